Context: an optimization exercise on an open-source flow, tuned for small area. The choices shown serve that exercise and are no tape-out recipe.
Where RTL was checked, it was by simulation tests only, not by an equivalence proof against the original.
The runs stand in the order in which they began. Some may have run side by side, so a run need not build on the results above it, and the first need not be the original design.
The series may have gaps, and a smaller design here may also do less where the tests do not look.
Function not checked in run 2: the RTL went through the layout flow alone.
No activity file was given, so power comes from the tool's default toggle rates.

## flow/config.mk

```make
export PLATFORM = sky130hd
export DESIGN_NAME = gpio_top
export DESIGN_NICKNAME = gpio_top
export VERILOG_FILES = /design/flow/design.v
export SDC_FILE = /design/flow/constraint.sdc
export NUM_CORES = 4
export LEC_CHECK = 0
export CAP_MARGIN = 20
export CORE_MARGIN = 2
export CORE_UTILIZATION = 40
export SLEW_MARGIN = 20
```

## flow/constraint.sdc

```tcl
create_clock -name core_clock -period 10.0 [get_ports {wb_clk_i}]
set_input_delay 2.0000 -clock core_clock [delete_from_list [all_inputs] [get_ports {wb_clk_i}]]
set_output_delay 2.0000 -clock core_clock [all_outputs]
set_load 0.01 [all_outputs]
```

## flow/design.v

```verilog
`timescale 1ns/10ps
 `timescale 1ns/10ps
module gpio_top(
	wb_clk_i, wb_rst_i, wb_cyc_i, wb_adr_i, wb_dat_i, wb_sel_i, wb_we_i, wb_stb_i,
	wb_dat_o, wb_ack_o, wb_err_o, wb_inta_o,
	ext_pad_i, ext_pad_o, ext_padoe_o
  , clk_pad_i 
);
parameter dw = 32;
parameter aw = 7+1;
parameter gw = 31;
input             wb_clk_i;	 
input             wb_rst_i;	 
input             wb_cyc_i;	 
input   [aw-1:0]	wb_adr_i;	 
input   [dw-1:0]	wb_dat_i;	 
input	  [3:0]     wb_sel_i;	 
input             wb_we_i;	 
input             wb_stb_i;	 
output  [dw-1:0]  wb_dat_o;	 
output            wb_ack_o;	 
output            wb_err_o;	 
output            wb_inta_o;	 
input   [gw-1:0]  ext_pad_i;	 
input             clk_pad_i;	 
output  [gw-1:0]  ext_pad_o;	 
output  [gw-1:0]  ext_padoe_o;	 
reg	[gw-1:0]	rgpio_in;	 
reg	[gw-1:0]	rgpio_out;	 
reg	[gw-1:0]	rgpio_oe;	 
reg	[gw-1:0]	rgpio_inte;	 
reg	[gw-1:0]	rgpio_ptrig;	 
wire	[gw-1:0]	rgpio_aux;	 
reg	[1:0]		rgpio_ctrl;	 
reg	[gw-1:0]	rgpio_ints;	 
reg	[gw-1:0]	rgpio_eclk;	 
reg	[gw-1:0]	rgpio_nec;	 
reg  [gw-1:0]  sync      ,
               ext_pad_s ;
wire            rgpio_out_sel;   
wire            rgpio_oe_sel;  
wire            rgpio_inte_sel;  
wire            rgpio_ptrig_sel; 
wire            rgpio_aux_sel;   
wire            rgpio_ctrl_sel;  
wire            rgpio_ints_sel;  
wire            rgpio_eclk_sel ;
wire            rgpio_nec_sel ;
wire            full_decoding;   
wire  [gw-1:0]  in_muxed;  
wire            wb_ack;    
wire            wb_err;    
wire            wb_inta;   
reg   [dw-1:0]  wb_dat;    
reg             wb_ack_o;  
reg             wb_err_o;  
reg             wb_inta_o;   
reg   [dw-1:0]  wb_dat_o;  
wire  [gw-1:0]  out_pad;   
reg   [gw-1:0]  ext_pad_o;   
wire  [gw-1:0]  extc_in;   
wire  [gw-1:0]  pext_clk;  
reg   [gw-1:0]  pextc_sampled;   
reg   [gw-1:0]  nextc_sampled;   
assign wb_ack = wb_cyc_i & wb_stb_i & !wb_err_o;
always @(posedge wb_clk_i or posedge wb_rst_i)
	if (wb_rst_i)
		wb_ack_o <= 1'b0;
	else
		wb_ack_o <= wb_ack & ~wb_ack_o & (!wb_err) ;
assign wb_err = wb_cyc_i & wb_stb_i & !full_decoding;
always @(posedge wb_clk_i or posedge wb_rst_i)
	if (wb_rst_i)
		wb_err_o <= 1'b0;
	else
		wb_err_o <= wb_err & ~wb_err_o;
assign full_decoding = (wb_adr_i[7:6] == {7-6+1{1'b0}}) &
			(wb_adr_i[1:0] == {1-0+1{1'b0}});
assign rgpio_out_sel = wb_cyc_i & wb_stb_i & (wb_adr_i[6-1:1+1] == 4'h1) & full_decoding;
assign rgpio_oe_sel = wb_cyc_i & wb_stb_i & (wb_adr_i[6-1:1+1] == 4'h2) & full_decoding;
assign rgpio_inte_sel = wb_cyc_i & wb_stb_i & (wb_adr_i[6-1:1+1] == 4'h3) & full_decoding;
assign rgpio_ptrig_sel = wb_cyc_i & wb_stb_i & (wb_adr_i[6-1:1+1] == 4'h4) & full_decoding;
assign rgpio_ctrl_sel = wb_cyc_i & wb_stb_i & (wb_adr_i[6-1:1+1] == 4'h6) & full_decoding;
assign rgpio_ints_sel = wb_cyc_i & wb_stb_i & (wb_adr_i[6-1:1+1] == 4'h7) & full_decoding;
assign rgpio_eclk_sel = wb_cyc_i & wb_stb_i & (wb_adr_i[6-1:1+1] == 4'h8) & full_decoding;
assign rgpio_nec_sel = wb_cyc_i & wb_stb_i & (wb_adr_i[6-1:1+1] == 4'h9) & full_decoding;
always @(posedge wb_clk_i or posedge wb_rst_i)
	if (wb_rst_i)
		rgpio_ctrl <= 2'b0;
	else if (rgpio_ctrl_sel && wb_we_i)
		rgpio_ctrl <= wb_dat_i[1:0];
	else if (rgpio_ctrl[0])
		rgpio_ctrl[1] <= rgpio_ctrl[1] | wb_inta_o;
always @(posedge wb_clk_i or posedge wb_rst_i)
	if (wb_rst_i)
		rgpio_out <= {gw{1'b0}};
	else if (rgpio_out_sel && wb_we_i)
    begin
     if ( wb_sel_i [3] == 1'b1 )
       rgpio_out [gw-1:24] <= wb_dat_i [gw-1:24] ;
     if ( wb_sel_i [2] == 1'b1 )
       rgpio_out [23:16] <= wb_dat_i [23:16] ;
     if ( wb_sel_i [1] == 1'b1 )
       rgpio_out [15:8] <= wb_dat_i [15:8] ;
     if ( wb_sel_i [0] == 1'b1 )
       rgpio_out [7:0] <= wb_dat_i [7:0] ;
   end
always @(posedge wb_clk_i or posedge wb_rst_i)
	if (wb_rst_i)
		rgpio_oe <= {gw{1'b0}};
	else if (rgpio_oe_sel && wb_we_i)
  begin
     if ( wb_sel_i [3] == 1'b1 )
       rgpio_oe [gw-1:24] <= wb_dat_i [gw-1:24] ;
     if ( wb_sel_i [2] == 1'b1 )
       rgpio_oe [23:16] <= wb_dat_i [23:16] ;
     if ( wb_sel_i [1] == 1'b1 )
       rgpio_oe [15:8] <= wb_dat_i [15:8] ;
     if ( wb_sel_i [0] == 1'b1 )
       rgpio_oe [7:0] <= wb_dat_i [7:0] ;
   end
always @(posedge wb_clk_i or posedge wb_rst_i)
	if (wb_rst_i)
		rgpio_inte <= {gw{1'b0}};
	else if (rgpio_inte_sel && wb_we_i)
  begin
     if ( wb_sel_i [3] == 1'b1 )
       rgpio_inte [gw-1:24] <= wb_dat_i [gw-1:24] ;
     if ( wb_sel_i [2] == 1'b1 )
       rgpio_inte [23:16] <= wb_dat_i [23:16] ;
     if ( wb_sel_i [1] == 1'b1 )
       rgpio_inte [15:8] <= wb_dat_i [15:8] ;
     if ( wb_sel_i [0] == 1'b1 )
       rgpio_inte [7:0] <= wb_dat_i [7:0] ;
   end
always @(posedge wb_clk_i or posedge wb_rst_i)
	if (wb_rst_i)
		rgpio_ptrig <= {gw{1'b0}};
	else if (rgpio_ptrig_sel && wb_we_i)
  begin
     if ( wb_sel_i [3] == 1'b1 )
       rgpio_ptrig [gw-1:24] <= wb_dat_i [gw-1:24] ;
     if ( wb_sel_i [2] == 1'b1 )
       rgpio_ptrig [23:16] <= wb_dat_i [23:16] ;
     if ( wb_sel_i [1] == 1'b1 )
       rgpio_ptrig [15:8] <= wb_dat_i [15:8] ;
     if ( wb_sel_i [0] == 1'b1 )
       rgpio_ptrig [7:0] <= wb_dat_i [7:0] ;
   end
assign rgpio_aux = 31'h0;	 
always @(posedge wb_clk_i or posedge wb_rst_i)
	if (wb_rst_i)
		rgpio_eclk <= {gw{1'b0}};
	else if (rgpio_eclk_sel && wb_we_i)
  begin
     if ( wb_sel_i [3] == 1'b1 )
       rgpio_eclk [gw-1:24] <= wb_dat_i [gw-1:24] ;
     if ( wb_sel_i [2] == 1'b1 )
       rgpio_eclk [23:16] <= wb_dat_i [23:16] ;
     if ( wb_sel_i [1] == 1'b1 )
       rgpio_eclk [15:8] <= wb_dat_i [15:8] ;
     if ( wb_sel_i [0] == 1'b1 )
       rgpio_eclk [7:0] <= wb_dat_i [7:0] ;
   end
always @(posedge wb_clk_i or posedge wb_rst_i)
	if (wb_rst_i)
		rgpio_nec <= {gw{1'b0}};
	else if (rgpio_nec_sel && wb_we_i)
  begin
     if ( wb_sel_i [3] == 1'b1 )
       rgpio_nec [gw-1:24] <= wb_dat_i [gw-1:24] ;
     if ( wb_sel_i [2] == 1'b1 )
       rgpio_nec [23:16] <= wb_dat_i [23:16] ;
     if ( wb_sel_i [1] == 1'b1 )
       rgpio_nec [15:8] <= wb_dat_i [15:8] ;
     if ( wb_sel_i [0] == 1'b1 )
       rgpio_nec [7:0] <= wb_dat_i [7:0] ;
   end
always @(posedge wb_clk_i or posedge wb_rst_i)
  if (wb_rst_i) begin
    sync      <= {gw{1'b0}} ; 
    ext_pad_s <= {gw{1'b0}} ; 
  end else begin
    sync      <= ext_pad_i  ; 
    ext_pad_s <= sync       ; 
  end
always @(posedge wb_clk_i or posedge wb_rst_i)
	if (wb_rst_i)
		rgpio_in <= {gw{1'b0}};
	else
		rgpio_in <= in_muxed;
reg  sync_clk,
     clk_s   ,
     clk_r   ;
wire pedge   ,
     nedge   ;
wire [gw-1:0] pedge_vec   ,
              nedge_vec   ;
wire [gw-1:0] in_lach     ;
assign pedge =  clk_s & !clk_r ; 
assign nedge = !clk_s &  clk_r ; 
assign pedge_vec = {gw{pedge}} ;   
assign nedge_vec = {gw{nedge}} ;   
assign in_lach = (~rgpio_nec & pedge_vec) | (rgpio_nec & nedge_vec) ;
assign extc_in = (in_lach & ext_pad_s) | (~in_lach & pextc_sampled) ;
always @(posedge wb_clk_i or posedge wb_rst_i)
  if (wb_rst_i) begin
    sync_clk <= 1'b0 ;
    clk_s    <= 1'b0 ;
    clk_r    <= 1'b0 ;
  end else begin
    sync_clk <= clk_pad_i ;
    clk_s    <= sync_clk  ;
    clk_r    <= clk_s     ;
  end
always @(posedge wb_clk_i or posedge wb_rst_i)
  if (wb_rst_i) begin
    pextc_sampled <= {gw{1'b0}};
  end else begin
    pextc_sampled <= extc_in ;
  end
assign in_muxed = (rgpio_eclk & pextc_sampled) | (~rgpio_eclk & ext_pad_s) ;
always @(wb_adr_i or rgpio_in or rgpio_out or rgpio_oe or rgpio_inte or
		rgpio_ptrig or rgpio_aux or rgpio_ctrl or rgpio_ints or rgpio_eclk or rgpio_nec)
	case (wb_adr_i[6-1:1+1])
  	4'h1: begin
			wb_dat[dw-1:0] = rgpio_out;
		end
		4'h2: begin
			wb_dat[dw-1:0] = rgpio_oe;
		end
		4'h3: begin
			wb_dat[dw-1:0] = rgpio_inte;
		end
		4'h4: begin
			wb_dat[dw-1:0] = rgpio_ptrig;
		end
		4'h9: begin
			wb_dat[dw-1:0] = rgpio_nec;
		end
		4'h8: begin
			wb_dat[dw-1:0] = rgpio_eclk;
		end
		4'h6: begin
			wb_dat[1:0] = rgpio_ctrl;
			wb_dat[dw-1:2] = {dw-2{1'b0}};
		end
		4'h7: begin
			wb_dat[dw-1:0] = rgpio_ints;
		end
		default: begin
			wb_dat[dw-1:0] = rgpio_in;
		end
	endcase
always @(posedge wb_clk_i or posedge wb_rst_i)
	if (wb_rst_i)
		wb_dat_o <= {dw{1'b0}};
	else
		wb_dat_o <= wb_dat;
always @(posedge wb_clk_i or posedge wb_rst_i)
	if (wb_rst_i)
		rgpio_ints <= {gw{1'b0}};
	else if (rgpio_ints_sel && wb_we_i)
		rgpio_ints <= wb_dat_i[gw-1:0];
	else if (rgpio_ctrl[0])
		rgpio_ints <= (rgpio_ints | ((in_muxed ^ rgpio_in) & ~(in_muxed ^ rgpio_ptrig)) & rgpio_inte);
assign wb_inta = |rgpio_ints ? rgpio_ctrl[0] : 1'b0;
always @(posedge wb_clk_i or posedge wb_rst_i)
	if (wb_rst_i)
		wb_inta_o <= 1'b0;
	else
		wb_inta_o <= wb_inta;
assign ext_padoe_o = rgpio_oe;
assign out_pad = rgpio_out ;
always @(posedge wb_clk_i or posedge wb_rst_i)
	if (wb_rst_i)
		ext_pad_o <= {gw{1'b0}};
	else
		ext_pad_o <= out_pad;
endmodule
```

## flow/run.sh

```bash
#!/bin/bash
# synth_recipe.tcl (not shown) runs the flow's synth.tcl, then flattens the netlist and writes it again
# the make line also repeats each setting of config.mk as NAME=value (left out here)
make -C /OpenROAD-flow-scripts/flow DESIGN_CONFIG=/design/flow/config.mk WORK_HOME=/design/flow/orfs CLKGATE_MAP_FILE= SYNTH_SCRIPT=/design/flow/synth_recipe.tcl finish
```

==> results of run 1 <==
[logic make-up after synthesis]
group	after synthesis
AO/OA/AOI/OAI	210
other	1
buffers and inverters	60
flip-flops	411
multiplexers	303
AND/OR/NAND/NOR	275
[registers in the layout, summed over array words and instances (netlist names), named ones only]
name	cells
rgpio_out	31
sync	31
rgpio_ints	31
ext_pad_o	31
wb_dat_o	31
wb_ack_o	1
sync_clk	1
clk_s	1
rgpio_nec	31
rgpio_oe	31
clk_r	1
rgpio_in	31
rgpio_ctrl	2
rgpio_ptrig	31
rgpio_inte	31
ext_pad_s	31
rgpio_eclk	31
wb_inta_o	1
wb_err_o	1
[power by group through the flow]
| stage | registers, mW | logic (mW) | clock network [mW] |
|---|---|---|---|
| 4_1_cts | 1.76 | 0.255 | 1.71 |
| 3_5_place_dp | 1.78 | 0.254 | 0 |
| 2_1_floorplan | 1.78 | 0.122 | 0 |
| 5_1_grt | 1.76 | 0.273 | 1.78 |
| 3_3_place_gp | 1.78 | 0.251 | 0 |
| 6_report | 1.76 | 0.251 | 1.67 |
[area by class of cell]
class	count	share of cell area [%]
Inverter	2	0.0542
Sequential cell	411	49.5
Multi-Input combinational cell	789	30.9
Antenna cell	1	0.0120
Tap cell	539	3.25
Clock buffer	64	6.15
Timing Repair Buffer	192	9.12
Clock inverter	16	1.04
[final timing paths]
path                                  end  slack, ns
setup / recovery           rgpio_ints[23]       5.32
hold / removal              ext_pad_s[25]       0.34
setup reg to reg                 register       7.97
hold reg to reg             ext_pad_s[25]       0.34
max in group asynchronous     wb_dat_o[2]       6.14
min in group asynchronous   rgpio_out[27]       1.86
[through the flow]
| stage | instances | hold WS [ns] | setup slack (ns) | total power [mW] |
|---|---|---|---|---|
| 2_1_floorplan | 1260 | 0.331 | 2.46 | 1.90 |
| 6_report | 2014 | 0.336 | 5.32 | 3.68 |
| 3_3_place_gp | 1933 | 0.332 | 4.80 | 2.03 |
| 4_1_cts | 2013 | 0.337 | 5.40 | 3.72 |
| 5_1_grt | 2013 | 0.345 | 5.21 | 3.82 |
| 3_5_place_dp | 1933 | 0.335 | 4.82 | 2.04 |
[per-layer routing]
layer	GRT usage, %	vias to the layer above	wire [um]
met1	30.1	5791	21000
met5	0	-	0
met2	33.6	371	21800
met3	4.97	95	3090
met4	8.71	0	1650
li1	-	4977	-
[Yosys cell counts (3+ instances only)]
master	count	share of area, %
nand2_2	20	0.74
nor2b_1	6	0.22
a22oi_1	26	1.2
a221oi_1	19	0.98
nand4_1	7	0.26
mux2_1	18	1.2
nand3b_1	8	0.35
a22o_1	18	0.93
mux2i_1	46	2.7
o211ai_1	9	0.40
nand2b_1	63	2.3
a21oi_1	44	1.3
nand2_1	68	1.5
nor2_1	43	0.95
and4b_1	3	0.18
nor4b_4	3	0.42
o2bb2ai_1	10	0.52
buf_4	4	0.18
a32oi_1	4	0.21
o21ai_0	30	0.89
a222oi_1	8	0.47
nor4_1	7	0.26
mux2_2	239	16
nand2_4	4	0.27
clkbuf_1	23	0.51
buf_2	27	0.80
dfrtp_1	411	61
and3_1	3	0.11
nand3_1	17	0.50
and2_1	9	0.33
a31oi_1	31	1.1
a2bb2oi_1	5	0.26
[worst max-delay path, cell delays in order]
cell and delay [ns]:
clkdlybuf4s50_1 0.46, buf_4 0.45, and4b_1 0.73, nand3_2 0.71, buf_4 0.52, nor2_1 0.15
a21oi_1 0.05
==> impl_metrics.csv, run 1 <==
group,metric,value,unit
finish,fillers,3700,
power,powerDensity,177,nW/um^2
finish,stdcell_area,20800,um^2
logic_synthesis,synth_compound_area_share,8.60,%
logic_synthesis,synth_mux_area_share,19.8,%
finish,drive_above_1_share,24.8,%
clocking,clk_latency,0.57,ns
worst_hold_path,worstHoldStart,"sync[25]",
run,maxCapViolCount,0,
sta,finalHoldViolCount,0,
grt,grt.overflow.total,0,
setup_path,r2r_start,"clk_s",
sta,fin_crit,4.68,ns
detailed_routing,route.detailed.drc,0,
sta,finClkSkew,0.0170,ns
clocking,cts.htree.levels,2,
finish,area_delta_synth_final,22.7,%
power,seq_power_share,47.7,%
sta,fmax,0.214,GHz
detailed_routing,vias,11234,
logic_synthesis,ys_warn_count,1,
finish,nets,1521,
setup_path,cp-end-kind,"register",
sta,setup-violations-final,0,
clocking,cts_buffer_depth,3,
setup_path,rr_worst_depth,3,
placed_design,io_buffers,175,
detailed_routing,viasPerCell,5.58,
power,switching_share,22.6,%
die,dieArea,44000,um^2
die,ios,178,
clocking,cts_hold_buf,0,
detailed_routing,post_drt_wl_per_cell,23.6,um
clocking,clk_pin_slew_worst_paths,0.06,ns
die,die_h,210,um
placed_design,dp_hpwl,29.5,mm
finish,final_util,49.6,%
clocking,cts_tree,"built",
die,rows,75,
placed_design,globalplace.congestion,0.805,
power,ir_drop,0.103,mV
finish,ff_latch_area,10300,um^2
sta,worst_slew_pin_slew,1.10,ns
clocking,clkSinkCount,411,
power,power_frac_comb,6.8,%
logic_synthesis,netlist_instances,1260,
grt,grt_max_degree,164,
setup_path,startpoint_type,"input port",
grt,track_usage,21.8,%
sta,drv_slew,0,
logic_synthesis,synth_edf_count,0,
setup_path,critPathArrivalTime,5.11,ns
logic_synthesis,seq_area_frac_synth,60.8,%
sta,rsz0062_at_grt,"false",
finish,mostFrequentLayoutCell,"dfrtp_1",
die,start_util,40.4,%
setup_path,worstPathRequired,10.43,ns
clocking,root_buffer,"clkbuf_16",
die,die_w,210,um
sta,timing.setup.tns,0,ns
detailed_routing,finalWirelength,47.5,mm
finish,final_cell_mix,"dfrtp_1, mux2_2, clkdlybuf4s50_1, nand2_1, nand2b_1",
grt,grt_first_pass_wirelength,71.5,mm
setup_path,path_max_fanout,35,
setup_path,crit_path_start,"wb_adr_i[3]",
logic_synthesis,async_reset_ff_share,100,%
sta,fin_crit_sh,46.8,%
logic_synthesis,synth-xor-area-share,0,%
logic_synthesis,synth_simple_gate_area_share,9.14,%
grt,antenna_found_initial,1,
detailed_routing,ant_nets,0,
power,pwr-share-clk,45.5,%
worst_hold_path,hp-class,"register to register",
logic_synthesis,synth_ff_type,"dfrtp_1",
logic_synthesis,synth.ff_latch_count,411,
logic_synthesis,synthAdderAreaFrac,0,%
setup_path,worst-setup-path-type,"input port to register",
power,p_switching,0.832,mW
worst_hold_path,hold_depth,0,
die,core,41900,um^2
detailed_routing,drtPass1Iterations,5,
power,p_leak,9.37,nW
clocking,cts_setup_buffers,0,
status,status,"timing/DRC/antenna clean",
finish,multi_input_area,6410,um^2
clocking,ctsResizeCount,0,
grt,grt_pass1_vias,11558,
logic_synthesis,syn_nets,1341,
logic_synthesis,synth_cell_type_count,52,
placed_design,placed_area,19300,um^2
sta,slew_headroom,26.9,%
logic_synthesis,synth_top_family_by_area,"multiplexers",
logic_synthesis,syn_avg_cell_area,13.4,um^2
logic_synthesis,synth_area,16900,um^2
clocking,cts_buffers,44,
detailed_routing,drt_iter0_markers,952,
power,p_int,2.85,mW
==> inputs of run 2 (changes only) <==
==> flow/design.v (replaced) <==
`timescale 1ns/10ps
 `timescale 1ns/10ps
module gpio_top(
	wb_clk_i, wb_rst_i, wb_cyc_i, wb_adr_i, wb_dat_i, wb_sel_i, wb_we_i, wb_stb_i,
	wb_dat_o, wb_ack_o, wb_err_o, wb_inta_o,
	ext_pad_i, ext_pad_o, ext_padoe_o, clk_pad_i
);
parameter dw = 32;
parameter aw = 8;
parameter gw = 31;
input             wb_clk_i;
input             wb_rst_i;
input             wb_cyc_i;
input   [aw-1:0]  wb_adr_i;
input   [dw-1:0]  wb_dat_i;
input   [3:0]     wb_sel_i;
input             wb_we_i;
input             wb_stb_i;
output  [dw-1:0]  wb_dat_o;
output            wb_ack_o;
output            wb_err_o;
output            wb_inta_o;
input   [gw-1:0]  ext_pad_i;
output  [gw-1:0]  ext_pad_o;
output  [gw-1:0]  ext_padoe_o;
input             clk_pad_i;
reg             wb_ack_o;
reg             wb_err_o;
reg             wb_inta_o;
reg   [gw-1:0]  wb_dat_r;
reg   [gw-1:0]  ext_pad_o;
reg   [gw-1:0]  rgpio_in;
reg   [gw-1:0]  rgpio_oe;
reg   [gw-1:0]  rgpio_inte;
reg   [gw-1:0]  rgpio_ptrig;
reg   [1:0]     rgpio_ctrl;
reg   [gw-1:0]  rgpio_ints;
reg   [gw-1:0]  rgpio_eclk;
reg   [gw-1:0]  rgpio_nec;
reg   [gw-1:0]  sync;
reg   [gw-1:0]  ext_pad_s;
reg   [gw-1:0]  pextc_sampled;
reg             sync_clk, clk_s, clk_r;
wire req  = wb_cyc_i & wb_stb_i;
wire dec  = (wb_adr_i[7:6] == 2'b00) & (wb_adr_i[1:0] == 2'b00);
wire wreq = req & dec & wb_we_i;
wire [3:0] ofs = wb_adr_i[5:2];
wire out_we   = wreq & (ofs == 4'h1) & wb_ack_o;
wire oe_we    = wreq & (ofs == 4'h2);
wire inte_we  = wreq & (ofs == 4'h3);
wire ptrig_we = wreq & (ofs == 4'h4);
wire ctrl_we  = wreq & (ofs == 4'h6);
wire ints_we  = wreq & (ofs == 4'h7);
wire eclk_we  = wreq & (ofs == 4'h8);
wire nec_we   = wreq & (ofs == 4'h9);
function [gw-1:0] bmerge;
	input [gw-1:0] old;
	input [dw-1:0] d;
	input [3:0]    s;
	begin
		bmerge[30:24] = s[3] ? d[30:24] : old[30:24];
		bmerge[23:16] = s[2] ? d[23:16] : old[23:16];
		bmerge[15:8]  = s[1] ? d[15:8]  : old[15:8];
		bmerge[7:0]   = s[0] ? d[7:0]   : old[7:0];
	end
endfunction
always @(posedge wb_clk_i or posedge wb_rst_i)
	if (wb_rst_i) begin
		wb_ack_o <= 1'b0;
		wb_err_o <= 1'b0;
	end else begin
		wb_ack_o <= req & dec & ~wb_err_o & ~wb_ack_o;
		wb_err_o <= req & ~dec & ~wb_err_o;
	end
always @(posedge wb_clk_i or posedge wb_rst_i)
	if (wb_rst_i) begin
		ext_pad_o   <= {gw{1'b0}};
		rgpio_oe    <= {gw{1'b0}};
		rgpio_inte  <= {gw{1'b0}};
		rgpio_ptrig <= {gw{1'b0}};
		rgpio_eclk  <= {gw{1'b0}};
		rgpio_nec   <= {gw{1'b0}};
	end else begin
		if (out_we)   ext_pad_o   <= bmerge(ext_pad_o,   wb_dat_i, wb_sel_i);
		if (oe_we)    rgpio_oe    <= bmerge(rgpio_oe,    wb_dat_i, wb_sel_i);
		if (inte_we)  rgpio_inte  <= bmerge(rgpio_inte,  wb_dat_i, wb_sel_i);
		if (ptrig_we) rgpio_ptrig <= bmerge(rgpio_ptrig, wb_dat_i, wb_sel_i);
		if (eclk_we)  rgpio_eclk  <= bmerge(rgpio_eclk,  wb_dat_i, wb_sel_i);
		if (nec_we)   rgpio_nec   <= bmerge(rgpio_nec,   wb_dat_i, wb_sel_i);
	end
always @(posedge wb_clk_i or posedge wb_rst_i)
	if (wb_rst_i)
		rgpio_ctrl <= 2'b0;
	else if (ctrl_we)
		rgpio_ctrl <= wb_dat_i[1:0];
	else if (rgpio_ctrl[0])
		rgpio_ctrl[1] <= rgpio_ctrl[1] | wb_inta_o;
always @(posedge wb_clk_i or posedge wb_rst_i)
	if (wb_rst_i) begin
		sync      <= {gw{1'b0}};
		ext_pad_s <= {gw{1'b0}};
		sync_clk  <= 1'b0;
		clk_s     <= 1'b0;
		clk_r     <= 1'b0;
	end else begin
		sync      <= ext_pad_i;
		ext_pad_s <= sync;
		sync_clk  <= clk_pad_i;
		clk_s     <= sync_clk;
		clk_r     <= clk_s;
	end
wire pedge =  clk_s & ~clk_r;
wire nedge = ~clk_s &  clk_r;
wire [gw-1:0] in_lach  = (~rgpio_nec & {gw{pedge}}) | (rgpio_nec & {gw{nedge}});
wire [gw-1:0] in_muxed = (rgpio_eclk & pextc_sampled) | (~rgpio_eclk & ext_pad_s);
always @(posedge wb_clk_i or posedge wb_rst_i)
	if (wb_rst_i) begin
		pextc_sampled <= {gw{1'b0}};
		rgpio_in      <= {gw{1'b0}};
	end else begin
		pextc_sampled <= (in_lach & ext_pad_s) | (~in_lach & pextc_sampled);
		rgpio_in      <= in_muxed;
	end
wire [gw-1:0] ev = (in_muxed ^ rgpio_in) & ~(in_muxed ^ rgpio_ptrig) & rgpio_inte;
always @(posedge wb_clk_i or posedge wb_rst_i)
	if (wb_rst_i)
		rgpio_ints <= {gw{1'b0}};
	else if (ints_we)
		rgpio_ints <= wb_dat_i[gw-1:0];
	else if (rgpio_ctrl[0])
		rgpio_ints <= rgpio_ints | ev;
always @(posedge wb_clk_i or posedge wb_rst_i)
	if (wb_rst_i)
		wb_inta_o <= 1'b0;
	else
		wb_inta_o <= (|rgpio_ints) & rgpio_ctrl[0];
wire s_out   = (ofs == 4'h1);
wire s_oe    = (ofs == 4'h2);
wire s_inte  = (ofs == 4'h3);
wire s_ptrig = (ofs == 4'h4);
wire s_ctrl  = (ofs == 4'h6);
wire s_ints  = (ofs == 4'h7);
wire s_eclk  = (ofs == 4'h8);
wire s_nec   = (ofs == 4'h9);
wire s_in    = ~(s_out | s_oe | s_inte | s_ptrig | s_ctrl | s_ints | s_eclk | s_nec);
wire [gw-1:0] rd;
gpio_rdsel9 u_rd0 (.s({s_out, s_oe, s_inte, s_ptrig, s_ints, s_eclk, s_nec, s_in, s_ctrl}),
	.d({ext_pad_o[0], rgpio_oe[0], rgpio_inte[0], rgpio_ptrig[0], rgpio_ints[0], rgpio_eclk[0], rgpio_nec[0], rgpio_in[0], rgpio_ctrl[0]}), .y(rd[0]));
gpio_rdsel9 u_rd1 (.s({s_out, s_oe, s_inte, s_ptrig, s_ints, s_eclk, s_nec, s_in, s_ctrl}),
	.d({ext_pad_o[1], rgpio_oe[1], rgpio_inte[1], rgpio_ptrig[1], rgpio_ints[1], rgpio_eclk[1], rgpio_nec[1], rgpio_in[1], rgpio_ctrl[1]}), .y(rd[1]));
genvar gi;
generate for (gi = 2; gi < gw; gi = gi + 1) begin : g_rd
	gpio_rdsel8 u_rd (.s({s_out, s_oe, s_inte, s_ptrig, s_ints, s_eclk, s_nec, s_in}),
		.d({ext_pad_o[gi], rgpio_oe[gi], rgpio_inte[gi], rgpio_ptrig[gi], rgpio_ints[gi], rgpio_eclk[gi], rgpio_nec[gi], rgpio_in[gi]}), .y(rd[gi]));
end endgenerate
always @(posedge wb_clk_i)
	wb_dat_r <= rd;
assign wb_dat_o    = {1'b0, wb_dat_r};
assign ext_padoe_o = rgpio_oe;
endmodule
module gpio_rdsel8 (input [7:0] s, input [7:0] d, output y);
wire [7:0] a = s & d;
assign y = (a[0] | a[1] | a[2]) | (a[3] | a[4] | a[5]) | (a[6] | a[7]);
endmodule
module gpio_rdsel9 (input [8:0] s, input [8:0] d, output y);
wire [8:0] a = s & d;
assign y = (a[0] | a[1] | a[2]) | (a[3] | a[4] | a[5]) | (a[6] | a[7] | a[8]);
endmodule
==> flow/flow/run.sh (new file) <==
#!/bin/bash
# Layout flow: the standard ORFS flow (standard.sh) with three changes.
#  1. Synthesis is the standard flow's own synthesis script (synth_recipe.tcl), unchanged
#     except for ABC's technology mapping: the read-data multiplexer slices
#     (modules gpio_rdsel8/9, kept apart by SYNTH_HIERARCHICAL) are mapped
#     with flow/abc_nf_map.script, the rest with the area-oriented
#     flow/abc_area_map.script, instead of ORFS's speed script. Flip-flops
#     are mapped before ABC runs and all live in the top module, so the
#     registers, their names and cell types are those of the standard
#     synthesis.
#  2. Every port still gets a buffer, but the smallest one (buf_1).
#  3. Clock tree synthesis uses larger sink clusters and no dummy loads.
# Each tool's output goes to its own log under orfs/logs; make's output to
# standard_flow.log.
set -euo pipefail
W=$PWD
cat > "$W/area_synth.tcl" <<EOF
proc abc {args} {
  set i [lsearch -exact \$args -script]
  set nf \$args
  set area \$args
  if {\$i >= 0} {
    lset nf [expr {\$i + 1}] $W/flow/abc_nf_map.script
    lset area [expr {\$i + 1}] $W/flow/abc_area_map.script
  }
  yosys abc {*}\$nf gpio_rdsel8 gpio_rdsel9
  yosys abc {*}\$area
}
source $W/synth_recipe.tcl
EOF
sed "s#SYNTH_SCRIPT=[^ ]*synth_recipe.tcl#SYNTH_SCRIPT=$W/area_synth.tcl#" standard.sh > area_standard.sh
grep -q "SYNTH_SCRIPT=$W/area_synth.tcl" area_standard.sh
export BUFFER_PORTS_ARGS="-buffer_cell sky130_fd_sc_hd__buf_1"
export CTS_ARGS="-sink_clustering_enable -repair_clock_nets -dont_use_dummy_load -buf_list sky130_fd_sc_hd__clkbuf_8 -sink_clustering_size 18 -sink_clustering_max_diameter 70"
bash area_standard.sh > standard_flow.log 2>&1
==> flow/flow/abc_area_map.script (new file) <==
strash
dc2
dch -f
amap
topo
==> flow/flow/abc_nf_map.script (new file) <==
&get -n
&st
&dch
&nf -R 1000
&put
==> flow/standard.sh (new file) <==
#!/bin/bash
# synth_recipe.tcl (not shown) runs the flow's synth.tcl, then flattens the netlist and writes it again
# the make line also repeats each setting of config.mk as NAME=value (left out here)
make -C /OpenROAD-flow-scripts/flow DESIGN_CONFIG=/design/flow/config.mk WORK_HOME=/design/flow/orfs CLKGATE_MAP_FILE= SYNTH_SCRIPT=/design/flow/synth_recipe.tcl "${@:-finish}"
--- a/flow/config.mk
+++ b/flow/config.mk
@@ -7,5 +7,7 @@
 export LEC_CHECK = 0
 export CAP_MARGIN = 20
 export CORE_MARGIN = 2
-export CORE_UTILIZATION = 40
+export CORE_UTILIZATION = 65
 export SLEW_MARGIN = 20
+export SYNTH_HIERARCHICAL = 1
+export SYNTH_MINIMUM_KEEP_SIZE = 0
removed: flow/run.sh
==> run 2 against run 1 <==
Against the previous run: via count is 4.7% higher; first-iteration DRC count increased by 38%; worst hold slack gained 0.0095 ns; synthesized cell count is 6.3% higher; critical path depth rose by 1; die area fell by 47%; cell count is 8.7% lower; core utilization increased by 24 points.
==> impl_metrics.csv, run 2 <==
group,metric,value,unit
placed_design,pre_cts_ws,4.85,ns
grt,grt_max_degree,163,
setup_path,worstPathRequired,10.49,ns
sta,fmax,0.211,GHz
finish,ff_latch_area,9350,um^2
sta,finClkSkew,0.0717,ns
finish,nets,1640,
finish,fillers,1618,
detailed_routing,route.detailed.drc,0,
sta,fin_crit_sh,47.5,%
grt,track_usage,33.0,%
logic_synthesis,synth.ff_latch_count,380,
worst_hold_path,hp-class,"register to register",
logic_synthesis,ys_warn_count,7,
detailed_routing,top_layer,"met4",
clocking,root_buffer,"clkbuf_8",
setup_path,worst-setup-path-type,"input port to register",
clocking,cts_tree,"built",
detailed_routing,viasPerCell,6.40,
status,status,"timing/DRC/antenna clean",
sta,worst_slack,5.25,ns
logic_synthesis,synth_ff_type,"dfrtp_1",
clocking,cts.htree.levels,1,
logic_synthesis,async_reset_ff_share,91.8,%
clocking,cts_buffer_depth,3,
clocking,clk_latency,0.59,ns
logic_synthesis,netlist_instances,1340,
finish,drive_above_1_share,3.85,%
setup_path,path_max_fanout,32,
detailed_routing,ant_nets,0,
finish,mostFrequentLayoutCell,"dfrtp_1",
die,dieArea,23400,um^2
die,core,21800,um^2
placed_design,dp_hpwl,24.0,mm
clocking,cts_buffers,25,
power,p_leak,6.31,nW
setup_path,cp-end-kind,"register",
detailed_routing,drtPass1Iterations,6,
finish,area_delta_synth_final,11.1,%
sta,fin_crit,4.75,ns
setup_path,critPathArrivalTime,5.24,ns
finish,multi_input_area,4380,um^2
detailed_routing,drt_iter0_markers,1313,
finish,final_cell_mix,"dfrtp_1, clkinv_1, buf_1, o22ai_1, a21oi_1",
logic_synthesis,seq_area_frac_synth,64.9,%
logic_synthesis,yosysMostFrequentCell,"dfrtp_1",
clocking,clk_pin_slew_worst_paths,0.12,ns
die,start_util,66.1,%
die,ios,178,
die,die_h,153,um
placed_design,globalplace.congestion,0.851,
die,die_w,153,um
clocking,cts_hold_buf,0,
sta,finalHoldViolCount,0,
sta,rsz0062_at_grt,"false",
detailed_routing,vias,11767,
logic_synthesis,synth_area,14400,um^2
setup_path,startpoint_type,"input port",
power,ir_drop,0.146,mV
logic_synthesis,synth_edf_count,0,
sta,setup-violations-final,0,
detailed_routing,finalWirelength,38.5,mm
sta,worst_slew_pin_slew,1.19,ns
logic_synthesis,ys_top_cells_by_area,"dfrtp_1, o22ai_1, clkinv_1",
setup_path,rr_worst_depth,4,
detailed_routing,post_drt_wl_per_cell,21.0,um
sta,drv_slew,0,
logic_synthesis,syn_nets,1421,
logic_synthesis,syn_avg_cell_area,10.8,um^2
detailed_routing,dr_wl_met3,3.64,mm
detailed_routing,wl_met1,15.4,mm
power,powerDensity,159,nW/um^2
run,maxCapViolCount,0,
grt,grt.overflow.total,0,
logic_synthesis,synth_common_cells,"dfrtp_1, clkinv_1, o22ai_1",
sta,timing.setup.tns,0,ns
clocking,ctsResizeCount,0,
clocking,clkSinkCount,380,
die,rows,54,
logic_synthesis,yosysTopAreaCell,"dfrtp_1",
logic_synthesis,synth_top_area_share,60.6,%
logic_synthesis,synth_cell_type_count,26,
clocking,cts_setup_buffers,0,
detailed_routing,wl_met2,18.5,mm
placed_design,io_buffers,175,
worst_hold_path,hold_depth,0,
grt,grt_first_pass_wirelength,61.2,mm
grt,antenna_found_initial,1,
grt,grt_pass1_vias,11495,
sta,hold_ws,0.345,ns
sta,slew_headroom,20.6,%
[run 2: metal layers]
metal / vias up / track usage, %
met5: - / 0
met3: 77 / 5.08
li1: 5344 / -
met1: 5714 / 47.3
met2: 632 / 52.8
met4: 0 / 11.0
[run 2: worst paths after layout]
path,start,end,slack [ns]
max in group asynchronous,wb_rst_i,rgpio_eclk[19],7.09
min in group asynchronous,wb_rst_i,sync[11],1.54
min,sync[13],ext_pad_s[13],0.35
max reg2reg,rgpio_ints[7],wb_inta_o,8.11
min reg2reg,sync[13],ext_pad_s[13],0.35
max,wb_adr_i[2],rgpio_inte[3],5.25
[run 2: kinds of logic after synthesis]
family / count (synthesis) / synth area share (%)
AO/OA/AOI/OAI: 501 / 22.2
flip-flops: 380 / 64.9
AND/OR/NAND/NOR: 256 / 7.58
buffers and inverters: 202 / 5.28
other: 1 / 0.0260
[run 2: per-module statistics from Yosys, one instance, submodules excluded]
module       area [um^2]  copies in the design  flops+latches  cells
gpio_rdsel8         32.5                    29              0      4
gpio_rdsel9         35.0                     2              0      4
gpio_top           13400                     1            380   1216
[run 2: worst max-delay path, cell delays in order]
cell and delay [ns]:
buf_1 0.35, clkinv_1 0.36, nor3_2 0.26, buf_4 0.47, nand2b_1 0.30, nor2_1 0.68
clkinv_1 0.52, o22ai_1 0.29
[run 2: power breakdown]
group / total, mW / switching [mW] / internal, mW / leakage, nW
logic: 0.231 / 0.156 / 0.0754 / 1.89
clock network: 0.675 / 0.451 / 0.225 / 0.180
registers: 1.65 / 0.0399 / 1.61 / 4.24
total: 2.55 / 0.646 / 1.91 / 6.31
[run 2: stage by stage]
stage | power, mW | util [%] | instance area (um^2) | cells
final | 2.55 | 73.4 | 16000 | 1838
after global routing | 2.64 | 73.4 | 16000 | 1837
after floorplan | 1.82 | - | 14400 | 1340
after CTS | 2.56 | 73.2 | 16000 | 1835
after detailed placement | 1.90 | 71.6 | 15600 | 1810
after global placement | 1.90 | 71.6 | 15600 | 1810
[run 2: cell type report]
cell class / instances / share of cell area, %
Multi-Input combinational cell: 758 / 27.4
Timing Repair Buffer: 193 / 5.15
Sequential cell: 380 / 58.4
Inverter: 201 / 4.76
Antenna cell: 1 / 0.0156
Tap cell: 280 / 2.19
Clock buffer: 25 / 2.15
==> inputs of run 3 (changes only) <==
--- a/flow/design.v
+++ b/flow/design.v
@@ -114,13 +114,18 @@
 wire [gw-1:0] in_lach  = (~rgpio_nec & {gw{pedge}}) | (rgpio_nec & {gw{nedge}});
 wire [gw-1:0] in_muxed = (rgpio_eclk & pextc_sampled) | (~rgpio_eclk & ext_pad_s);
 always @(posedge wb_clk_i or posedge wb_rst_i)
-	if (wb_rst_i) begin
-		pextc_sampled <= {gw{1'b0}};
-		rgpio_in      <= {gw{1'b0}};
-	end else begin
-		pextc_sampled <= (in_lach & ext_pad_s) | (~in_lach & pextc_sampled);
-		rgpio_in      <= in_muxed;
-	end
+	if (wb_rst_i)
+		rgpio_in <= {gw{1'b0}};
+	else
+		rgpio_in <= in_muxed;
+genvar gp;
+generate for (gp = 0; gp < gw; gp = gp + 1) begin : g_pextc
+	always @(posedge wb_clk_i or posedge wb_rst_i)
+		if (wb_rst_i)
+			pextc_sampled[gp] <= 1'b0;
+		else if (in_lach[gp])
+			pextc_sampled[gp] <= ext_pad_s[gp];
+end endgenerate
 wire [gw-1:0] ev = (in_muxed ^ rgpio_in) & ~(in_muxed ^ rgpio_ptrig) & rgpio_inte;
 always @(posedge wb_clk_i or posedge wb_rst_i)
 	if (wb_rst_i)
--- a/flow/flow/run.sh
+++ b/flow/flow/run.sh
@@ -31,5 +31,5 @@
 sed "s#SYNTH_SCRIPT=[^ ]*synth_recipe.tcl#SYNTH_SCRIPT=$W/area_synth.tcl#" standard.sh > area_standard.sh
 grep -q "SYNTH_SCRIPT=$W/area_synth.tcl" area_standard.sh
 export BUFFER_PORTS_ARGS="-buffer_cell sky130_fd_sc_hd__buf_1"
-export CTS_ARGS="-sink_clustering_enable -repair_clock_nets -dont_use_dummy_load -buf_list sky130_fd_sc_hd__clkbuf_8 -sink_clustering_size 18 -sink_clustering_max_diameter 70"
+export CTS_ARGS="-sink_clustering_enable -repair_clock_nets -dont_use_dummy_load -buf_list sky130_fd_sc_hd__clkbuf_4 -sink_clustering_size 8 -sink_clustering_max_diameter 60"
 bash area_standard.sh > standard_flow.log 2>&1
--- a/flow/config.mk
+++ b/flow/config.mk
@@ -5,9 +5,9 @@
 export SDC_FILE = /design/flow/constraint.sdc
 export NUM_CORES = 4
 export LEC_CHECK = 0
-export CAP_MARGIN = 20
+export CAP_MARGIN = 0
 export CORE_MARGIN = 2
 export CORE_UTILIZATION = 65
-export SLEW_MARGIN = 20
+export SLEW_MARGIN = 0
 export SYNTH_HIERARCHICAL = 1
 export SYNTH_MINIMUM_KEEP_SIZE = 0
==> run 3 against run 2 <==
Against the previous run: clock skew down 0.021 ns; still clean; worst hold slack about the same; maximum frequency up 6.8%; critical path type unchanged; first-iteration DRC count down 1.5%; cell count up 1.3%; global-route usage down 0.27 points; area after synthesis down 0.53%; die area down 0.52%; core utilization down 0.30 points.
==> impl_metrics.csv, run 3 <==
group,metric,value,unit
status,status,"timing/DRC/antenna clean",
sta,worst_slew_pin_slew,1.29,ns
finish,mostFrequentLayoutCell,"dfrtp_1",
setup_path,path_max_fanout,9,
power,switching_share,25.3,%
power,power_frac_comb,7.6,%
logic_synthesis,synth_top_area_share,60.9,%
die,die_h,153,um
detailed_routing,finalWirelength,37.9,mm
power,p_switching,0.642,mW
setup_path,startpoint_type,"input port",
setup_path,cp-end-kind,"register",
clocking,cts_tree,"built",
finish,stdcell_area,15900,um^2
setup_path,crit_slowest_cell,"nor2_1",
clocking,clk_pin_slew_worst_paths,0.09,ns
clocking,cts.htree.levels,2,
die,rows,54,
run,maxCapViolCount,0,
die,start_util,65.9,%
power,p_int,1.90,mW
power,ir_drop,0.129,mV
placed_design,globalplace.congestion,0.823,
setup_path,worstPathRequired,10.59,ns
grt,antenna_found_initial,1,
die,core,21800,um^2
clocking,clkSinkCount,380,
placed_design,placed_area,15500,um^2
grt,grt_max_degree,126,
setup_path,critPathMaxStageDelay,0.71,ns
logic_synthesis,synth_area,14300,um^2
setup_path,worst-setup-path-type,"input port to register",
logic_synthesis,synth_common_cells,"dfrtp_1, a21oi_1, nor2_1",
finish,multi_input_area,4480,um^2
sta,drv_slew,0,
power,p_leak,6.34,nW
placed_design,pre_cts_ws,4.93,ns
detailed_routing,drtPass1Iterations,9,
placed_design,dp_hpwl,23.0,mm
detailed_routing,viasPerCell,6.26,
grt,track_usage,32.7,%
sta,worst_slack,5.56,ns
clocking,cts_setup_buffers,0,
worst_hold_path,hp-class,"register to register",
logic_synthesis,ys_warn_count,7,
clocking,root_buffer,"clkbuf_4",
detailed_routing,ant_nets,0,
detailed_routing,post_drt_wl_per_cell,20.4,um
setup_path,crit_path_start,"wb_adr_i[6]",
grt,grt_first_pass_wirelength,60.1,mm
finish,fin_cells,1862,
logic_synthesis,syn_avg_cell_area,10.7,um^2
setup_path,cp_cell_sequence,"buf_1 -> nor4_1 -> nand4_1 -> or3_1 -> nor2_1 -> clkinv_1 -> o22ai_1",
logic_synthesis,synth_edf_count,0,
power,powerDensity,160,nW/um^2
sta,finalHoldViolCount,0,
power,pwr-share-clk,28.4,%
clocking,cts_buffer_depth,3,
sta,finClkSkew,0.0509,ns
placed_design,io_buffers,175,
grt,grt.overflow.total,0,
placed_design,dp.cells,1807,
sta,timing.setup.tns,0,ns
logic_synthesis,synth.ff_latch_count,380,
worst_hold_path,hold_depth,0,
logic_synthesis,synth_cell_type_count,25,
detailed_routing,drt_iter0_markers,1293,
detailed_routing,vias,11652,
die,die_w,153,um
finish,drive_above_1_share,5.00,%
logic_synthesis,synth_ff_type,"dfrtp_1",
grt,grt_pass1_vias,11310,
logic_synthesis,syn_nets,1420,
worst_hold_path,worstHoldStart,"sync[25]",
detailed_routing,route.detailed.drc,0,
finish,fillers,1632,
clocking,cts_hold_buf,0,
logic_synthesis,ys_top_cells_by_area,"dfrtp_1, a21oi_1, nor2_1",
clocking,ctsResizeCount,0,
clocking,clk_latency,0.71,ns
setup_path,reg2reg_slack,8.08,ns
sta,slew_headroom,13.9,%
finish,area_delta_synth_final,10.9,%
logic_synthesis,async_reset_ff_share,91.8,%
sta,fin_crit_sh,44.4,%
sta,fmax,0.225,GHz
finish,final_cell_mix,"dfrtp_1, a21oi_1, nor2_1, buf_1, clkinv_1",
die,dieArea,23300,um^2
setup_path,rr_worst_depth,3,
finish,ff_latch_area,9350,um^2
power,seq_power_share,64.0,%
clocking,cts_buffers,53,
sta,setup-violations-final,0,
setup_path,r2r_end,"ext_pad_o[18]",
finish,nets,1663,
sta,rsz0062_at_grt,"false",
logic_synthesis,seq_area_frac_synth,65.2,%
logic_synthesis,netlist_instances,1339,
die,ios,178,
setup_path,r2r_start,"wb_ack_o",
worst_hold_path,holdPathEnd,"ext_pad_s[25]",
logic_synthesis,yosysTopAreaCell,"dfrtp_1",
sta,fin_crit,4.44,ns
logic_synthesis,yosysMostFrequentCell,"dfrtp_1",
power,total_power,2.54,mW
setup_path,critPathArrivalTime,5.04,ns
## run 3: cell types whose count changed after synthesis, sizes merged, moves of 2 or more
cell,previous run,this run
a21oi,130,185
or4,2,0
nor2b,2,0
nor2,120,180
o22ai,148,95
nor4,8,10
o21ai,97,93
clkinv,201,146
## run 3: how the worst max path moves through the flow
stage                          to  slack [ns]  cells after the start
floorplan                   clk_r        1.52                      1
global route        rgpio_nec[10]        5.36                      7
finish              rgpio_nec[10]        5.56                      7
detailed placement  rgpio_nec[10]        4.93                      7
CTS                 rgpio_nec[10]        5.66                      7
global placement    rgpio_nec[10]        5.06                      7
## run 3: logic make-up (layout without fill, tap and decap cells)
logic type	after synthesis	after routing	share of synthesized area, %
other	1	3	0.0261
AND/OR/NAND/NOR	311	311	8.98
AO/OA/AOI/OAI	500	500	21.9
buffers and inverters	147	388	3.87
flip-flops	380	380	65.2
## run 3: cell type report
class / instances / share of cell area [%]
antenna: 2 / 0.0315
sequential: 380 / 58.8
clock buffer: 53 / 2.50
timing repair buffer: 189 / 4.79
multi-input combinational: 812 / 28.2
tap: 280 / 2.20
inverter: 146 / 3.49
## run 3: through the flow
step                util, %  hold WS [ns]
CTS                    73.1         0.349
global placement       71.3         0.331
finish                 73.1         0.345
floorplan                 -         0.331
global route           73.1         0.352
detailed placement     71.3         0.335
## run 3: power groups by stage
stage	sequential, mW	clock [mW]	combinational, mW
5_1_grt	1.63	0.796	0.217
3_5_place_dp	1.66	0	0.193
4_1_cts	1.62	0.736	0.194
6_report	1.63	0.720	0.194
3_3_place_gp	1.65	0	0.189
2_1_floorplan	1.66	0	0.113
## run 3: per-module statistics from Yosys (local to each module, per instance)
module / cells inside / area, um^2 / copies in the design / flops+latches
gpio_rdsel9: 4 / 35.0 / 2 / 0
gpio_rdsel8: 4 / 32.5 / 29 / 0
gpio_top: 1215 / 13300 / 1 / 380
## run 3: per-layer routing
metal | vias up | global-route usage, % | share of wire [%]
met5 | - | 0 | 0
met4 | 0 | 10.7 | 2.7
met3 | 76 | 6.91 | 9.8
met2 | 565 | 50.0 | 47
met1 | 5606 | 48.0 | 41
li1 | 5405 | - | -
## run 3: worst max-delay path, delay by kind of cell
kind	cells	cell delay, ns
buffers and inverters	2	0.65
AOI/OAI and AO/OA	1	0.33
and+or+nand+nor	4	2.05
==> inputs of run 4 (changes only) <==
--- a/flow/config.mk
+++ b/flow/config.mk
@@ -7,7 +7,7 @@
 export LEC_CHECK = 0
 export CAP_MARGIN = 0
 export CORE_MARGIN = 2
-export CORE_UTILIZATION = 65
+export CORE_UTILIZATION = 72
 export SLEW_MARGIN = 0
 export SYNTH_HIERARCHICAL = 1
 export SYNTH_MINIMUM_KEEP_SIZE = 0
==> run 4 against run 3 <==
Against the previous run: critical path depth stayed put; worst setup slack lost 0.13 ns; clock-buffer cell count stayed put; via count grew 4.4%; cell count down 0.86%; die area shrank 9.5%; sequential power barely moved; core utilization is 8.2 points higher; sequential cell count stayed put; power decreased by 0.20%; area after synthesis did not move; critical path type unchanged; highest routed layer unchanged.
==> impl_metrics.csv, run 4 <==
group,metric,value,unit
finish,mostFrequentLayoutCell,"dfrtp_1",
sta,worst_slew_pin_slew,1.31,ns
sta,drv_slew,0,
logic_synthesis,synth_area,14300,um^2
detailed_routing,route.detailed.drc,0,
placed_design,globalplace.congestion,0.863,
logic_synthesis,synth_common_cells,"dfrtp_1, a21oi_1, nor2_1",
finish,nets,1663,
logic_synthesis,ys_top_cells_by_area,"dfrtp_1, a21oi_1, nor2_1",
finish,ff_latch_area,9350,um^2
status,status,"timing/DRC/antenna clean",
sta,slew_headroom,12.1,%
placed_design,io_buffers,175,
logic_synthesis,yosysMostFrequentCell,"dfrtp_1",
die,dieArea,21100,um^2
run,maxCapViolCount,0,
power,ir_drop,0.140,mV
worst_hold_path,hp-class,"register to register",
worst_hold_path,holdPathEnd,"clk_s",
setup_path,worstPathRequired,10.57,ns
logic_synthesis,synth_top_area_share,60.9,%
setup_path,cp-end-kind,"register",
clocking,cts.htree.levels,2,
logic_synthesis,synth_edf_count,0,
finish,final_cell_mix,"dfrtp_1, a21oi_1, nor2_1, buf_1, clkinv_1",
logic_synthesis,syn_avg_cell_area,10.7,um^2
detailed_routing,ant_nets,0,
logic_synthesis,async_reset_ff_share,91.8,%
setup_path,reg2reg_slack,8.09,ns
sta,setup-violations-final,0,
power,p_leak,6.34,nW
detailed_routing,drtPass1Iterations,10,
placed_design,dp.cells,1792,
sta,fin_crit,4.57,ns
grt,track_usage,36.9,%
die,die_w,145,um
grt,grt_pass1_vias,12347,
finish,multi_input_area,4480,um^2
finish,fin_cells,1846,
die,core,19500,um^2
detailed_routing,post_drt_wl_per_cell,20.9,um
placed_design,placed_area,15500,um^2
logic_synthesis,yosysTopAreaCell,"dfrtp_1",
finish,fillers,1231,
detailed_routing,finalWirelength,38.6,mm
power,seq_power_share,64.2,%
detailed_routing,vias,12165,
setup_path,r2r_end,"rgpio_ints[30]",
setup_path,rr_worst_depth,5,
die,die_h,145,um
power,power_frac_comb,7.7,%
finish,stdcell_area,15900,um^2
setup_path,r2r_start,"rgpio_ctrl[0]",
sta,rsz0062_at_grt,"false",
sta,timing.setup.tns,0,ns
power,total_power,2.53,mW
clocking,clk_latency,0.69,ns
power,switching_share,25.1,%
sta,fin_crit_sh,45.7,%
clocking,cts_buffer_depth,3,
setup_path,worst-setup-path-type,"input port to register",
clocking,cts_buffers,53,
die,rows,51,
clocking,cts_hold_buf,0,
grt,grt_max_degree,126,
placed_design,dp_hpwl,24.1,mm
power,pwr-share-clk,28.1,%
clocking,ctsResizeCount,0,
grt,grt.overflow.total,0,
sta,fmax,0.219,GHz
finish,area_delta_synth_final,10.8,%
die,ios,178,
logic_synthesis,syn_nets,1420,
grt,grt_first_pass_wirelength,61.5,mm
power,powerDensity,159,nW/um^2
sta,finClkSkew,0.0346,ns
sta,finalHoldViolCount,0,
setup_path,critPathArrivalTime,5.14,ns
worst_hold_path,worstHoldStart,"sync_clk",
clocking,root_buffer,"clkbuf_4",
power,p_int,1.90,mW
clocking,clkSinkCount,380,
clocking,clk_pin_slew_worst_paths,0.09,ns
logic_synthesis,synth.ff_latch_count,380,
setup_path,startpoint_type,"input port",
setup_path,path_max_fanout,9,
power,p_switching,0.637,mW
logic_synthesis,seq_area_frac_synth,65.2,%
worst_hold_path,hold_depth,0,
clocking,cts_tree,"built",
logic_synthesis,synth_cell_type_count,25,
finish,final_util,81.4,%
clocking,cts_setup_buffers,0,
grt,antenna_found_initial,1,
logic_synthesis,synth_ff_type,"dfrtp_1",
logic_synthesis,netlist_instances,1339,
die,start_util,73.5,%
detailed_routing,viasPerCell,6.59,
detailed_routing,drt_iter0_markers,1593,
finish,drive_above_1_share,5.00,%
logic_synthesis,ys_warn_count,7,
-- run 4: cell counts after synthesis --
No cell type changed its count.
-- run 4: metal layers --
layer	track usage, %	routed length, um	vias to the layer above
met2	58.5	18400	731
met3	7.55	4130	142
li1	-	-	5407
met5	0	0	-
met4	18.4	1550	0
met1	49.6	14500	5885
-- run 4: worst max-delay path by stage --
stage               cells past startpoint  slack, ns            end         from
finish                                  7       5.43  rgpio_nec[15]  wb_adr_i[6]
global route                            7       5.25  rgpio_nec[10]  wb_adr_i[6]
CTS                                     7       5.52  rgpio_nec[10]  wb_adr_i[6]
detailed placement                      7       4.82  rgpio_nec[10]  wb_adr_i[6]
global placement                        7       5.07   rgpio_nec[8]  wb_adr_i[6]
floorplan                               1       1.52          clk_r     wb_rst_i
-- run 4: modules after synthesis, one instance, submodules excluded --
module	flip-flops and latches	area [um^2]	cells
gpio_rdsel8	0	32.5	4
gpio_rdsel9	0	35.0	4
gpio_top	380	13300	1215
-- run 4: metrics by stage --
step	setup WS [ns]	hold WS, ns
global placement	5.07	0.331
finish	5.43	0.332
global route	5.25	0.359
floorplan	1.52	0.331
CTS	5.52	0.327
detailed placement	4.82	0.336
-- run 4: area by class of cell --
class	instances	area share, %
Tap cell	265	2.09
Antenna cell	1	0.0158
Clock buffer	53	2.50
Sequential cell	380	58.9
Timing Repair Buffer	189	4.80
Inverter	146	3.50
Multi-Input combinational cell	812	28.2
-- run 4: critical path: stages --
cell	delay, ns
buf_1	0.07
nor4_1	0.49
nand4_1	0.41
or3_1	0.57
nor2_1	0.70
clkinv_1	0.56
o22ai_1	0.34
-- run 4: power groups by stage --
stage               Combinational, mW  Clock [mW]  Sequential [mW]
global route                    0.216       0.788             1.63
finish                          0.196       0.711             1.63
CTS                             0.195       0.718             1.63
detailed placement              0.194           0             1.66
floorplan                       0.113           0             1.66
global placement                0.187           0             1.65
-- run 4: logic make-up (layout without fill, tap and decap cells) --
group / after synthesis / after routing / synth area share [%]
other: 1 / 2 / 0.0261
AOI/OAI and AO/OA: 500 / 500 / 21.9
DFF: 380 / 380 / 65.2
and+or+nand+nor: 311 / 311 / 8.98
buffers and inverters: 147 / 388 / 3.87
==> inputs of run 5 (changes only) <==
--- a/flow/flow/run.sh
+++ b/flow/flow/run.sh
@@ -31,5 +31,5 @@
 sed "s#SYNTH_SCRIPT=[^ ]*synth_recipe.tcl#SYNTH_SCRIPT=$W/area_synth.tcl#" standard.sh > area_standard.sh
 grep -q "SYNTH_SCRIPT=$W/area_synth.tcl" area_standard.sh
 export BUFFER_PORTS_ARGS="-buffer_cell sky130_fd_sc_hd__buf_1"
-export CTS_ARGS="-sink_clustering_enable -repair_clock_nets -dont_use_dummy_load -buf_list sky130_fd_sc_hd__clkbuf_4 -sink_clustering_size 8 -sink_clustering_max_diameter 60"
+export CTS_ARGS="-sink_clustering_enable -repair_clock_nets -dont_use_dummy_load -buf_list sky130_fd_sc_hd__clkbuf_4 -sink_clustering_size 9 -sink_clustering_max_diameter 60"
 bash area_standard.sh > standard_flow.log 2>&1
--- a/flow/config.mk
+++ b/flow/config.mk
@@ -7,7 +7,7 @@
 export LEC_CHECK = 0
 export CAP_MARGIN = 0
 export CORE_MARGIN = 2
-export CORE_UTILIZATION = 72
+export CORE_UTILIZATION = 65
 export SLEW_MARGIN = 0
 export SYNTH_HIERARCHICAL = 1
 export SYNTH_MINIMUM_KEEP_SIZE = 0
==> run 5 against run 4 <==
Against the previous run: power decreased by 0.78%; combinational power about the same; via count decreased by 3.9%; clock power decreased by 2%; critical path depth unchanged; cell area decreased by 0.12%; worst setup slack improved by 0.13 ns; cell count increased by 0.54%; still clean; worst hold slack improved by 0.011 ns; core utilization decreased by 8.4 points; sequential share of layout area increased by 0.069 points.
==> impl_metrics.csv, run 5 <==
group,metric,value,unit
clocking,cts.htree.levels,2,
sta,finalHoldViolCount,0,
setup_path,reg2reg_slack,8.07,ns
clocking,clk_pin_slew_worst_paths,0.10,ns
finish,mostFrequentLayoutCell,"dfrtp_1",
placed_design,io_buffers,175,
die,die_h,153,um
placed_design,dp_hpwl,23.0,mm
finish,ff_latch_area,9350,um^2
logic_synthesis,async_reset_ff_share,91.8,%
logic_synthesis,syn_avg_cell_area,10.7,um^2
detailed_routing,finalWirelength,38.1,mm
setup_path,worst-setup-path-type,"input port to register",
logic_synthesis,synth_edf_count,0,
die,die_w,153,um
setup_path,r2r_start,"wb_ack_o",
grt,antenna_found_initial,1,
logic_synthesis,synth.ff_latch_count,380,
detailed_routing,wl_met2,17.6,mm
sta,fin_crit,4.44,ns
die,core,21800,um^2
logic_synthesis,ys_top_cells_by_area,"dfrtp_1, a21oi_1, nor2_1",
logic_synthesis,synth_common_cells,"dfrtp_1, a21oi_1, nor2_1",
detailed_routing,drtPass1Iterations,8,
sta,slew_headroom,13.8,%
run,maxCapViolCount,0,
logic_synthesis,synth_area,14300,um^2
grt,grt_first_pass_wirelength,60.3,mm
grt,grt_max_degree,126,
clocking,cts_setup_buffers,0,
logic_synthesis,ys_warn_count,7,
sta,worst_slack,5.56,ns
power,ir_drop,0.123,mV
finish,fillers,1630,
die,ios,178,
finish,area_delta_synth_final,10.6,%
setup_path,worstSetupEndpoint,"rgpio_nec[10]",
clocking,clkSinkCount,380,
finish,final_util,72.9,%
clocking,cts_buffers,48,
setup_path,path_max_fanout,9,
finish,final_cell_mix,"dfrtp_1, a21oi_1, nor2_1, buf_1, clkinv_1",
detailed_routing,route.detailed.drc,0,
grt,grt.overflow.total,0,
detailed_routing,ant_nets,0,
sta,fin_crit_sh,44.4,%
sta,worst_slew_pin_slew,1.29,ns
grt,track_usage,32.8,%
detailed_routing,wl_met1,15.7,mm
sta,fmax,0.225,GHz
placed_design,globalplace.congestion,0.823,
logic_synthesis,seq_area_frac_synth,65.2,%
logic_synthesis,synth_top_area_share,60.9,%
logic_synthesis,yosysTopAreaCell,"dfrtp_1",
status,status,"timing/DRC/antenna clean",
clocking,ctsResizeCount,0,
die,rows,54,
logic_synthesis,synth_ff_type,"dfrtp_1",
logic_synthesis,syn_nets,1420,
sta,finClkSkew,0.0549,ns
clocking,cts_tree,"built",
setup_path,startpoint_type,"input port",
detailed_routing,vias,11694,
setup_path,cp-end-kind,"register",
clocking,clk_latency,0.69,ns
detailed_routing,drt_iter0_markers,1313,
finish,drive_above_1_share,4.70,%
logic_synthesis,yosysMostFrequentCell,"dfrtp_1",
worst_hold_path,hp-class,"register to register",
clocking,root_buffer,"clkbuf_4",
detailed_routing,post_drt_wl_per_cell,20.5,um
detailed_routing,dr_wl_met3,3.64,mm
clocking,cts_buffer_depth,3,
detailed_routing,top_layer,"met4",
sta,drv_slew,0,
sta,rsz0062_at_grt,"false",
die,start_util,65.9,%
die,dieArea,23300,um^2
sta,setup-violations-final,0,
finish,nets,1658,
power,powerDensity,158,nW/um^2
sta,timing.setup.tns,0,ns
logic_synthesis,synth_cell_type_count,25,
setup_path,rr_worst_depth,3,
clocking,cts_hold_buf,0,
setup_path,r2r_end,"ext_pad_o[18]",
grt,grt_pass1_vias,11311,
power,p_leak,6.32,nW
setup_path,worstPathRequired,10.58,ns
setup_path,critPathArrivalTime,5.03,ns
setup_path,crit_path_start,"wb_adr_i[6]",
logic_synthesis,netlist_instances,1339,
placed_design,pre_cts_ws,4.93,ns
detailed_routing,viasPerCell,6.30,
finish,multi_input_area,4480,um^2
[run 5: cell counts after synthesis]
Identical to the previous run, type by type.
[run 5: Yosys stat by module, one instance, submodules excluded]
module / cells inside / flops+latches / cell area (um^2) / copies in the design
gpio_top: 1215 / 380 / 13300 / 1
gpio_rdsel9: 4 / 0 / 35.0 / 2
gpio_rdsel8: 4 / 0 / 32.5 / 29
[run 5: kinds of logic after synthesis]
kind of cell | count (synthesis) | share of synthesized area [%]
compound gates | 500 | 21.9
flops | 380 | 65.2
simple gates | 311 | 8.98
buf+inv | 147 | 3.87
other cells | 1 | 0.0261
[run 5: stage by stage]
| step | cells | instance area (um^2) | hold WS [ns] | power [mW] |
|---|---|---|---|---|
| 2_1_floorplan | 1339 | 14300 | 0.331 | 1.77 |
| 3_3_place_gp | 1807 | 15500 | 0.331 | 1.84 |
| 3_5_place_dp | 1807 | 15500 | 0.335 | 1.85 |
| 4_1_cts | 1855 | 15900 | 0.351 | 2.53 |
| 5_1_grt | 1856 | 15900 | 0.360 | 2.62 |
| 6_report | 1856 | 15900 | 0.343 | 2.51 |
[run 5: worst max-delay path, cell delays in order]
cell	delay (ns)
buf_1	0.07
nor4_1	0.39
nand4_1	0.40
or3_1	0.56
nor2_1	0.70
clkinv_1	0.58
o22ai_1	0.33
[run 5: worst min-delay path by stage]
| stage | start | to | slack, ns | cells after the start |
|---|---|---|---|---|
| after global placement | sync[20] | ext_pad_s[20] | 0.33 | 0 |
| final | sync[25] | ext_pad_s[25] | 0.34 | 0 |
| after global routing | sync[13] | ext_pad_s[13] | 0.36 | 0 |
| after floorplan | sync_clk | clk_s | 0.33 | 0 |
| after detailed placement | sync[25] | ext_pad_s[25] | 0.33 | 0 |
| after CTS | sync[2] | ext_pad_s[2] | 0.35 | 0 |
[run 5: layer usage]
layer / global-route usage [%] / up-vias
met2: 50.3 / 591
met4: 11.2 / 0
met1: 48.8 / 5617
met3: 5.69 / 96
li1: - / 5390
met5: 0 / -
[run 5: layout make-up]
type	count	share of cell area [%]
tap	280	2.21
timing repair buffer	189	4.80
inverter	146	3.50
multi-input combinational	812	28.2
clock buffer	48	2.27
sequential	380	59.0
antenna	1	0.0158
[run 5: power breakdown]
group / internal, mW / switching, mW / total [mW]
logic: 0.0595 / 0.135 / 0.194
registers: 1.59 / 0.0311 / 1.63
clock network: 0.221 / 0.474 / 0.694
==> inputs of run 6 (changes only) <==
--- a/flow/config.mk
+++ b/flow/config.mk
@@ -7,7 +7,7 @@
 export LEC_CHECK = 0
 export CAP_MARGIN = 0
 export CORE_MARGIN = 2
-export CORE_UTILIZATION = 65
+export CORE_UTILIZATION = 72
 export SLEW_MARGIN = 0
 export SYNTH_HIERARCHICAL = 1
 export SYNTH_MINIMUM_KEEP_SIZE = 0
==> run 6 against run 5 <==
Against the previous run: worst setup slack worse by 0.14 ns; largest cell class unchanged; clock-buffer cell count unchanged; clock power down 1%; via count up 4.1%; clock skew up 0.0082 ns; combinational power about the same; worst hold slack worse by 0.044 ns; routed wire length up 0.99%; critical path depth unchanged; sequential share of layout area up 0.070 points.
==> impl_metrics.csv, run 6 <==
group,metric,value,unit
detailed_routing,ant_nets,0,
placed_design,placed_area,15500,um^2
worst_hold_path,hp-class,"register to register",
logic_synthesis,synth_mux_area_share,0,%
sta,slew_headroom,13.2,%
detailed_routing,vias,12174,
finish,fillers,1268,
worst_hold_path,holdPathEnd,"ext_pad_s[28]",
finish,final_cell_mix,"dfrtp_1, a21oi_1, nor2_1, buf_1, clkinv_1",
logic_synthesis,synth_area,14300,um^2
grt,track_usage,36.9,%
setup_path,critPathArrivalTime,5.14,ns
clocking,cts_hold_buf,0,
clocking,ctsResizeCount,0,
finish,nets,1658,
grt,grt_pass1_vias,12317,
logic_synthesis,synth_ff_type,"dfrtp_1",
setup_path,startpoint_type,"input port",
clocking,root_buffer,"clkbuf_4",
clocking,cts.htree.levels,2,
logic_synthesis,async_reset_ff_share,91.8,%
clocking,cts_tree,"built",
clocking,clkSinkCount,380,
die,dieArea,21100,um^2
clocking,cts_buffer_depth,3,
grt,grt_max_degree,126,
placed_design,dp_hpwl,24.1,mm
grt,grt_first_pass_wirelength,61.3,mm
placed_design,dp.cells,1792,
die,die_h,145,um
sta,fmax,0.218,GHz
clocking,cts_setup_buffers,0,
setup_path,cp-end-kind,"register",
sta,finalHoldViolCount,0,
logic_synthesis,synth.ff_latch_count,380,
finish,area_delta_synth_final,10.5,%
sta,drv_slew,0,
detailed_routing,post_drt_wl_per_cell,20.9,um
status,status,"timing/DRC/antenna clean",
logic_synthesis,synth_cell_type_count,25,
clocking,clk_latency,0.71,ns
setup_path,reg2reg_slack,8.05,ns
die,rows,51,
logic_synthesis,syn_avg_cell_area,10.7,um^2
logic_synthesis,synth_common_cells,"dfrtp_1, a21oi_1, nor2_1",
sta,finClkSkew,0.0631,ns
finish,stdcell_area,15800,um^2
power,p_leak,6.32,nW
sta,timing.setup.tns,0,ns
placed_design,io_buffers,175,
sta,fin_crit_sh,45.8,%
grt,grt.overflow.total,0,
finish,drive_above_1_share,4.70,%
logic_synthesis,synth_simple_gate_area_share,8.98,%
die,start_util,73.5,%
sta,setup-violations-final,0,
grt,antenna_found_initial,1,
setup_path,r2r_end,"ext_pad_o[22]",
detailed_routing,drt_iter0_markers,1606,
clocking,cts_buffers,48,
die,core,19500,um^2
power,ir_drop,0.120,mV
die,die_w,145,um
logic_synthesis,synth_top_family_by_area,"compound AO/OA/AOI/OAI gates",
setup_path,worstPathRequired,10.56,ns
detailed_routing,drtPass1Iterations,8,
detailed_routing,finalWirelength,38.5,mm
logic_synthesis,synth_edf_count,0,
logic_synthesis,netlist_instances,1339,
logic_synthesis,synthAdderAreaFrac,0,%
logic_synthesis,ys_top_cells_by_area,"dfrtp_1, a21oi_1, nor2_1",
die,ios,178,
setup_path,r2r_start,"wb_ack_o",
detailed_routing,viasPerCell,6.61,
setup_path,worst-setup-path-type,"input port to register",
placed_design,globalplace.congestion,0.863,
logic_synthesis,seq_area_frac_synth,65.2,%
setup_path,rr_worst_depth,3,
worst_hold_path,worstHoldStart,"sync[28]",
clocking,clk_pin_slew_worst_paths,0.09,ns
setup_path,path_max_fanout,9,
sta,fin_crit,4.58,ns
finish,fin_cells,1841,
finish,mostFrequentLayoutCell,"dfrtp_1",
logic_synthesis,yosysMostFrequentCell,"dfrtp_1",
logic_synthesis,synth_compound_area_share,21.9,%
logic_synthesis,synth-xor-area-share,0,%
run,maxCapViolCount,0,
worst_hold_path,hold_depth,0,
logic_synthesis,ys_warn_count,7,
logic_synthesis,synth_top_area_share,60.9,%
detailed_routing,route.detailed.drc,0,
logic_synthesis,yosysTopAreaCell,"dfrtp_1",
power,powerDensity,158,nW/um^2
sta,worst_slew_pin_slew,1.30,ns
sta,rsz0062_at_grt,"false",
logic_synthesis,syn_nets,1420,
[run 6: area by class of cell]
class / instances / area [um^2] / area share (%)
inverter: 146 / 556 / 3.51
clock buffer: 48 / 360 / 2.27
timing repair buffer: 189 / 762 / 4.81
multi-input combinational: 812 / 4480 / 28.3
sequential: 380 / 9350 / 59.0
antenna: 1 / 2.50 / 0.0158
tap: 265 / 332 / 2.09
[run 6: worst max-delay path: stages]
cell and delay [ns]:
buf_1 0.07, nor4_1 0.48, nand4_1 0.44, or3_1 0.57, nor2_1 0.69, clkinv_1 0.55, o22ai_1 0.33
[run 6: Yosys stat by module (local to each module, per instance)]
module | cells | cell area [um^2]
gpio_top | 1215 | 13300
gpio_rdsel9 | 4 | 35.0
gpio_rdsel8 | 4 | 32.5
[run 6: metrics by stage]
| stage | setup WS [ns] | util, % | hold WS [ns] | total power, mW |
|---|---|---|---|---|
| floorplan | 1.52 | - | 0.331 | 1.77 |
| global route | 5.21 | 81.2 | 0.299 | 2.61 |
| CTS | 5.50 | 81.1 | 0.300 | 2.51 |
| detailed placement | 4.82 | 79.3 | 0.336 | 1.85 |
| global placement | 5.07 | 79.3 | 0.331 | 1.84 |
| finish | 5.42 | 81.2 | 0.299 | 2.51 |
[run 6: per-layer routing]
layer	track usage, %	part of all wire, %	wire length [um]	vias to the layer above
met5	0	0	0	-
met4	20.3	4.9	1890	0
met3	8.11	10	3890	158
met2	57.6	47	18100	716
met1	49.2	38	14600	5904
li1	-	-	-	5396
[run 6: how the worst max path moves through the flow]
stage,start,end,slack [ns]
finish,wb_adr_i[6],rgpio_nec[15],5.42
global route,wb_adr_i[6],rgpio_nec[10],5.21
CTS,wb_adr_i[6],rgpio_nec[10],5.50
detailed placement,wb_adr_i[6],rgpio_nec[10],4.82
global placement,wb_adr_i[6],rgpio_nec[8],5.07
floorplan,wb_rst_i,clk_r,1.52
[run 6: cells by family after synthesis]
group                  Yosys count
buffers and inverters          147
AND/OR/NAND/NOR                311
flip-flops                     380
AO/OA/AOI/OAI                  500
other                            1
[run 6: power breakdown]
group / internal (mW) / switching, mW / leakage (nW)
Combinational: 0.0599 / 0.136 / 1.77
Clock: 0.221 / 0.464 / 0.221
Sequential: 1.59 / 0.0322 / 4.32
==> inputs of run 7 (changes only) <==
--- a/flow/flow/run.sh
+++ b/flow/flow/run.sh
@@ -31,5 +31,5 @@
 sed "s#SYNTH_SCRIPT=[^ ]*synth_recipe.tcl#SYNTH_SCRIPT=$W/area_synth.tcl#" standard.sh > area_standard.sh
 grep -q "SYNTH_SCRIPT=$W/area_synth.tcl" area_standard.sh
 export BUFFER_PORTS_ARGS="-buffer_cell sky130_fd_sc_hd__buf_1"
-export CTS_ARGS="-sink_clustering_enable -repair_clock_nets -dont_use_dummy_load -buf_list sky130_fd_sc_hd__clkbuf_4 -sink_clustering_size 9 -sink_clustering_max_diameter 60"
+export CTS_ARGS="-sink_clustering_enable -repair_clock_nets -dont_use_dummy_load -buf_list sky130_fd_sc_hd__clkbuf_4 -sink_clustering_size 10 -sink_clustering_max_diameter 80"
 bash area_standard.sh > standard_flow.log 2>&1
--- a/flow/config.mk
+++ b/flow/config.mk
@@ -7,7 +7,7 @@
 export LEC_CHECK = 0
 export CAP_MARGIN = 0
 export CORE_MARGIN = 2
-export CORE_UTILIZATION = 72
+export CORE_UTILIZATION = 65
 export SLEW_MARGIN = 0
 export SYNTH_HIERARCHICAL = 1
 export SYNTH_MINIMUM_KEEP_SIZE = 0
==> run 7 against run 6 <==
Against the previous run: combinational power barely moved; still clean; worst hold slack improved by 0.054 ns; largest cell class unchanged; routed wire length fell by 1.7%; cell area fell by 0.12%.
==> impl_metrics.csv, run 7 <==
group,metric,value,unit
logic_synthesis,synth_common_cells,"dfrtp_1, a21oi_1, nor2_1",
logic_synthesis,synth_edf_count,0,
logic_synthesis,async_reset_ff_share,91.8,%
sta,finClkSkew,0.0134,ns
finish,fillers,1631,
detailed_routing,viasPerCell,6.27,
logic_synthesis,synth_ff_type,"dfrtp_1",
power,powerDensity,157,nW/um^2
sta,fin_crit,4.45,ns
logic_synthesis,ys_warn_count,7,
grt,grt_first_pass_wirelength,60.1,mm
clocking,cts_buffers,43,
clocking,root_buffer,"clkbuf_4",
worst_hold_path,hp-class,"register to register",
finish,mostFrequentLayoutCell,"dfrtp_1",
sta,finalHoldViolCount,0,
logic_synthesis,seq_area_frac_synth,65.2,%
clocking,cts_setup_buffers,0,
sta,slew_headroom,13.5,%
logic_synthesis,synth_area,14300,um^2
setup_path,worstPathRequired,10.57,ns
setup_path,cp_cell_sequence,"buf_1 -> nor4_1 -> nand4_1 -> or3_1 -> nor2_1 -> clkinv_1 -> o22ai_1",
sta,rsz0062_at_grt,"false",
detailed_routing,ant_nets,0,
logic_synthesis,netlist_instances,1339,
clocking,clk_pin_slew_worst_paths,0.11,ns
detailed_routing,drtPass1Iterations,7,
die,core,21800,um^2
die,rows,54,
finish,nets,1653,
grt,grt.overflow.total,0,
finish,drive_above_1_share,4.39,%
clocking,cts_tree,"built",
logic_synthesis,syn_avg_cell_area,10.7,um^2
clocking,clk_latency,0.66,ns
clocking,cts_buffer_depth,3,
placed_design,io_buffers,175,
logic_synthesis,synth_top_area_share,60.9,%
detailed_routing,drt_iter0_markers,1402,
status,status,"timing/DRC/antenna clean",
die,ios,178,
logic_synthesis,synth_cell_type_count,25,
logic_synthesis,yosysTopAreaCell,"dfrtp_1",
logic_synthesis,ys_top_cells_by_area,"dfrtp_1, a21oi_1, nor2_1",
clocking,ctsResizeCount,0,
logic_synthesis,yosysMostFrequentCell,"dfrtp_1",
clocking,cts.htree.levels,2,
die,die_w,153,um
run,maxCapViolCount,0,
sta,timing.setup.tns,0,ns
setup_path,worst-setup-path-type,"input port to register",
grt,track_usage,32.7,%
setup_path,cp-end-kind,"register",
sta,setup-violations-final,0,
die,dieArea,23300,um^2
power,p_leak,6.29,nW
placed_design,dp_hpwl,23.0,mm
finish,final_cell_mix,"dfrtp_1, a21oi_1, nor2_1, buf_1, clkinv_1",
setup_path,startpoint_type,"input port",
setup_path,path_max_fanout,9,
power,total_power,2.48,mW
finish,area_delta_synth_final,10.4,%
grt,grt_pass1_vias,11266,
detailed_routing,route.detailed.drc,0,
setup_path,crit_buf_inv,2,
sta,worst_slew_pin_slew,1.29,ns
logic_synthesis,syn_nets,1420,
die,die_h,153,um
sta,fin_crit_sh,44.5,%
detailed_routing,finalWirelength,37.8,mm
grt,grt_max_degree,126,
setup_path,crit_family,"simple AND/OR/NAND/NOR gates",
logic_synthesis,synth.ff_latch_count,380,
detailed_routing,vias,11615,
setup_path,crit_slowest_cell,"nor2_1",
die,start_util,65.9,%
power,ir_drop,0.123,mV
sta,fmax,0.225,GHz
clocking,clkSinkCount,380,
setup_path,critPathArrivalTime,5.02,ns
detailed_routing,post_drt_wl_per_cell,20.4,um
grt,antenna_found_initial,1,
sta,drv_slew,0,
finish,final_util,72.8,%
placed_design,globalplace.congestion,0.823,
clocking,cts_hold_buf,0,
setup_path,critPathMaxStageDelay,0.70,ns
==> run 7: logic make-up after synthesis <==
| logic type | Yosys count | synth area share [%] |
|---|---|---|
| other cells | 1 | 0.0261 |
| simple gates | 311 | 8.98 |
| flops | 380 | 65.2 |
| buf+inv | 147 | 3.87 |
| compound gates | 500 | 21.9 |
==> run 7: per-module statistics from Yosys, one instance, submodules excluded <==
module	cells	cell area, um^2	copies in the design	flops+latches
gpio_rdsel8	4	32.5	29	0
gpio_rdsel9	4	35.0	2	0
gpio_top	1215	13300	1	380
==> run 7: per-layer routing <==
layer  share of wire (%)  up-vias  track usage, %
met3                  10       91            5.94
li1                    -     5380               -
met1                  41     5541            48.4
met5                   0        -               0
met2                  46      603            50.6
met4                 2.9        0            10.1
==> run 7: layout make-up <==
cell class	instances	area, um^2	area share (%)
Tap cell	280	350	2.21
Clock buffer	43	323	2.04
Sequential cell	380	9350	59.1
Inverter	146	556	3.51
Timing Repair Buffer	189	762	4.81
Multi-Input combinational cell	812	4480	28.3
Antenna cell	1	2.50	0.0158
==> run 7: report_power, final <==
part | total [mW] | switching, mW | internal, mW
Combinational | 0.194 | 0.134 | 0.0595
Clock | 0.662 | 0.463 | 0.199
Sequential | 1.63 | 0.0311 | 1.59
==> run 7: worst paths after layout <==
kind,start,endpoint,slack (ns),cells after the start
max in group asynchronous,wb_rst_i,rgpio_eclk[25],6.86,3
hold / removal,sync[2],ext_pad_s[2],0.35,0
min in group asynchronous,wb_rst_i,ext_pad_o[27],1.52,2
setup / recovery,wb_adr_i[6],rgpio_nec[10],5.55,7
setup reg to reg,wb_ack_o,ext_pad_o[18],8.09,4
hold reg to reg,sync[2],ext_pad_s[2],0.35,0
==> run 7: per-stage QoR <==
stage	setup WS [ns]	hold slack, ns	std cells	cell area (um^2)
2_1_floorplan	1.52	0.331	1339	14300
3_3_place_gp	5.06	0.331	1807	15500
3_5_place_dp	4.93	0.335	1807	15500
4_1_cts	5.63	0.357	1850	15800
5_1_grt	5.34	0.361	1851	15800
6_report	5.55	0.354	1851	15800
==> inputs of run 8 (changes only) <==
--- a/flow/config.mk
+++ b/flow/config.mk
@@ -7,7 +7,8 @@
 export LEC_CHECK = 0
 export CAP_MARGIN = 0
 export CORE_MARGIN = 2
-export CORE_UTILIZATION = 65
+export CORE_UTILIZATION = 72
+export PLACE_DENSITY = 0.9
 export SLEW_MARGIN = 0
 export SYNTH_HIERARCHICAL = 1
 export SYNTH_MINIMUM_KEEP_SIZE = 0
==> run 8 against run 7 <==
Against the previous run: sequential cell count stayed put; sequential power hardly changed; non-clock buffer count is 2 lower; first-iteration DRC count is 12% higher; maximum frequency is 0.85% lower; register-to-register slack better by 0.07 ns; core utilization is 8.1 points higher; clock skew is 0.046 ns higher; critical path type unchanged.
==> impl_metrics.csv, run 8 <==
group,metric,value,unit
sta,setup-violations-final,0,
detailed_routing,finalWirelength,37.7,mm
setup_path,critPathMaxStageDelay,0.71,ns
logic_synthesis,synth_common_cells,"dfrtp_1, a21oi_1, nor2_1",
clocking,root_buffer,"clkbuf_4",
clocking,clkSinkCount,380,
clocking,cts_tree,"built",
sta,drv_slew,0,
placed_design,io_buffers,175,
logic_synthesis,yosysMostFrequentCell,"dfrtp_1",
logic_synthesis,synth_ff_type,"dfrtp_1",
status,status,"timing/DRC/antenna clean",
detailed_routing,drtPass1Iterations,8,
clocking,cts_buffers,43,
logic_synthesis,syn_avg_cell_area,10.7,um^2
detailed_routing,ant_nets,0,
grt,grt.overflow.total,0,
die,start_util,73.5,%
setup_path,critPathArrivalTime,5.08,ns
worst_hold_path,worstHoldStart,"sync[1]",
logic_synthesis,yosysTopAreaCell,"dfrtp_1",
sta,finClkSkew,0.0594,ns
logic_synthesis,ys_warn_count,7,
sta,finalHoldViolCount,0,
finish,mostFrequentLayoutCell,"dfrtp_1",
logic_synthesis,synth_top_area_share,60.9,%
setup_path,crit_family,"simple AND/OR/NAND/NOR gates",
clocking,ctsResizeCount,0,
setup_path,cp-end-kind,"register",
setup_path,r2r_start,"clk_s",
sta,timing.setup.tns,0,ns
logic_synthesis,synth.ff_latch_count,380,
logic_synthesis,synth_edf_count,0,
run,maxCapViolCount,0,
logic_synthesis,netlist_instances,1339,
clocking,cts_hold_buf,0,
die,dieArea,21100,um^2
setup_path,path_max_fanout,9,
sta,slew_headroom,10.7,%
logic_synthesis,async_reset_ff_share,91.8,%
sta,fin_crit_sh,44.9,%
clocking,cts.htree.levels,2,
die,core,19500,um^2
logic_synthesis,ys_top_cells_by_area,"dfrtp_1, a21oi_1, nor2_1",
die,rows,51,
finish,area_delta_synth_final,10.1,%
grt,antenna_found_initial,1,
grt,grt_pass1_vias,11916,
grt,grt_first_pass_wirelength,60.4,mm
setup_path,worst-setup-path-type,"input port to register",
die,ios,178,
detailed_routing,drt_iter0_markers,1574,
placed_design,globalplace.congestion,0.838,
logic_synthesis,syn_nets,1420,
detailed_routing,route.detailed.drc,0,
sta,rsz0062_at_grt,"false",
grt,track_usage,36.2,%
finish,final_cell_mix,"dfrtp_1, a21oi_1, nor2_1, buf_1, clkinv_1",
power,ir_drop,0.112,mV
finish,nets,1651,
die,die_h,145,um
logic_synthesis,synth_cell_type_count,25,
clocking,clk_latency,0.69,ns
clocking,cts_setup_buffers,0,
clocking,clk_pin_slew_worst_paths,0.11,ns
sta,fin_crit,4.49,ns
setup_path,startpoint_type,"input port",
placed_design,dp_hpwl,23.5,mm
finish,drive_above_1_share,4.27,%
power,p_leak,6.28,nW
setup_path,crit_slowest_cell,"nor2_1",
setup_path,worstPathRequired,10.60,ns
logic_synthesis,seq_area_frac_synth,65.2,%
worst_hold_path,hp-class,"register to register",
detailed_routing,post_drt_wl_per_cell,20.5,um
sta,worst_slew_pin_slew,1.33,ns
setup_path,crit_buf_inv,2,
die,die_w,145,um
setup_path,crit_path_start,"wb_adr_i[6]",
detailed_routing,viasPerCell,6.58,
sta,fmax,0.223,GHz
grt,grt_max_degree,156,
finish,stdcell_area,15800,um^2
power,powerDensity,157,nW/um^2
logic_synthesis,synth_area,14300,um^2
placed_design,placed_area,15500,um^2
setup_path,cp_cell_sequence,"buf_1 -> nor4_1 -> nand4_1 -> or3_1 -> nor2_1 -> clkinv_1 -> o22ai_1",
clocking,cts_buffer_depth,3,
detailed_routing,vias,12067,
-- run 8: Yosys stat by module, one instance, submodules excluded --
module / copies in the design / cell area (um^2) / flops+latches / cells inside
gpio_top: 1 / 13300 / 380 / 1215
gpio_rdsel9: 2 / 35.0 / 0 / 4
gpio_rdsel8: 29 / 32.5 / 0 / 4
-- run 8: logic make-up after synthesis --
group,count (synthesis),synth area share [%]
compound gates,500,21.9
buf+inv,147,3.87
flops,380,65.2
other cells,1,0.0261
simple gates,311,8.98
-- run 8: power breakdown --
part,switching (mW),internal (mW)
registers,0.0312,1.59
logic,0.136,0.0597
clock network,0.465,0.199
-- run 8: through the flow --
stage / setup WS (ns) / hold slack (ns) / utilization (%) / power (mW) / cells
finish: 5.51 / 0.352 / 80.9 / 2.48 / 1834
global route: 5.45 / 0.356 / 80.9 / 2.58 / 1834
CTS: 5.68 / 0.333 / 80.9 / 2.49 / 1833
detailed placement: 5.00 / 0.335 / 79.2 / 1.85 / 1790
global placement: 5.09 / 0.331 / 79.2 / 1.84 / 1790
floorplan: 1.52 / 0.331 / - / 1.77 / 1339
-- run 8: final cells by class --
type | count | area, um^2
sequential | 380 | 9350
multi-input combinational | 812 | 4480
antenna | 1 | 2.50
inverter | 146 | 556
tap | 265 | 332
timing repair buffer | 187 | 747
fill | 1182 | 3730
clock buffer | 43 | 323
-- run 8: layer usage --
metal / global-route usage [%] / wire length, um / vias up
li1: - / - / 5382
met1: 50.3 / 14200 / 5772
met2: 57.2 / 17900 / 769
met3: 6.89 / 4050 / 144
met4: 15.7 / 1530 / 0
met5: 0 / 0 / -
-- run 8: final timing paths --
path	to	slack [ns]	cells past startpoint
worst max-delay path	rgpio_nec[2]	5.51	7
worst min-delay path	ext_pad_s[1]	0.35	0
worst max register to register	pextc_sampled[11]	8.16	5
worst min register to register	ext_pad_s[1]	0.35	0
max in group asynchronous	rgpio_inte[15]	6.79	3
min in group asynchronous	sync[26]	1.58	2

[port drivers added, routing unchanged]
No port has a modelled driver above. Below, the same layouts with a new extraction and two added sets of constraints.
Step 1 sets driving cells, clkbuf_16 on the clock port and buf_2 on the other inputs (assumed; they add their load-dependent delay and slew).
Step 2, shift: input delay + t, output delay - t, t = (earliest + latest rising clock arrival at the registers) / 2. This alone moves slack from input paths to output paths.
a / b / c = ideal / step 1 / step 2; a / b = the first two.
run | shift t [ns] | slack for setup (ns) | hold slack, ns | worst setup path at the end | worst slew at a driven data input, ns
run 1 | 0.615 | 5.320 / 5.344 / 4.730 | 0.336 / 0.336 / 0.336 | input to register | 0.08
run 2 | 0.601 | 5.255 / 5.211 / 4.610 | 0.345 / 0.345 / 0.345 | input to register | 0.08
run 3 | 0.724 | 5.558 / 5.578 / 4.854 | 0.345 / 0.345 / 0.345 | input to register | 0.07
run 4 | 0.713 | 5.426 / 5.447 / 4.734 | 0.332 / 0.332 / 0.332 | input to register | 0.06
run 5 | 0.716 | 5.557 / 5.582 / 4.866 | 0.343 / 0.343 / 0.343 | input to register | 0.07
run 6 | 0.723 | 5.422 / 5.439 / 4.716 | 0.299 / 0.299 / 0.299 | input to register | 0.06
run 7 | 0.692 | 5.550 / 5.571 / 4.879 | 0.354 / 0.354 / 0.354 | input to register | 0.08
run 8 | 0.705 | 5.512 / 5.533 / 4.828 | 0.352 / 0.352 / 0.352 | input to register | 0.07
After both steps every run listed still meets setup and hold. The setup slack of run 6, which loses most, moves by +0.017 ns with the drivers and by -0.706 ns with both steps.
